This design comes from an exercise in tuning for a short achievable clock period and few clock cycles on the open sky130 flow, not from production work. The RTL was checked by simulation tests, not by an equivalence proof against the original design. The runs stand in the order in which they began. Some may have run side by side, so a run need not build on the results above it, and the first need not be the original design. The series may have gaps, and a smaller design here may also do less where the tests do not look. Power figures rest on the tool's default switching activity, not on a simulated workload.

==> flow/design.v <==
module alu #(
    parameter int XLen = 32
) (
    input  logic [XLen-1:0] a_i,
    input  logic [XLen-1:0] b_i,
    input  logic [5:0]      op_i,
    output logic [XLen-1:0] result_o
);
  logic [XLen-1:0] sum, diff;
  logic lt;
  assign sum  = a_i + b_i;
  assign diff = a_i - b_i;
  assign lt   = (a_i[XLen-1] ^ b_i[XLen-1]) ? a_i[XLen-1] : diff[XLen-1];
  assign result_o = ({XLen{op_i[0]}} & sum)
                  | ({XLen{op_i[1]}} & diff)
                  | ({XLen{op_i[2]}} & (a_i & b_i))
                  | ({XLen{op_i[3]}} & (a_i | b_i))
                  | ({XLen{op_i[4]}} & (a_i ^ b_i))
                  | ({{(XLen-1){1'b0}}, op_i[5] & lt});
endmodule
module regfile #(
    parameter int XLen = 32,
    parameter int NReg = 32,
    localparam int NRegWidth = $clog2(NReg)
) (
    input  logic                 clk_i,
    input  logic                 rst_ni,
    input  logic [NRegWidth-1:0] a1_i,
    input  logic [NRegWidth-1:0] a2_i,
    input  logic [NRegWidth-1:0] a3_i,    
    input  logic [XLen-1:0]      wd3_i,
    output logic [XLen-1:0]      rd1_o,
    output logic [XLen-1:0]      rd2_o
);
  logic [NReg-1:1]         valid_q;
  logic [NReg*XLen-1:XLen] rf_q;
  for (genvar i = 1; i < NReg; i++) begin : g_reg
    always_ff @(posedge clk_i or negedge rst_ni) begin
      if (!rst_ni) valid_q[i] <= 1'b0;
      else if (a3_i == i) valid_q[i] <= 1'b1;
    end
    always_ff @(posedge clk_i) begin
      if (a3_i == i) rf_q[i*XLen+:XLen] <= wd3_i;
    end
  end
  logic [XLen-1:0] r1, r2;
  always_comb begin
    r1 = '0;
    r2 = '0;
    for (int i = 1; i < NReg; i++) begin
      if (a1_i == i && valid_q[i]) r1 = r1 | rf_q[i*XLen+:XLen];
      if (a2_i == i && valid_q[i]) r2 = r2 | rf_q[i*XLen+:XLen];
    end
  end
  assign rd1_o = (a3_i != '0 && a3_i == a1_i) ? wd3_i : r1;
  assign rd2_o = (a3_i != '0 && a3_i == a2_i) ? wd3_i : r2;
endmodule
module riscv_sc #(
    parameter int XLen = 32,
    parameter int ILen = 32,
    parameter int AddrWidth = 16
) (
    input logic clk_i,
    input logic rst_ni,
    output logic [AddrWidth-1:0] pmem_addr_o,
    input logic [ILen-1:0] pmem_rdata_i,
    output logic [AddrWidth-1:0] dmem_addr_o,
    input logic [XLen-1:0] dmem_rdata_i,
    output logic dmem_we_o,
    output logic [XLen-1:0] dmem_wdata_o
);
  localparam logic [6:0] OpLoad = 7'b0000011;
  localparam logic [6:0] OpStore = 7'b0100011;
  localparam logic [6:0] OpReg = 7'b0110011;
  localparam logic [6:0] OpImm = 7'b0010011;
  localparam logic [6:0] OpBranch = 7'b1100011;
  localparam logic [6:0] OpLui = 7'b0110111;
  localparam logic [6:0] OpJal = 7'b1101111;
  logic [31:0] pc_q;
  logic        d_valid_q;
  logic [31:0] d_ir_q;
  logic [31:0] d_pc_q;
  logic [31:0] e_a_q, e_b_q, e_r2_q;
  logic        e_fa_m_q, e_fa_w_q, e_fb_m_q, e_fb_w_q, e_fr_m_q, e_fr_w_q;
  logic [5:0]  e_op_q;
  logic [4:0]  e_rd_q;       
  logic        e_load_q, e_store_q, e_beq_q;
  logic [31:0] e_target_q;
  logic [31:0] m_res_q, m_wdata_q;
  logic [4:0]  m_rd_q;
  logic        m_load_q, m_store_q;
  logic [31:0] w_res_q;
  logic [4:0]  w_rd_q;
  logic [31:0] ir;
  logic [6:0]  op;
  logic [4:0]  rs1, rs2, rd;
  logic [2:0]  funct3;
  logic is_load, is_store, is_reg, is_imm, is_beq, is_lui, is_jal;
  logic beq_same, uses_rs1, uses_rs2, writes_rd;
  logic [31:0] imm_i, imm_s, imm_b, imm_j, imm_u;
  logic [31:0] rd1, rd2;
  logic [31:0] d_target, d_link;
  logic [5:0]  d_aluop;
  logic redirect_d, stall, flush_e;
  assign ir     = d_ir_q;
  assign op     = ir[6:0];
  assign rs1    = ir[19:15];
  assign rs2    = ir[24:20];
  assign rd     = ir[11:7];
  assign funct3 = ir[14:12];
  assign is_load  = op == OpLoad;
  assign is_store = op == OpStore;
  assign is_reg   = op == OpReg;
  assign is_imm   = op == OpImm;
  assign is_beq   = op == OpBranch;
  assign is_lui   = op == OpLui;
  assign is_jal   = op == OpJal;
  assign beq_same  = is_beq && rs1 == rs2;
  assign uses_rs1  = is_load | is_store | is_reg | is_imm | (is_beq & ~beq_same);
  assign uses_rs2  = is_store | is_reg | (is_beq & ~beq_same);
  assign writes_rd = (is_load | is_reg | is_imm | is_lui | is_jal) && rd != 5'd0;
  assign imm_i = {{20{ir[31]}}, ir[31:20]};
  assign imm_s = {{20{ir[31]}}, ir[31:25], ir[11:7]};
  assign imm_b = {{19{ir[31]}}, ir[31], ir[7], ir[30:25], ir[11:8], 1'b0};
  assign imm_j = {{11{ir[31]}}, ir[31], ir[19:12], ir[20], ir[30:21], 1'b0};
  assign imm_u = {ir[31:12], 12'b0};
  assign d_target = d_pc_q + (is_jal ? imm_j : imm_b);
  assign d_link   = d_pc_q + 32'd4;
  always_comb begin
    d_aluop = 6'b000001;
    if (is_reg | is_imm) begin
      unique case (funct3)
        3'b000:  d_aluop = (is_reg && ir[30]) ? 6'b000010 : 6'b000001;
        3'b111:  d_aluop = 6'b000100;
        3'b110:  d_aluop = 6'b001000;
        3'b100:  d_aluop = 6'b010000;
        3'b010:  d_aluop = 6'b100000;
        default: d_aluop = 6'b000001;
      endcase
    end
  end
  regfile #(
      .XLen(XLen),
      .NReg(32)
  ) regfile_i (
      .clk_i (clk_i),
      .rst_ni(rst_ni),
      .a1_i  (rs1),
      .a2_i  (rs2),
      .a3_i  (w_rd_q),
      .wd3_i (w_res_q),
      .rd1_o (rd1),
      .rd2_o (rd2)
  );
  assign stall = d_valid_q && e_load_q && e_rd_q != 5'd0 &&
                 ((uses_rs1 && rs1 == e_rd_q) || (uses_rs2 && rs2 == e_rd_q));
  assign redirect_d = d_valid_q && (is_jal || beq_same) && !flush_e;
  logic fa_m, fa_w, fr_m, fr_w;
  assign fa_m = rs1 != 5'd0 && rs1 == e_rd_q;
  assign fa_w = rs1 != 5'd0 && rs1 == m_rd_q && !fa_m;
  assign fr_m = rs2 != 5'd0 && rs2 == e_rd_q;
  assign fr_w = rs2 != 5'd0 && rs2 == m_rd_q && !fr_m;
  logic [31:0] a, b, r2, res;
  logic eq;
  assign a  = e_fa_m_q ? m_res_q : e_fa_w_q ? w_res_q : e_a_q;
  assign b  = e_fb_m_q ? m_res_q : e_fb_w_q ? w_res_q : e_b_q;
  assign r2 = e_fr_m_q ? m_res_q : e_fr_w_q ? w_res_q : e_r2_q;
  alu #(
      .XLen(XLen)
  ) alu_i (
      .a_i(a),
      .b_i(b),
      .op_i(e_op_q),
      .result_o(res)
  );
  assign eq = a == r2;
  assign flush_e = e_beq_q && eq;
  always_ff @(posedge clk_i or negedge rst_ni) begin
    if (!rst_ni) begin
      pc_q      <= '0;
      d_valid_q <= 1'b0;
      e_rd_q    <= '0;
      e_load_q  <= 1'b0;
      e_store_q <= 1'b0;
      e_beq_q   <= 1'b0;
      m_rd_q    <= '0;
      m_load_q  <= 1'b0;
      m_store_q <= 1'b0;
      w_rd_q    <= '0;
    end else begin
      if (flush_e) pc_q <= e_target_q;
      else if (stall) pc_q <= pc_q;
      else if (redirect_d) pc_q <= d_target;
      else pc_q <= pc_q + 32'd4;
      if (flush_e || redirect_d) d_valid_q <= 1'b0;
      else if (!stall) d_valid_q <= 1'b1;
      if (flush_e || stall || !d_valid_q) begin
        e_rd_q    <= '0;
        e_load_q  <= 1'b0;
        e_store_q <= 1'b0;
        e_beq_q   <= 1'b0;
      end else begin
        e_rd_q    <= writes_rd ? rd : 5'd0;
        e_load_q  <= is_load;
        e_store_q <= is_store;
        e_beq_q   <= is_beq && !beq_same;
      end
      m_rd_q    <= e_rd_q;
      m_load_q  <= e_load_q;
      m_store_q <= e_store_q;
      w_rd_q <= m_rd_q;
    end
  end
  always_ff @(posedge clk_i) begin
    if (!stall) begin
      d_ir_q <= pmem_rdata_i;
      d_pc_q <= pc_q;
    end
    e_a_q      <= (is_lui) ? 32'd0 : (is_jal) ? d_link : rd1;
    e_b_q      <= (is_reg) ? rd2 : (is_store) ? imm_s : (is_lui) ? imm_u : (is_jal) ? 32'd0 : imm_i;
    e_r2_q     <= rd2;
    e_fa_m_q   <= fa_m && uses_rs1;
    e_fa_w_q   <= fa_w && uses_rs1;
    e_fb_m_q   <= fr_m && is_reg;
    e_fb_w_q   <= fr_w && is_reg;
    e_fr_m_q   <= fr_m;
    e_fr_w_q   <= fr_w;
    e_op_q     <= (is_reg | is_imm) ? d_aluop : 6'b000001;
    e_target_q <= d_pc_q + imm_b;
    m_res_q   <= res;
    m_wdata_q <= r2;
    w_res_q <= m_load_q ? dmem_rdata_i : m_res_q;
  end
  assign pmem_addr_o  = pc_q[AddrWidth-1:0];
  assign dmem_addr_o  = m_res_q[AddrWidth-1:0];
  assign dmem_we_o    = m_store_q;
  assign dmem_wdata_o = m_wdata_q;
endmodule
==> flow/run.sh <==
#!/bin/bash
# synth_recipe.tcl (not shown) runs the flow's synth.tcl, then flattens the netlist and writes it again
# the make line also repeats each setting of config.mk as NAME=value (left out here)
make -C /OpenROAD-flow-scripts/flow DESIGN_CONFIG=/design/flow/config.mk WORK_HOME=/design/flow/orfs CLKGATE_MAP_FILE= SYNTH_SCRIPT=/design/flow/synth_recipe.tcl finish
==> flow/config.mk <==
export PLATFORM = sky130hd
export DESIGN_NAME = riscv_sc
export DESIGN_NICKNAME = riscv_sc
export VERILOG_FILES = /design/flow/design.v
export SDC_FILE = /design/flow/constraint.sdc
export NUM_CORES = 4
export LEC_CHECK = 0
export CAP_MARGIN = 20
export CORE_MARGIN = 2
export CORE_UTILIZATION = 30
export SETUP_SLACK_MARGIN = 0.5
export SLEW_MARGIN = 20
==> flow/constraint.sdc <==
create_clock -name core_clock -period 11.0 [get_ports {clk_i}]
set_input_delay 2.2000 -clock core_clock [delete_from_list [all_inputs] [get_ports {clk_i}]]
set_output_delay 2.2000 -clock core_clock [all_outputs]
set_load 0.01 [all_outputs]
==> out/summary.md, run 1 <==
The analysis attributes to cell leakage a power of 0.0253 uW. The clock arrives with 0.0468 ns of skew. The tools report the initial core utilization as 0.302.

The first global-routing pass estimated 408 mm of wire. The worst slew margin relative to its limit is 0.173. The most used flip-flop cell after synthesis is sky130_fd_sc_hd__edfxtp_1.

Final standard cell count with taps included and fillers excluded: 8219. For the via count of the first global-routing pass, the log shows 51.2k. The root buffer cell chosen for the clock tree is sky130_fd_sc_hd__clkbuf_16. The run gives 0.0692 mm2 as the cell area after placement. The cell taking the most area after synthesis is sky130_fd_sc_hd__edfxtp_1. The count of pins over their slew limit was 0; the total non-filler cell area in the finished layout was 0.0740 mm2. The run gives 0.596 as the sequential element share of the synthesized area. Clock-pin slew was measured on the worst setup and hold paths at 0.06 ns.

The standard cell core area came out at 0.215 mm2. Detailed placement finished with a half-perimeter wire length of 172 mm. Among the stages of the critical path, the cell type that occurs most often is sky130_fd_sc_hd__a21oi_1. The share of the synthesized area in the top cell type is 0.490. 131 I/O pins were placed.

In this run the vertical extent of the chip is 468 um. The number of design rule violations left after detail routing is 0. The first detailed-routing pass ran for 12 iterations. The number of antenna-violating nets in the routed design was 0; the share of flip-flops with an asynchronous set or reset was 0.0610. The run gives 145 as the number of CTS-inserted buffers.

The run finished with no timing, DRC or antenna violations. At the pin with the least slew margin, the transition time is 1.24 ns. The longest clock path from root to sink contains 3 buffers.

The layer flagged by global routing as most heavily used is met2. The layout cell share with drive strength beyond 1 came out at 0.109. For the finished layout, the period the worst path requires is 5.69 ns. Via count of the routed design: 54.9k. Endpoint kind of the worst setup timing path: a flop. The number of antenna violations at the first check in global routing came out at 20.

The die covers 0.219 mm2. The H-tree was split into 4 levels. For the worst-skew pair, the clock arrives at the later sink with an insertion delay of 0.83 ns.

At the worst endpoint, the required time is 11.76 ns. Counting every instance in the synthesized netlist gives 5259. After synthesis, the netlist uses 98 different library cells. The number of clock sinks came out at 1376. The signal on the critical path passes through buf_4, mux2_1, mux2i_1, inv_1, ha_1, o21bai_1, a21oi_1, o31ai_1, o211ai_1, a21oi_1, o41ai_1, o31ai_1, a21o_1, a21oi_1, fa_1, o21ai_0, nor2_1, a21bo_2. The number of buffers inserted for hold repair after clock tree synthesis is 0. The via count normalized by instance count was 6.68. The number of core rows was 170; the final weighted congestion in routability-driven placement was 0.965. The maximum achievable frequency is 0.176 GHz.

The number of buffers inserted by port buffering came out at 130. In this run, synthesis produced a sequential element count of 1376. Yosys attributes the largest share of cell area to sky130_fd_sc_hd__edfxtp_1 (49%), sky130_fd_sc_hd__dfxtp_1 (7.3%), sky130_fd_sc_hd__a22oi_1 (4.4%), sky130_fd_sc_hd__a22o_1 (3.7%), sky130_fd_sc_hd__a221oi_1 (3.7%).

Setup violations remaining at the end of the flow were counted as 0. Prior to clock tree synthesis, the placed netlist has a worst setup slack of 5.61 ns. The met2 usage in global routing came out at 0.361. The number of DRC markers after the initial detailed-route iteration is 13.6k, and the largest net degree at the start of global routing is 65. The run gives 0.337 as the met1 track demand over resource in global routing. Adding up every negative setup slack in the final design gives 0 ns.

The number of setup buffers added after CTS is 0. The total global-route track usage came out at 0.264. For the worst setup path, the data arrival time is 6.45 ns. The tool flagged a number of max-cap violations equal to 0.

Compared with the post-synthesis result, the final layout area differs by 14.3%. Once placement completed, the tool counted placed cells totaling 7941. The biggest fanout along the worst timing path is 32, and the quantity of gates resized following cts is 0. Setup repair after global routing left no endpoint under its margin. TritonCTS built the clock tree.

Number of failing hold endpoints at the final stage: 0. The standard cell with the maximum stage delay on the critical path was sky130_fd_sc_hd__o41ai_1. The run gives 2 as the number of warnings issued by yosys. Final cycle utilization of the critical path: 0.518.

The classification of the worst-slack hold path was flop to flop. The critical path in this run is classified as flop to flop. The count of flip-flops with a built-in enable after synthesis works out to 1056. For this design the ratio of total power to cell area is 174 mW/mm2. Synthesis produced a netlist with a net count of 5470. The met3 routing resource usage after global routing was 0.126. The worst path meets setup with 5.31 ns of slack.

The total congestion overflow is 0, and the highest cell delay on the worst timing path is 0.74 ns. The worst voltage drop across the vdd grid was 177 uV; the net count reported at finish was 5462. The run gives 302 mm as the final wirelength.

Dividing the detail-routed wire length by the instance count gives 36.7 um. After synthesis the cells add up to 0.0647 mm2. From left edge to right edge, the die measures 468 um.

Element type at the critical path start: a flop. The average instance in the mapped netlist occupies 12.3 um2.
-- worst paths after layout --
| kind | startpoint | endpoint | slack, ns | depth (start not counted) |
|---|---|---|---|---|
| worst max-delay path | e_fa_w_q$_DFF_P_ | m_res_q[31]$_DFF_P_ | 5.31 | 18 |
| worst min-delay path | e_load_q$_DFF_PN0_ | m_load_q$_DFF_PN0_ | 0.40 | 0 |
| worst max register to register | e_fa_w_q$_DFF_P_ | m_res_q[31]$_DFF_P_ | 5.31 | 18 |
| worst min register to register | e_load_q$_DFF_PN0_ | m_load_q$_DFF_PN0_ | 0.40 | 0 |
| max in group asynchronous | rst_ni | regfile_i.valid_q[21]$_DFFE_PN0N_ | 8.38 | 2 |
| min in group asynchronous | rst_ni | pc_q[25]$_DFFE_PN0P_ | 1.35 | 1 |
-- worst max-delay path: cells and delay by family, from the launching register on --
| family | cells | cell delay [ns] |
|---|---|---|
| AOI/OAI and AO/OA | 11 | 3.18 |
| adders and majority gates | 2 | 0.64 |
| buffers and inverters | 2 | 0.64 |
| DFF | 1 | 0.31 |
| muxes | 2 | 0.75 |
| and+or+nand+nor | 1 | 0.05 |
-- Yosys cell counts (all sizes together) (12+ instances only) --
cell and count:
edfxtp 1056, a22oi 380, clkbuf 276, a22o 271
a221oi 270, nand2 246, dfxtp 236, nor2 220
a21oi 206, buf 163, nand3 149, ha 140
o21ai 138, nand4 134, inv 114, nor3 106
mux2i 103, and3 96, dfrtp 84, xnor2 82
xor2 81, a222oi 64, mux2 64, a21o 43
o21a 43, or2 41, a211oi 37, a31oi 37
and2 37, o21bai 29, nor2b 27, o22ai 27
nand2b 23, a221o 22, o211ai 19, o221ai 18
o31ai 18, nor4 14, or3 14, a2bb2oi 12
-- kinds of logic (layout without fill, tap and decap cells) --
group	count (synthesis)	after routing	synth area share
other cells	0	9	0
compound gates	1703	1703	0.200
xor+xnor	163	163	0.0221
flops	1376	1376	0.596
fa+ha+maj	145	145	0.0286
buf+inv	556	669	0.0365
simple gates	1149	1149	0.0898
mux	167	167	0.0275
-- registers in the layout, summed over array words and instances, names as in the netlist, 6 cells and up --
register	count
regfile_i.rf_q	992
d_pc_q	32
e_op_q	6
m_res_q	32
d_ir_q	32
m_wdata_q	32
w_res_q	32
e_b_q	32
e_r2_q	32
regfile_i.valid_q	31
e_target_q	32
e_a_q	32
pc_q	32
-- routing by layer --
| layer | up-vias | share of wire |
|---|---|---|
| met5 | - | 0.00028 |
| met4 | 10 | 0.076 |
| met3 | 1405 | 0.18 |
| met2 | 5931 | 0.39 |
| met1 | 26600 | 0.35 |
| li1 | 21000 | - |
-- layout make-up --
type	instances	area, um2
fill	20700	141000
sequential	1376	38600
multi-input combinational	3327	24300
clock buffer	185	3870
tap	2838	3550
timing repair buffer	284	2450
clock inverter	83	820
inverter	117	439
antenna	9	22.5
-- power breakdown --
part           total [uW]  internal [uW]  leakage [uW]  switching [uW]
Clock                4960           2730       0.00226            2230
Combinational        1630            592        0.0103            1040
Sequential           6270           5960        0.0127             318
-- through the flow --
step	hold slack, ns	util	total power, uW
floorplan	0.331	-	7250
global placement	0.390	0.322	7920
detailed placement	0.398	0.322	7940
CTS	0.408	0.344	12800
global route	0.424	0.345	13200
finish	0.397	0.345	12900
-- cells in the final DEF (no fill, tap or decap), drive strengths merged, types with 18 or more instances in the layout --
master            n
edfxtp         1056
a22oi           380
o22ai            27
mux2             64
dfxtp           236
o221ai           18
inv             124
nand2b           23
clkbuf          185
o21ai           138
nand3           149
clkdlybuf4s50   129
ha              140
dfrtp            84
o21a             43
xor2             81
nor3            106
a21oi           206
and3             96
a222oi           64
a221o            22
nand2           246
o31ai            18
nand4           134
or2              41
mux2i           103
a21o             43
o21bai           29
clkinv           63
a31oi            37
a221oi          270
nor2b            27
nor2            220
a211oi           37
and2             37
buf             155
xnor2            82
o211ai           19
a22o            271
Testbench counts, summed over its fixed seeds: cycles 93,771.
==> run 2, diff against run 1 <==
--- a/flow/design.v
+++ b/flow/design.v
@@ -79,3 +79,9 @@
   logic [31:0] pc_q;
+  localparam int NBtb = 8;
+  logic [NBtb-1:0]   btb_valid_q;
+  logic [31:2]       btb_tag_q[NBtb];
+  logic [31:0]       btb_target_q[NBtb];
+  logic [$clog2(NBtb)-1:0] btb_ptr_q;
   logic        d_valid_q;
+  logic        d_pred_q;     
   logic [31:0] d_ir_q;
@@ -93,2 +99,14 @@
   logic [4:0]  w_rd_q;
+  logic        btb_hit;
+  logic [31:0] btb_target;
+  always_comb begin
+    btb_hit = 1'b0;
+    btb_target = '0;
+    for (int i = 0; i < NBtb; i++) begin
+      if (btb_valid_q[i] && btb_tag_q[i] == pc_q[31:2]) begin
+        btb_hit = 1'b1;
+        btb_target = btb_target_q[i];
+      end
+    end
+  end
   logic [31:0] ir;
@@ -103,3 +121,3 @@
   logic [5:0]  d_aluop;
-  logic redirect_d, stall, flush_e;
+  logic stall, flush_e;
   assign ir     = d_ir_q;
@@ -156,3 +174,6 @@
                  ((uses_rs1 && rs1 == e_rd_q) || (uses_rs2 && rs2 == e_rd_q));
-  assign redirect_d = d_valid_q && (is_jal || beq_same) && !flush_e;
+  logic taken_d, mispred_d, redirect_d;
+  assign taken_d    = is_jal || beq_same;
+  assign redirect_d = d_valid_q && !flush_e && (taken_d != d_pred_q);
+  assign mispred_d  = d_pred_q;    
   logic fa_m, fa_w, fr_m, fr_w;
@@ -180,2 +201,4 @@
       pc_q      <= '0;
+      btb_valid_q <= '0;
+      btb_ptr_q <= '0;
       d_valid_q <= 1'b0;
@@ -192,4 +215,9 @@
       else if (stall) pc_q <= pc_q;
-      else if (redirect_d) pc_q <= d_target;
+      else if (redirect_d) pc_q <= mispred_d ? d_link : d_target;
+      else if (btb_hit) pc_q <= btb_target;
       else pc_q <= pc_q + 32'd4;
+      if (redirect_d && !mispred_d) begin
+        btb_valid_q[btb_ptr_q] <= 1'b1;
+        btb_ptr_q <= btb_ptr_q + 1'b1;
+      end
       if (flush_e || redirect_d) d_valid_q <= 1'b0;
@@ -217,2 +245,7 @@
       d_pc_q <= pc_q;
+      d_pred_q <= btb_hit;
+    end
+    if (redirect_d && !mispred_d) begin
+      btb_tag_q[btb_ptr_q] <= d_pc_q[31:2];
+      btb_target_q[btb_ptr_q] <= d_target;
     end
--- a/flow/config.mk
+++ b/flow/config.mk
@@ -7,2 +7,3 @@
 export LEC_CHECK = 0
+export ABC_CLOCK_PERIOD_IN_PS = 2500
 export CAP_MARGIN = 20
@@ -10,3 +11,3 @@
 export CORE_UTILIZATION = 30
-export SETUP_SLACK_MARGIN = 0.5
+export SETUP_SLACK_MARGIN = 5
 export SLEW_MARGIN = 20
==> run 2 against run 1 <==
Worst hold slack got worse by 0.038 ns. Critical path depth decreased by 1. Die area increased by 33%. Critical path type unchanged. Still clean on timing, DRC and antenna.
==> out/summary.md, run 2 <==
The tools report the die area as 0.292 mm2 (was 0.219 mm2). The via count of the routed design came out at 69.6k (was 54.9k). Worst voltage drop across the vdd grid: 144 uV (was 177 uV). The quantity of gates resized following cts is 0 (unchanged), and the max-capacitance violation count is 0 (unchanged). The logs give 0.285 mm2 (was 0.215 mm2) for the standard cell core area and 0 (unchanged) for the number of antenna-violating nets in the routed design. The number of flip-flops in the largest register is 992 (unchanged). The synthesis-to-layout area growth is 14.6% (was 14.3%), and the net count reported at finish is 7032 (was 5462).

The logs give 0 ns (unchanged) for the final setup TNS and 0 (unchanged) for the total congestion overflow. Top cells by area, synth: sky130_fd_sc_hd__edfxtp_1 (54%), sky130_fd_sc_hd__dfxtp_1 (5.5%), sky130_fd_sc_hd__xnor2_1 (3.6%), sky130_fd_sc_hd__a22oi_1 (3.5%), sky130_fd_sc_hd__dfrtp_1 (2.8%) (was sky130_fd_sc_hd__edfxtp_1 (49%), sky130_fd_sc_hd__dfxtp_1 (7.3%), sky130_fd_sc_hd__a22oi_1 (4.4%), sky130_fd_sc_hd__a22o_1 (3.7%), sky130_fd_sc_hd__a221oi_1 (3.7%)). Setup repair after global routing left no endpoint under its margin. The routed length per placed instance works out to 36.2 um (was 36.7 um). Leading cell type in the layout, fill and taps excluded: sky130_fd_sc_hd__edfxtp_1 (unchanged). The number of buffers inserted by port buffering came out at 130 (unchanged).

The tools report the estimated wirelength of the detail-placed design as 230 mm (was 172 mm). The number of CTS-inserted buffers is 196 (was 145). The layout cell share with drive strength beyond 1 is 0.114 (was 0.109), and the flip-flop and latch count after synthesis is 1884 (was 1376). The number of instances in the placed design was 10.4k (was 7941). The clock latency reported for the late side of the worst-skew pair was 0.92 ns (was 0.83 ns); the cell count after synthesis was 6779 (was 5259).

The initial core utilization was 0.302 (about the same); the clock tree skew after final layout was 0.0997 ns (was 0.0468 ns). The maximum level of the CTS H-tree was 4 (unchanged). The number of design rule violations left after detail routing is 0 (unchanged), and the via count of the first global-routing pass is 64.6k (was 51.2k). The highest cell delay on the worst timing path works out to 0.57 ns (was 0.74 ns). The top register by number of flip-flops was regfile_i.rf_q (unchanged). The final setup violation count was 0 (unchanged); the sequential element share of the synthesized area was 0.624 (was 0.596). The post-route minimum period is 5.67 ns (was 5.69 ns), and the slack of the worst reg-to-reg path is 5.33 ns (was 5.31 ns).

The logs give 0 (unchanged) for the number of buffers inserted for hold repair after clock tree synthesis and 0.176 GHz (about the same) for the maximum achievable frequency. The number of failing hold endpoints at the final stage is 0 (unchanged). The total standard cell area after synthesis is 0.0862 mm2 (was 0.0647 mm2). The static leakage was 0.0331 uW (was 0.0253 uW); the count of pins over their slew limit was 0 (unchanged).

For the final standard cell count with taps included and fillers excluded, the log shows 10.8k (was 8219). The run finished with no timing, DRC or antenna violations. The total global-route track usage was 0.256 (was 0.264). The number of warnings issued by yosys was 2 (unchanged).

Final wirelength: 390 mm (was 302 mm). The element type at the critical path start is a flop (unchanged). The run gives 1884 (was 1376) as the number of clock sinks. Post-synth net total: 6994 (was 5470). The most repeated cell in the gate-level netlist after synthesis is sky130_fd_sc_hd__edfxtp_1 (unchanged). Most frequent cells in the layout: sky130_fd_sc_hd__edfxtp_1 (1553), sky130_fd_sc_hd__a22oi_1 (400), sky130_fd_sc_hd__nand2_1 (374) (was sky130_fd_sc_hd__edfxtp_1 (1056), sky130_fd_sc_hd__a22oi_1 (380), sky130_fd_sc_hd__a22o_1 (271)).

The count of flip-flops with a built-in enable after synthesis came out at 1553 (was 1056). The share of flip-flops with an asynchronous set or reset came out at 0.0504 (was 0.0610). In the final layout, the registers with the most flip-flops are regfile_i.rf_q: 992 flops, btb_target_q: 256 flops, btb_tag_q: 240 flops. The tools report the number of antenna violations at the first check in global routing as 32 (was 20).

The number of buffers on the longest clock path was 4 (was 3). The tools report the number of detailed-routing iterations run before antenna repair as 13 (was 12). The worst endpoint data arrival time is 6.45 ns (about the same).

The tools report the endpoint kind of the worst setup timing path as a flop (unchanged). The number of distinct library cells after synthesis is 102 (was 98), and the share of the synthesized area in the top cell type is 0.541 (was 0.490). The count of pins on the block boundary is 131 (unchanged), and the post-CTS setup-driven buffer insertion count is 0 (unchanged). Most frequent cells after synthesis: sky130_fd_sc_hd__edfxtp_1 (1553), sky130_fd_sc_hd__a22oi_1 (400), sky130_fd_sc_hd__nand2_1 (375) (was sky130_fd_sc_hd__edfxtp_1 (1056), sky130_fd_sc_hd__a22oi_1 (380), sky130_fd_sc_hd__clkbuf_1 (275)).

The run gives 0.988 (was 0.965) as the final weighted congestion in routability-driven placement. The hold path depth was 0 (unchanged); the total power per unit cell area was 193 mW/mm2 (was 174 mW/mm2). The hold path startpoint was e_store_q$_DFF_PN0_ (was e_load_q$_DFF_PN0_).

The run gives 16.1k (was 13.6k) as the number of DRC markers after the initial detailed-route iteration. Width of the die: 540 um (was 468 um). The cell chosen for the clock root is sky130_fd_sc_hd__clkbuf_16 (unchanged). The mean cell area of the mapped netlist came out at 12.7 um2 (was 12.3 um2).

The classification of the worst-slack hold path is flop to flop (unchanged). Endpoint of the worst hold-timing path: m_store_q$_DFF_PN0_ (was m_load_q$_DFF_PN0_). The tools report the worst slew margin relative to its limit as 0.0728 (was 0.173). The standard cell with the maximum stage delay on the critical path is sky130_fd_sc_hd__o21ai_1 (was sky130_fd_sc_hd__o41ai_1).

The wire length of the first global-routing pass came out at 528 mm (was 408 mm). The kind of critical path is flop to flop (unchanged). The flip-flop cell with the highest count after synthesis was sky130_fd_sc_hd__edfxtp_1 (unchanged).

The clock transition at the register clock pins on the worst setup and hold paths after CTS came out at 0.06 ns (about the same). The biggest fanout along the worst timing path came out at 32 (unchanged). Crit path cell chain: buf_4, mux2_2, mux2i_1, inv_1, ha_1, o311a_1, o211a_1, o211ai_1, nor2_1, o21ai_1, o31ai_1, a21o_1, a2111o_1, a21oi_1, fa_1, o21ai_0, a211o_1 (was buf_4, mux2_1, mux2i_1, inv_1, ha_1, o21bai_1, a21oi_1, o31ai_1, o211ai_1, a21oi_1, o41ai_1, o31ai_1, a21o_1, a21oi_1, fa_1, o21ai_0, nor2_1, a21bo_2). Beginning of the worst register-to-register path: e_fa_w_q$_DFF_P_ (unchanged). The pin slew with the least headroom to its limit is 1.38 ns (was 1.24 ns). The via count normalized by instance count is 6.46 (was 6.68). The number of core rows was 196 (was 170). The required time reported for the critical path endpoint was 11.78 ns (was 11.76 ns); the worst-case reg-to-reg path depth was 17 (was 18).

The cell taking the most area after synthesis is sky130_fd_sc_hd__edfxtp_1 (unchanged). The final cycle utilization of the critical path is 0.516 (was 0.518), and the largest net degree at the start of global routing is 65 (unchanged). TritonCTS built the clock tree. End of the worst register-to-register path: m_res_q[31]$_DFF_P_ (unchanged). Die boundary height: 540 um (was 468 um).
## run 2: report_power, final
part	internal, uW	leakage [uW]	total [uW]	switching [uW]
clock network	4050	0.00319	7000	2950
logic	960	0.0126	3280	2320
registers	8380	0.0174	8760	379
total	13400	0.0331	19000	5650
## run 2: cell families after synthesis
group	Yosys count	synth area share
XOR/XNOR	437	0.0448
AO/OA/AOI/OAI	1805	0.157
multiplexers	185	0.0228
AND/OR/NAND/NOR	1654	0.0960
adder cells (fa/ha/maj)	149	0.0221
buffers and inverters	665	0.0339
flip-flops	1884	0.624
## run 2: metal layers
metal,routed length [um],share of wire,GRT usage
met1,139000,0.36,0.329
met2,157000,0.40,0.357
met3,63500,0.16,0.102
met4,30900,0.079,0.162
met5,473,0.0012,0.00806
## run 2: worst max-delay path by stage
| stage | slack, ns | to | cells after the start | from |
|---|---|---|---|---|
| floorplan | 5.60 | btb_tag_q[2][0]$_DFFE_PP_ | 9 | d_ir_q[4]$_DFFE_PN_ |
| global placement | 5.38 | m_res_q[31]$_DFF_P_ | 17 | e_fa_w_q$_DFF_P_ |
| detailed placement | 5.42 | btb_target_q[6][6]$_DFFE_PP_ | 12 | w_res_q[8]$_DFF_P_ |
| CTS | 5.37 | btb_target_q[6][31]$_DFFE_PP_ | 12 | w_res_q[8]$_DFF_P_ |
| global route | 5.16 | m_res_q[31]$_DFF_P_ | 17 | e_fa_w_q$_DFF_P_ |
| finish | 5.33 | m_res_q[31]$_DFF_P_ | 17 | e_fa_w_q$_DFF_P_ |
## run 2: layout make-up
type	count	area [um2]
Fill cell	27500	187000
Clock inverter	111	1300
Clock buffer	239	5230
Antenna cell	35	87.6
Sequential cell	1884	53800
Inverter	143	539
Multi-Input combinational cell	4230	30100
Timing Repair Buffer	362	3040
Tap cell	3762	4710
## run 2: critical path: cells and delay by family, from the launching register on
family                     cells  cell delay (ns)
AOI/OAI and AO/OA             10             3.04
DFF                            1             0.32
muxes                          2             0.80
and+or+nand+nor                1             0.13
adders and majority gates      2             0.68
buffers and inverters          2             0.63
## run 2: through the flow
step	area (um2)	setup slack (ns)	total power, uW	hold slack [ns]	util
after global routing	98700	5.16	19400	0.375	0.346
after floorplan	86200	5.60	10400	0.331	-
final	98800	5.33	19000	0.359	0.346
after CTS	98600	5.37	18900	0.359	0.345
after global placement	92000	5.38	12000	0.340	0.322
after detailed placement	92000	5.42	12000	0.345	0.322
Testbench counts for the RTL of run 2, summed over its fixed seeds: cycles 86,380.
==> run 3, diff against run 2 <==
--- a/flow/design.v
+++ b/flow/design.v
@@ -10,5 +10,5 @@
   logic lt;
-  assign sum  = a_i + b_i;
-  assign diff = a_i - b_i;
-  assign lt   = (a_i[XLen-1] ^ b_i[XLen-1]) ? a_i[XLen-1] : diff[XLen-1];
+  pfx_add #(.W(XLen)) add_i (.a_i(a_i), .b_i(b_i),  .cin_i(1'b0), .s_o(sum));
+  pfx_add #(.W(XLen)) sub_i (.a_i(a_i), .b_i(~b_i), .cin_i(1'b1), .s_o(diff));
+  assign lt = (a_i[XLen-1] ^ b_i[XLen-1]) ? a_i[XLen-1] : diff[XLen-1];
   assign result_o = ({XLen{op_i[0]}} & sum)
@@ -19,2 +19,31 @@
                   | ({{(XLen-1){1'b0}}, op_i[5] & lt});
+endmodule
+module pfx_add #(
+    parameter int W = 32,
+    localparam int L = $clog2(W)
+) (
+    input  logic [W-1:0] a_i,
+    input  logic [W-1:0] b_i,
+    input  logic         cin_i,
+    output logic [W-1:0] s_o
+);
+  logic [(L+1)*W-1:0] g, p;
+  logic [W-1:0] p0;
+  assign p0 = a_i ^ b_i;
+  assign g[0] = (a_i[0] & b_i[0]) | (p0[0] & cin_i);
+  assign p[0] = 1'b0;
+  assign g[W-1:1] = a_i[W-1:1] & b_i[W-1:1];
+  assign p[W-1:1] = p0[W-1:1];
+  for (genvar l = 0; l < L; l++) begin : g_lvl
+    for (genvar i = 0; i < W; i++) begin : g_bit
+      if (i >= (1 << l)) begin : g_op
+        assign g[(l+1)*W+i] = g[l*W+i] | (p[l*W+i] & g[l*W+i-(1<<l)]);
+        assign p[(l+1)*W+i] = p[l*W+i] & p[l*W+i-(1<<l)];
+      end else begin : g_pass
+        assign g[(l+1)*W+i] = g[l*W+i];
+        assign p[(l+1)*W+i] = p[l*W+i];
+      end
+    end
+  end
+  assign s_o = p0 ^ {g[L*W+:W-1], cin_i};
 endmodule
@@ -81,4 +110,4 @@
   logic [NBtb-1:0]   btb_valid_q;
-  logic [31:2]       btb_tag_q[NBtb];
-  logic [31:0]       btb_target_q[NBtb];
+  logic [15:2]       btb_tag_q[NBtb];
+  logic [15:2]       btb_target_q[NBtb];
   logic [$clog2(NBtb)-1:0] btb_ptr_q;
@@ -100,3 +129,3 @@
   logic        btb_hit;
-  logic [31:0] btb_target;
+  logic [15:2] btb_target;
   always_comb begin
@@ -105,3 +134,3 @@
     for (int i = 0; i < NBtb; i++) begin
-      if (btb_valid_q[i] && btb_tag_q[i] == pc_q[31:2]) begin
+      if (btb_valid_q[i] && btb_tag_q[i] == pc_q[15:2]) begin
         btb_hit = 1'b1;
@@ -178,2 +207,7 @@
   assign mispred_d  = d_pred_q;    
+  logic        fill_q;
+  logic [31:0] fill_pc_q, fill_target_q;
+  logic        btb_fill;
+  assign btb_fill = fill_q && fill_target_q[31:16] == fill_pc_q[31:16] &&
+                    fill_target_q[1:0] == 2'b00;
   logic fa_m, fa_w, fr_m, fr_w;
@@ -203,2 +237,3 @@
       btb_ptr_q <= '0;
+      fill_q    <= 1'b0;
       d_valid_q <= 1'b0;
@@ -216,5 +251,6 @@
       else if (redirect_d) pc_q <= mispred_d ? d_link : d_target;
-      else if (btb_hit) pc_q <= btb_target;
+      else if (btb_hit) pc_q <= {pc_q[31:16], btb_target, 2'b00};
       else pc_q <= pc_q + 32'd4;
-      if (redirect_d && !mispred_d) begin
+      fill_q <= redirect_d && !mispred_d;
+      if (btb_fill) begin
         btb_valid_q[btb_ptr_q] <= 1'b1;
@@ -247,5 +283,7 @@
     end
-    if (redirect_d && !mispred_d) begin
-      btb_tag_q[btb_ptr_q] <= d_pc_q[31:2];
-      btb_target_q[btb_ptr_q] <= d_target;
+    fill_pc_q <= d_pc_q;
+    fill_target_q <= d_target;
+    if (btb_fill) begin
+      btb_tag_q[btb_ptr_q] <= fill_pc_q[15:2];
+      btb_target_q[btb_ptr_q] <= fill_target_q[15:2];
     end
==> flow/flow/run.sh (new file) <==
#!/bin/bash
set -euo pipefail
bash standard.sh SETUP_SLACK_MARGIN=7.5 finish > standard.log 2>&1
==> flow/standard.sh (new file) <==
#!/bin/bash
# synth_recipe.tcl (not shown) runs the flow's synth.tcl, then flattens the netlist and writes it again
# the make line also repeats each setting of config.mk as NAME=value (left out here)
make -C /OpenROAD-flow-scripts/flow DESIGN_CONFIG=/design/flow/config.mk WORK_HOME=/design/flow/orfs CLKGATE_MAP_FILE= SYNTH_SCRIPT=/design/flow/synth_recipe.tcl "${@:-finish}"
--- a/flow/config.mk
+++ b/flow/config.mk
@@ -7,3 +7,3 @@
 export LEC_CHECK = 0
-export ABC_CLOCK_PERIOD_IN_PS = 2500
+export ABC_CLOCK_PERIOD_IN_PS = 2000
 export CAP_MARGIN = 20
removed: flow/run.sh
==> run 3 against run 2 <==
Worst hold slack improved by 0.0070 ns. Flip-flop and latch count down 210. Synthesized area shrank 12%. Die area shrank 12%. Cell count is 9.9% lower. Sequential power decreased by 9.1%. Critical path depth fell by 2. Count of clock-buffer cells in the layout fell by 29. Power decreased by 14%. First-iteration DRC count fell by 14%. Synthesized cell count is 11% lower. Via count is 9.9% lower.
==> out/summary.md, run 3 <==
The flow ran to the end and the layout has no timing, DRC or antenna violations. Routed length per placed instance: 35.5 um (was 36.2 um). The number of buffers inserted by port buffering was 130 (unchanged); the final cycle utilization of the critical path was 0.389 (was 0.516).

The most repeated cell in the gate-level netlist after synthesis was sky130_fd_sc_hd__edfxtp_1 (unchanged). The pin slew with the least headroom to its limit is 1.19 ns (was 1.38 ns). Element type at the critical path start: a flop (unchanged).

Endpoint kind of the worst setup timing path: a flop (unchanged). Cell internal power dissipation: 11700 uW (was 13400 uW). For the final setup TNS, the log shows 0 ns (unchanged). The worst-case reg-to-reg path depth came out at 15 (was 17). The hold path depth works out to 0 (unchanged). The final weighted congestion in routability-driven placement came out at 0.955 (was 0.988). The layout cell share with drive strength beyond 1 came out at 0.197 (was 0.114). Most frequent cells after synthesis: sky130_fd_sc_hd__edfxtp_1 (1281), sky130_fd_sc_hd__a22oi_1 (377), sky130_fd_sc_hd__clkbuf_1 (357) (was sky130_fd_sc_hd__edfxtp_1 (1553), sky130_fd_sc_hd__a22oi_1 (400), sky130_fd_sc_hd__nand2_1 (375)).

The portion of total power attributed to sequential cells came out at 0.484 (was 0.460). The clock latency reported for the late side of the worst-skew pair was 0.85 ns (was 0.92 ns); the number of design rule violations left after detail routing was 0 (unchanged). The switching share of power was 0.291 (was 0.297). The kind of critical path was flop to flop (unchanged). The synthesis-to-layout area growth was 19.9% (was 14.6%). The share of flip-flops with an asynchronous set or reset came out at 0.0573 (was 0.0504).

The number of CTS-inserted buffers came out at 168 (was 196). The cell taking the most area after synthesis was sky130_fd_sc_hd__edfxtp_1 (unchanged). Standard cell core area: 0.251 mm2 (was 0.285 mm2). The number of antenna violations at the first check in global routing was 23 (was 32). The via count normalized by instance count is 6.46 (about the same). The fill cell total of the finished layout was 23.9k (was 27.5k); the worst slew margin relative to its limit was 0.200 (was 0.0728). The tools report the total global-route track usage as 0.255 (was 0.256). The biggest fanout along the worst timing path was 8 (was 32). Maximum achievable frequency: 0.234 GHz (was 0.176 GHz). TritonCTS built the clock tree. For the number of core rows, the log shows 184 (was 196). The number of flip-flops in the largest register was 992 (unchanged). The number of warnings issued by yosys is 2 (unchanged), and the number of detailed-routing iterations run before antenna repair is 12 (was 13).

The die boundary height is 507 um (was 540 um). The maximum level of the CTS H-tree is 4 (unchanged), and the count of flip-flops with a built-in enable after synthesis is 1281 (was 1553). Beginning of the worst register-to-register path: e_fa_w_q$_DFF_P_ (unchanged). The mean cell area of the mapped netlist is 12.6 um2 (was 12.7 um2), and the total power per unit cell area is 181 mW/mm2 (was 193 mW/mm2). The number of DRC markers after the initial detailed-route iteration came out at 13.8k (was 16.1k). The logs give 58.4k (was 64.6k) for the via count of the first global-routing pass and 0 (unchanged) for the number of failing hold endpoints at the final stage. Standard cell with the maximum stage delay on the critical path: sky130_fd_sc_hd__or4_4 (was sky130_fd_sc_hd__o21ai_1).

The run gives 6023 (was 6779) as the cell count after synthesis. The post-route minimum period came out at 4.28 ns (was 5.67 ns). The endpoint of the worst hold-timing path was m_store_q$_DFF_PN0_ (unchanged). The end of the worst register-to-register path was m_res_q[28]$_DFF_P_ (was m_res_q[31]$_DFF_P_). Top cells by area, synth: sky130_fd_sc_hd__edfxtp_1 (51%), sky130_fd_sc_hd__dfxtp_1 (7.8%), sky130_fd_sc_hd__a22oi_1 (3.7%), sky130_fd_sc_hd__a221oi_1 (3.2%), sky130_fd_sc_hd__dfrtp_1 (3.2%) (was sky130_fd_sc_hd__edfxtp_1 (54%), sky130_fd_sc_hd__dfxtp_1 (5.5%), sky130_fd_sc_hd__xnor2_1 (3.6%), sky130_fd_sc_hd__a22oi_1 (3.5%), sky130_fd_sc_hd__dfrtp_1 (2.8%)).

Largest registers: regfile_i.rf_q: 992 flops, btb_tag_q: 112 flops, btb_target_q: 112 flops (was regfile_i.rf_q: 992 flops, btb_target_q: 256 flops, btb_tag_q: 240 flops). The number of clock sinks came out at 1674 (was 1884). The clock network fraction of design power was 0.358 (was 0.368). The logs give 195 mm (was 230 mm) for the estimated wirelength of the detail-placed design and 0 (unchanged) for the final setup violation count.

The classification of the worst-slack hold path was flop to flop (unchanged). The number of buffers on the longest clock path is 3 (was 4), and the count of pins over their slew limit is 0 (unchanged). The total standard cell area after synthesis came out at 0.0758 mm2 (was 0.0862 mm2). Top register by number of flip-flops: regfile_i.rf_q (unchanged). The highest cell delay on the worst timing path came out at 0.58 ns (was 0.57 ns). Required time reported for the critical path endpoint: 11.73 ns (was 11.78 ns).

The worst-case setup slack after placement is 6.11 ns (was 5.42 ns). The flip-flop and latch count after synthesis was 1674 (was 1884). The logs give 131 (unchanged) for the count of pins on the block boundary and 4790 uW (was 5650 uW) for the net load switching power.

The leading cell type in the layout, fill and taps excluded was sky130_fd_sc_hd__edfxtp_1 (unchanged). The share of the synthesized area in the top cell type is 0.508 (was 0.541), and the final wirelength is 344 mm (was 390 mm). Crit path cell chain: buf_12, mux2_2, mux2i_4, ha_4, or4_4, buf_6, buf_6, nor4_4, a211oi_4, o311a_4, o41a_1, o41a_1, o21bai_1, nand3b_1, o211ai_1 (was buf_4, mux2_2, mux2i_1, inv_1, ha_1, o311a_1, o211a_1, o211ai_1, nor2_1, o21ai_1, o31ai_1, a21o_1, a2111o_1, a21oi_1, fa_1, o21ai_0, a211o_1).

The least setup slack across all paths after layout came out at 6.72 ns (was 5.33 ns). The logs give 0.302 (about the same) for the initial core utilization and 6414 (was 7032) for the net count reported at finish. The width of the die is 507 um (was 540 um), and the cell area after placement is 0.0812 mm2 (was 0.0920 mm2). The slack of the worst reg-to-reg path is 6.72 ns (was 5.33 ns). Cell chosen for the clock root: sky130_fd_sc_hd__clkbuf_16 (unchanged). Max-capacitance violation count: 0 (unchanged). The wire length of the first global-routing pass is 464 mm (was 528 mm).

For the largest net degree at the start of global routing, the log shows 65 (unchanged). The total congestion overflow is 0 (unchanged). The via count of the routed design was 62.7k (was 69.6k).

Clock tree skew after final layout: 0.0665 ns (was 0.0997 ns). For the worst endpoint data arrival time, the log shows 5.01 ns (was 6.45 ns). The tightest hold margin is 0.366 ns (was 0.359 ns). The static leakage came out at 0.0313 uW (was 0.0331 uW). The post-synth net total was 6238 (was 6994).

The logs give 0.362 (was 0.346) for the final core utilization and 0.257 mm2 (was 0.292 mm2) for the die area. The combinational cell fraction of total power came out at 0.158 (was 0.172). For the number of distinct library cells after synthesis, the log shows 85 (was 102). The run gives 0.0470 mm2 (was 0.0538 mm2) as the storage element area. Setup repair after global routing could not meet its margin everywhere. The run gives 0 (unchanged) as the number of antenna-violating nets in the routed design. The total non-filler cell area in the finished layout is 0.0909 mm2 (was 0.0988 mm2), and the worst voltage drop across the vdd grid is 165 uV (was 144 uV). The sequential element share of the synthesized area is 0.618 (was 0.624). The flip-flop cell with the highest count after synthesis is sky130_fd_sc_hd__edfxtp_1 (unchanged). The area taken by multi-input logic gates was 0.0290 mm2 (was 0.0301 mm2). The tools report the hold path startpoint as e_store_q$_DFF_PN0_ (unchanged).

The clock transition at the register clock pins on the worst setup and hold paths after CTS works out to 0.06 ns (about the same). Most frequent cells in the layout: sky130_fd_sc_hd__edfxtp_1 (1281), sky130_fd_sc_hd__a22oi_1 (375), sky130_fd_sc_hd__nand2_1 (328) (was sky130_fd_sc_hd__edfxtp_1 (1553), sky130_fd_sc_hd__a22oi_1 (400), sky130_fd_sc_hd__nand2_1 (374)).
==> run 3: per-stage QoR <==
| stage | total power [uW] | instances |
|---|---|---|
| 5_1_grt | 16800 | 9688 |
| 3_5_place_dp | 10100 | 9195 |
| 4_1_cts | 16100 | 9601 |
| 2_1_floorplan | 9120 | 6023 |
| 6_report | 16400 | 9704 |
| 3_3_place_gp | 10100 | 9193 |
==> run 3: power by group through the flow <==
stage	registers [uW]	logic (uW)	clock network, uW
3_5_place_dp	8120	1970	0
5_1_grt	7980	2730	6110
4_1_cts	7930	2320	5860
3_3_place_gp	8110	1960	0
6_report	7960	2600	5880
2_1_floorplan	7810	1310	0
==> run 3: metal layers <==
metal	global-route usage	vias to the layer above	part of all wire
li1	-	24000	-
met1	0.330	30600	0.36
met2	0.357	6439	0.40
met3	0.107	1604	0.17
met4	0.139	12	0.074
met5	0.000370	-	0.00031
==> run 3: worst max path at each step <==
stage	from	end	slack [ns]	depth (start not counted)
floorplan	e_fa_w_q$_DFF_P_	m_res_q[31]$_DFF_P_	6.95	20
global placement	e_fa_w_q$_DFF_P_	m_res_q[31]$_DFF_P_	5.99	19
detailed placement	e_fa_w_q$_DFF_P_	m_res_q[31]$_DFF_P_	6.11	18
CTS	e_fa_w_q$_DFF_P_	m_res_q[31]$_DFF_P_	6.72	19
global route	e_fa_w_q$_DFF_P_	m_res_q[31]$_DFF_P_	6.60	22
finish	e_fa_w_q$_DFF_P_	m_res_q[28]$_DFF_P_	6.72	15
==> run 3: area by class of cell <==
| cell class | count | area share |
|---|---|---|
| Clock buffer | 210 | 0.0495 |
| Antenna cell | 17 | 0.000468 |
| Clock inverter | 100 | 0.0116 |
| Sequential cell | 1674 | 0.517 |
| Multi-Input combinational cell | 3727 | 0.319 |
| Inverter | 147 | 0.00642 |
| Timing Repair Buffer | 480 | 0.0495 |
| Tap cell | 3348 | 0.0461 |
| Timing Repair inverter | 1 | 0.000179 |
==> run 3: what timing repair did <==
item                                    in CTS  in global routing
setup buffers                               91                 80
cloned                                       5                  4
gates resized for setup                    698                241
hold buffers                                 0                  0
endpoints found under the setup margin     287                165
pin swaps                                   50                129
endpoints found under the hold margin        0                  0
==> run 3: logic make-up after synthesis <==
| family | count (synthesis) | synth area share |
|---|---|---|
| xor+xnor | 332 | 0.0384 |
| compound gates | 1744 | 0.172 |
| mux | 185 | 0.0258 |
| fa+ha+maj | 149 | 0.0251 |
| buf+inv | 624 | 0.0335 |
| simple gates | 1315 | 0.0871 |
| flops | 1674 | 0.618 |
==> run 3: worst max-delay path: cells and delay by family, from the launching register on <==
kind | cells | cell delay (ns)
multiplexers | 2 | 0.57
buffers and inverters | 3 | 0.43
AND/OR/NAND/NOR | 3 | 0.93
flip-flops | 1 | 0.39
adder cells (fa/ha/maj) | 1 | 0.24
AO/OA/AOI/OAI | 6 | 1.63
Testbench counts for the RTL of run 3, summed over its fixed seeds: cycles 86,380.
==> run 4, diff against run 3 <==
--- a/flow/design.v
+++ b/flow/design.v
@@ -113,2 +113,4 @@
   logic [$clog2(NBtb)-1:0] btb_ptr_q;
+  logic        fill_q;
+  logic [31:0] fill_pc_q, fill_target_q;
   logic        d_valid_q;
@@ -118,3 +120,2 @@
   logic [31:0] e_a_q, e_b_q, e_r2_q;
-  logic        e_fa_m_q, e_fa_w_q, e_fb_m_q, e_fb_w_q, e_fr_m_q, e_fr_w_q;
   logic [5:0]  e_op_q;
@@ -140,2 +141,5 @@
   end
+  logic btb_fill;
+  assign btb_fill = fill_q && fill_target_q[31:16] == fill_pc_q[31:16] &&
+                    fill_target_q[1:0] == 2'b00;
   logic [31:0] ir;
@@ -148,3 +152,3 @@
   logic [31:0] rd1, rd2;
-  logic [31:0] d_target, d_link;
+  logic [31:0] d_target_b, d_target_j, d_target, d_link;
   logic [5:0]  d_aluop;
@@ -173,4 +177,6 @@
   assign imm_u = {ir[31:12], 12'b0};
-  assign d_target = d_pc_q + (is_jal ? imm_j : imm_b);
-  assign d_link   = d_pc_q + 32'd4;
+  assign d_target_b = d_pc_q + imm_b;
+  assign d_target_j = d_pc_q + imm_j;
+  assign d_target   = is_jal ? d_target_j : d_target_b;
+  assign d_link     = d_pc_q + 32'd4;
   always_comb begin
@@ -207,17 +213,14 @@
   assign mispred_d  = d_pred_q;    
-  logic        fill_q;
-  logic [31:0] fill_pc_q, fill_target_q;
-  logic        btb_fill;
-  assign btb_fill = fill_q && fill_target_q[31:16] == fill_pc_q[31:16] &&
-                    fill_target_q[1:0] == 2'b00;
-  logic fa_m, fa_w, fr_m, fr_w;
-  assign fa_m = rs1 != 5'd0 && rs1 == e_rd_q;
-  assign fa_w = rs1 != 5'd0 && rs1 == m_rd_q && !fa_m;
-  assign fr_m = rs2 != 5'd0 && rs2 == e_rd_q;
-  assign fr_w = rs2 != 5'd0 && rs2 == m_rd_q && !fr_m;
-  logic [31:0] a, b, r2, res;
+  logic [31:0] m_value, a_d, r2_d, b_d;
+  logic fa_e, fa_m, fr_e, fr_m;
+  assign m_value = m_load_q ? dmem_rdata_i : m_res_q;
+  assign fa_e = uses_rs1 && rs1 == e_rd_q && rs1 != 5'd0;
+  assign fa_m = uses_rs1 && rs1 == m_rd_q && rs1 != 5'd0;
+  assign fr_e = uses_rs2 && rs2 == e_rd_q && rs2 != 5'd0;
+  assign fr_m = uses_rs2 && rs2 == m_rd_q && rs2 != 5'd0;
+  assign a_d  = fa_m ? m_value : is_lui ? 32'd0 : is_jal ? d_link : rd1;
+  assign r2_d = fr_m ? m_value : rd2;
+  assign b_d  = is_reg ? r2_d : is_store ? imm_s : is_lui ? imm_u : is_jal ? 32'd0 : imm_i;
+  logic [31:0] res;
   logic eq;
-  assign a  = e_fa_m_q ? m_res_q : e_fa_w_q ? w_res_q : e_a_q;
-  assign b  = e_fb_m_q ? m_res_q : e_fb_w_q ? w_res_q : e_b_q;
-  assign r2 = e_fr_m_q ? m_res_q : e_fr_w_q ? w_res_q : e_r2_q;
   alu #(
@@ -225,4 +228,4 @@
   ) alu_i (
-      .a_i(a),
-      .b_i(b),
+      .a_i(e_a_q),
+      .b_i(e_b_q),
       .op_i(e_op_q),
@@ -230,3 +233,3 @@
   );
-  assign eq = a == r2;
+  assign eq = e_a_q == e_r2_q;
   assign flush_e = e_beq_q && eq;
@@ -234,15 +237,15 @@
     if (!rst_ni) begin
-      pc_q      <= '0;
+      pc_q        <= '0;
       btb_valid_q <= '0;
-      btb_ptr_q <= '0;
-      fill_q    <= 1'b0;
-      d_valid_q <= 1'b0;
-      e_rd_q    <= '0;
-      e_load_q  <= 1'b0;
-      e_store_q <= 1'b0;
-      e_beq_q   <= 1'b0;
-      m_rd_q    <= '0;
-      m_load_q  <= 1'b0;
-      m_store_q <= 1'b0;
-      w_rd_q    <= '0;
+      btb_ptr_q   <= '0;
+      fill_q      <= 1'b0;
+      d_valid_q   <= 1'b0;
+      e_rd_q      <= '0;
+      e_load_q    <= 1'b0;
+      e_store_q   <= 1'b0;
+      e_beq_q     <= 1'b0;
+      m_rd_q      <= '0;
+      m_load_q    <= 1'b0;
+      m_store_q   <= 1'b0;
+      w_rd_q      <= '0;
     end else begin
@@ -278,27 +281,21 @@
   always_ff @(posedge clk_i) begin
-    if (!stall) begin
-      d_ir_q <= pmem_rdata_i;
-      d_pc_q <= pc_q;
-      d_pred_q <= btb_hit;
-    end
-    fill_pc_q <= d_pc_q;
+    fill_pc_q     <= d_pc_q;
     fill_target_q <= d_target;
     if (btb_fill) begin
-      btb_tag_q[btb_ptr_q] <= fill_pc_q[15:2];
+      btb_tag_q[btb_ptr_q]    <= fill_pc_q[15:2];
       btb_target_q[btb_ptr_q] <= fill_target_q[15:2];
     end
-    e_a_q      <= (is_lui) ? 32'd0 : (is_jal) ? d_link : rd1;
-    e_b_q      <= (is_reg) ? rd2 : (is_store) ? imm_s : (is_lui) ? imm_u : (is_jal) ? 32'd0 : imm_i;
-    e_r2_q     <= rd2;
-    e_fa_m_q   <= fa_m && uses_rs1;
-    e_fa_w_q   <= fa_w && uses_rs1;
-    e_fb_m_q   <= fr_m && is_reg;
-    e_fb_w_q   <= fr_w && is_reg;
-    e_fr_m_q   <= fr_m;
-    e_fr_w_q   <= fr_w;
+    if (!stall) begin
+      d_ir_q   <= pmem_rdata_i;
+      d_pc_q   <= pc_q;
+      d_pred_q <= btb_hit;
+    end
+    e_a_q      <= fa_e ? res : a_d;
+    e_b_q      <= (fr_e && is_reg) ? res : b_d;
+    e_r2_q     <= fr_e ? res : r2_d;
     e_op_q     <= (is_reg | is_imm) ? d_aluop : 6'b000001;
-    e_target_q <= d_pc_q + imm_b;
+    e_target_q <= d_target_b;
     m_res_q   <= res;
-    m_wdata_q <= r2;
-    w_res_q <= m_load_q ? dmem_rdata_i : m_res_q;
+    m_wdata_q <= e_r2_q;
+    w_res_q <= m_value;
   end
--- a/flow/config.mk
+++ b/flow/config.mk
@@ -7,6 +7,6 @@
 export LEC_CHECK = 0
-export ABC_CLOCK_PERIOD_IN_PS = 2000
 export CAP_MARGIN = 20
 export CORE_MARGIN = 2
-export CORE_UTILIZATION = 30
+export CORE_UTILIZATION = 40
+export PLACE_DENSITY = 0.5
 export SETUP_SLACK_MARGIN = 5
==> run 4 against run 3 <==
Register-to-register slack better by 0.58 ns. Final area increased by 3.3%. Flip-flop and latch count fell by 6. Non-clock buffer count is 117 higher. Largest power group unchanged. Critical path type is now flop to output port. Synthesized cell count increased by 6.7%. Clock skew up 0.012 ns. Sequential share of layout area down 1.8 points. Worst hold slack worse by 0.0040 ns. Cell count fell by 2.7%.
==> out/summary.md, run 4 <==
The layout cell share with drive strength beyond 1 was 0.213 (was 0.197); the required time reported for the critical path endpoint was 8.80 ns (was 11.73 ns). The end of the worst register-to-register path was e_a_q[16]$_DFF_P_ (was m_res_q[28]$_DFF_P_). The logs give 4 (unchanged) for the maximum level of the CTS H-tree and 161 (was 184) for the number of core rows. The family of cells with the greatest summed delay on the critical path is flip-flops (was compound AO/OA/AOI/OAI gates). The final cycle utilization of the critical path was 0.340 (was 0.389); the portion of total power attributed to sequential cells was 0.455 (was 0.484).

The run gives 100 (was 85) as the number of distinct library cells after synthesis. Crit path cell chain: buf_12, buf_6 (was buf_12, mux2_2, mux2i_4, ha_4, or4_4, buf_6, buf_6, nor4_4, a211oi_4, o311a_4, o41a_1, o41a_1, o21bai_1, nand3b_1, o211ai_1). The number of flip-flops in the largest register was 992 (unchanged).

The sequential element share of the synthesized area was 0.605 (was 0.618). The width of the die was 443 um (was 507 um); the max-capacitance violation count was 0 (unchanged). The post-route minimum period was 3.74 ns (was 4.28 ns); the number of antenna violations at the first check in global routing was 34 (was 23). For the final setup TNS, the log shows 0 ns (unchanged). The die boundary height came out at 443 um (was 507 um). The highest cell delay on the worst timing path came out at 0.45 ns (was 0.58 ns).

Share of flip-flops with an asynchronous set or reset: 0.0576 (was 0.0573). Cell taking the most area after synthesis: sky130_fd_sc_hd__edfxtp_1 (unchanged). The tools report the beginning of the worst register-to-register path as d_ir_q[15]$_DFFE_PN_ (was e_fa_w_q$_DFF_P_). Pin slew with the least headroom to its limit: 1.27 ns (was 1.19 ns). Setup repair after global routing could not meet its margin everywhere. The run gives 3 (unchanged) as the number of buffers on the longest clock path. TritonCTS built the clock tree. The flip-flop and latch count after synthesis is 1668 (was 1674), and the number of CTS-inserted buffers is 182 (was 168). The final weighted congestion in routability-driven placement was 0.956 (was 0.955); the count of flip-flops with a built-in enable after synthesis was 1281 (unchanged). The cell count after synthesis is 6428 (was 6023).

The logs give 65.9k (was 62.7k) for the via count of the routed design and 0.197 mm2 (was 0.257 mm2) for the die area. The cell chosen for the clock root was sky130_fd_sc_hd__clkbuf_16 (unchanged). The mean cell area of the mapped netlist works out to 12.0 um2 (was 12.6 um2). The number of design rule violations left after detail routing is 0 (unchanged). For the post-synth net total, the log shows 6643 (was 6238). Largest registers: regfile_i.rf_q: 992 flops, btb_tag_q: 112 flops, btb_target_q: 112 flops (unchanged). The least setup slack across all paths after layout is 7.26 ns (was 6.72 ns), and the routed length per placed instance is 41.5 um (was 35.5 um). The biggest fanout along the worst timing path is 2 (was 8), and the switching share of power is 0.296 (was 0.291).

The number of clock sinks was 1668 (was 1674); the total power per unit cell area was 186 mW/mm2 (was 181 mW/mm2). The number of buffer and inverter stages on the critical path works out to 2 (was 3). The tools report the total congestion overflow as 0 (unchanged). The share of the synthesized area in the top cell type is 0.498 (was 0.508), and the via count normalized by instance count is 6.98 (was 6.46). The count of pins over their slew limit came out at 0 (unchanged).

The top register by number of flip-flops was regfile_i.rf_q (unchanged). Top cells by area, synth: sky130_fd_sc_hd__edfxtp_1 (50%), sky130_fd_sc_hd__a22oi_1 (8.5%), sky130_fd_sc_hd__dfxtp_1 (7.5%), sky130_fd_sc_hd__dfrtp_1 (3.1%), sky130_fd_sc_hd__xnor2_1 (2.4%) (was sky130_fd_sc_hd__edfxtp_1 (51%), sky130_fd_sc_hd__dfxtp_1 (7.8%), sky130_fd_sc_hd__a22oi_1 (3.7%), sky130_fd_sc_hd__a221oi_1 (3.2%), sky130_fd_sc_hd__dfrtp_1 (3.2%)). Most frequent cells after synthesis: sky130_fd_sc_hd__edfxtp_1 (1281), sky130_fd_sc_hd__a22oi_1 (875), sky130_fd_sc_hd__nand2_1 (480) (was sky130_fd_sc_hd__edfxtp_1 (1281), sky130_fd_sc_hd__a22oi_1 (377), sky130_fd_sc_hd__clkbuf_1 (357)).

Via count of the first global-routing pass: 60.8k (was 58.4k). The worst-case setup slack after placement was 6.34 ns (was 6.11 ns). The number of detailed-routing iterations run before antenna repair is 9 (was 12), and the net load switching power is 5180 uW (was 4790 uW).

The capture point of the critical path was pmem_addr_o[6] (was m_res_q[28]$_DFF_P_). The logs give 0.374 (was 0.255) for the total global-route track usage and 17.0k (was 23.9k) for the fill cell total of the finished layout. For the worst voltage drop across the vdd grid, the log shows 140 uV (was 165 uV).

The estimated wirelength of the detail-placed design came out at 226 mm (was 195 mm). The tools report the maximum achievable frequency as 0.267 GHz (was 0.234 GHz). The classification of the worst-slack hold path is flop to flop (unchanged). The slack of the worst reg-to-reg path is 7.30 ns (was 6.72 ns).

The number of antenna-violating nets in the routed design was 0 (unchanged). The worst-case reg-to-reg path depth works out to 10 (was 15). The tools report the source of the critical timing path as pc_q[6]$_DFFE_PN0P_ (was e_fa_w_q$_DFF_P_).

The logs give 0.362 ns (was 0.366 ns) for the tightest hold margin and 1.54 ns (was 5.01 ns) for the worst endpoint data arrival time. The count of pins on the block boundary is 131 (unchanged), and the standard cell core area is 0.192 mm2 (was 0.251 mm2). The number of DRC markers after the initial detailed-route iteration came out at 13.8k (about the same).

Standard cell with the maximum stage delay on the critical path: sky130_fd_sc_hd__dfrtp_2 (was sky130_fd_sc_hd__or4_4). For the clock tree skew after final layout, the log shows 0.0789 ns (was 0.0665 ns). The number of warnings issued by yosys came out at 2 (unchanged).

The flip-flop cell with the highest count after synthesis is sky130_fd_sc_hd__edfxtp_1 (unchanged). The run finished with no timing, DRC or antenna violations. Largest net degree at the start of global routing: 53 (was 65).

The cell area after placement is 0.0817 mm2 (was 0.0812 mm2), and the clock latency reported for the late side of the worst-skew pair is 0.87 ns (was 0.85 ns). The most repeated cell in the gate-level netlist after synthesis is sky130_fd_sc_hd__edfxtp_1 (unchanged). The endpoint kind of the worst setup timing path is an output port (was a flop). The critical path depth was 2 (was 15). Final wirelength: 392 mm (was 344 mm). The wire length of the first global-routing pass is 511 mm (was 464 mm), and the total non-filler cell area in the finished layout is 0.0938 mm2 (was 0.0909 mm2).

The tools report the static leakage as 0.0342 uW (was 0.0313 uW). Worst slew margin relative to its limit: 0.150 (was 0.200). The kind of critical path is flop to output port (was flop to flop). The run gives 0 (unchanged) as the number of failing hold endpoints at the final stage. The initial core utilization was 0.402 (was 0.302); the number of buffers inserted by port buffering was 130 (unchanged). The cell internal power dissipation is 12300 uW (was 11700 uW), and the clock network fraction of design power is 0.373 (was 0.358). Most frequent cells in the layout: sky130_fd_sc_hd__edfxtp_1 (1281), sky130_fd_sc_hd__a22oi_1 (857), sky130_fd_sc_hd__nand2_1 (475) (was sky130_fd_sc_hd__edfxtp_1 (1281), sky130_fd_sc_hd__a22oi_1 (375), sky130_fd_sc_hd__nand2_1 (328)).

The synthesis-to-layout area growth works out to 21.5% (was 19.9%). For the total standard cell area after synthesis, the log shows 0.0772 mm2 (was 0.0758 mm2). The combinational cell fraction of total power came out at 0.172 (was 0.158). The leading cell type in the layout, fill and taps excluded was sky130_fd_sc_hd__edfxtp_1 (unchanged). The element type at the critical path start was a flop (unchanged). The run gives 0 (unchanged) as the final setup violation count.

The net count reported at finish came out at 6960 (was 6414). The clock transition at the register clock pins on the worst setup and hold paths after CTS is 0.06 ns (about the same).
run 4: kinds of logic after synthesis:
logic type / Yosys count / synth area share
AOI/OAI and AO/OA: 1859 / 0.175
xor gates and xnor gates: 325 / 0.0369
adders and majority gates: 149 / 0.0246
buffers and inverters: 634 / 0.0351
DFF: 1668 / 0.605
muxes: 88 / 0.0120
and+or+nand+nor: 1705 / 0.112
run 4: worst register-to-register path, cell delays in order, from the launching register on:
cell	delay [ns]
sky130_fd_sc_hd__edfxtp_1	0.35
sky130_fd_sc_hd__buf_4	0.22
sky130_fd_sc_hd__and3b_1	0.27
sky130_fd_sc_hd__and4b_2	0.26
sky130_fd_sc_hd__clkbuf_8	0.37
sky130_fd_sc_hd__a22oi_1	0.40
sky130_fd_sc_hd__nand4_1	0.17
sky130_fd_sc_hd__nor3_2	0.25
sky130_fd_sc_hd__a31oi_4	0.25
sky130_fd_sc_hd__o211ai_1	0.79
sky130_fd_sc_hd__a21oi_1	0.23
run 4: routing by layer:
metal | share of wire | global-route usage
met1 | 0.36 | 0.478
met2 | 0.41 | 0.543
met3 | 0.15 | 0.135
met4 | 0.078 | 0.222
met5 | 0.00096 | 0.00220
run 4: worst min-delay path by stage:
stage / slack, ns / startpoint / end / cells after the start
floorplan: 0.33 / e_store_q$_DFF_PN0_ / m_store_q$_DFF_PN0_ / 0
global placement: 0.36 / e_r2_q[22]$_DFF_P_ / m_wdata_q[22]$_DFF_P_ / 0
detailed placement: 0.36 / e_r2_q[8]$_DFF_P_ / m_wdata_q[8]$_DFF_P_ / 0
CTS: 0.36 / e_r2_q[22]$_DFF_P_ / m_wdata_q[22]$_DFF_P_ / 0
global route: 0.37 / e_r2_q[22]$_DFF_P_ / m_wdata_q[22]$_DFF_P_ / 0
finish: 0.36 / e_r2_q[22]$_DFF_P_ / m_wdata_q[22]$_DFF_P_ / 0
run 4: area by class of cell:
| cell class | instances | area [um2] | share of cell area |
|---|---|---|---|
| Antenna cell | 15 | 37.5 | 0.000400 |
| Clock buffer | 241 | 4950 | 0.0527 |
| Multi-Input combinational cell | 4129 | 30600 | 0.326 |
| Sequential cell | 1668 | 46900 | 0.500 |
| Timing Repair inverter | 1 | 5.00 | 0.0000533 |
| Inverter | 166 | 647 | 0.00689 |
| Timing Repair Buffer | 597 | 6180 | 0.0658 |
| Clock inverter | 102 | 1370 | 0.0146 |
| Tap cell | 2526 | 3160 | 0.0337 |
run 4: metrics by stage:
stage | util | cells | power [uW]
6_report | 0.488 | 9445 | 17500
5_1_grt | 0.488 | 9433 | 17900
4_1_cts | 0.472 | 9288 | 17300
3_5_place_dp | 0.425 | 8824 | 10600
3_3_place_gp | 0.425 | 8822 | 10600
2_1_floorplan | - | 6428 | 9410
run 4: repair_timing:
item / 4_1_cts / 5_1_grt
buffers inserted: 117 / 123
pin swaps: 44 / 68
hold buffers: 0 / 0
resized for setup: 785 / 341
gates cloned: 4 / 19
endpoints found under the setup margin: 502 / 178
run 4: power by group through the flow:
stage               clock, uW  sequential, uW  combinational (uW)
global placement            0            8170                2390
detailed placement          0            8170                2390
global route             6770            7990                3160
floorplan                   0            7800                1610
finish                   6520            7960                3000
CTS                      6540            7940                2800
Testbench counts for the RTL of run 4, summed over its fixed seeds: cycles 86,380.
==> run 5, diff against run 4 <==
--- a/flow/design.v
+++ b/flow/design.v
@@ -8,15 +8,18 @@
 );
-  logic [XLen-1:0] sum, diff;
+  logic [XLen-1:0] p, cs, cd;
   logic lt;
-  pfx_add #(.W(XLen)) add_i (.a_i(a_i), .b_i(b_i),  .cin_i(1'b0), .s_o(sum));
-  pfx_add #(.W(XLen)) sub_i (.a_i(a_i), .b_i(~b_i), .cin_i(1'b1), .s_o(diff));
-  assign lt = (a_i[XLen-1] ^ b_i[XLen-1]) ? a_i[XLen-1] : diff[XLen-1];
-  assign result_o = ({XLen{op_i[0]}} & sum)
-                  | ({XLen{op_i[1]}} & diff)
+  assign p = a_i ^ b_i;
+  pfx_carry #(.W(XLen)) add_i (.a_i(a_i), .b_i(b_i),  .cin_i(1'b0), .c_o(cs));
+  pfx_carry #(.W(XLen)) sub_i (.a_i(a_i), .b_i(~b_i), .cin_i(1'b1), .c_o(cd));
+  assign lt = p[XLen-1] ? a_i[XLen-1] : ~cd[XLen-1];
+  assign result_o = ({XLen{op_i[0]}} & p & ~cs)
+                  | ({XLen{op_i[0]}} & ~p & cs)
+                  | ({XLen{op_i[1]}} & ~p & ~cd)
+                  | ({XLen{op_i[1]}} & p & cd)
                   | ({XLen{op_i[2]}} & (a_i & b_i))
                   | ({XLen{op_i[3]}} & (a_i | b_i))
-                  | ({XLen{op_i[4]}} & (a_i ^ b_i))
+                  | ({XLen{op_i[4]}} & p)
                   | ({{(XLen-1){1'b0}}, op_i[5] & lt});
 endmodule
-module pfx_add #(
+module pfx_carry #(
     parameter int W = 32,
@@ -27,3 +30,3 @@
     input  logic         cin_i,
-    output logic [W-1:0] s_o
+    output logic [W-1:0] c_o
 );
@@ -47,3 +50,3 @@
   end
-  assign s_o = p0 ^ {g[L*W+:W-1], cin_i};
+  assign c_o = {g[L*W+:W-1], cin_i};
 endmodule
@@ -108,2 +111,3 @@
   logic [31:0] pc_q;
+  logic [AddrWidth-1:0] pc_out_q;      
   localparam int NBtb = 8;
@@ -119,2 +123,5 @@
   logic [31:0] d_pc_q;
+  logic        d_pred_h_q;
+  logic [31:0] d_ir_h_q;
+  logic [31:0] d_pc_h_q;
   logic [31:0] e_a_q, e_b_q, e_r2_q;
@@ -209,4 +216,7 @@
                  ((uses_rs1 && rs1 == e_rd_q) || (uses_rs2 && rs2 == e_rd_q));
+  logic beq_z, e_zero;
+  assign beq_z = is_beq && !beq_same && e_rd_q != 5'd0 && !e_load_q && !e_op_q[5] &&
+                 ((rs2 == 5'd0 && rs1 == e_rd_q) || (rs1 == 5'd0 && rs2 == e_rd_q));
   logic taken_d, mispred_d, redirect_d;
-  assign taken_d    = is_jal || beq_same;
+  assign taken_d    = is_jal || beq_same || (beq_z && e_zero);
   assign redirect_d = d_valid_q && !flush_e && (taken_d != d_pred_q);
@@ -234,3 +244,17 @@
   assign eq = e_a_q == e_r2_q;
+  logic [31:0] e_ab_x;
+  assign e_ab_x = e_a_q ^ e_b_q;
+  assign e_zero = (e_op_q[0] && e_ab_x == {e_a_q[30:0] | e_b_q[30:0], 1'b0})
+               || ((e_op_q[1] || e_op_q[4]) && e_ab_x == 32'd0)
+               || (e_op_q[2] && (e_a_q & e_b_q) == 32'd0)
+               || (e_op_q[3] && (e_a_q | e_b_q) == 32'd0);
   assign flush_e = e_beq_q && eq;
+  logic [31:0] pc_d;
+  always_comb begin
+    if (flush_e) pc_d = e_target_q;
+    else if (stall) pc_d = pc_q;
+    else if (redirect_d) pc_d = mispred_d ? d_link : d_target;
+    else if (btb_hit) pc_d = {pc_q[31:16], btb_target, 2'b00};
+    else pc_d = pc_q + 32'd4;
+  end
   always_ff @(posedge clk_i or negedge rst_ni) begin
@@ -248,11 +272,6 @@
       m_load_q    <= 1'b0;
-      m_store_q   <= 1'b0;
       w_rd_q      <= '0;
     end else begin
-      if (flush_e) pc_q <= e_target_q;
-      else if (stall) pc_q <= pc_q;
-      else if (redirect_d) pc_q <= mispred_d ? d_link : d_target;
-      else if (btb_hit) pc_q <= {pc_q[31:16], btb_target, 2'b00};
-      else pc_q <= pc_q + 32'd4;
-      fill_q <= redirect_d && !mispred_d;
+      pc_q <= pc_d;
+      fill_q <= redirect_d && !mispred_d && (is_jal || beq_same);
       if (btb_fill) begin
@@ -272,3 +291,3 @@
         e_store_q <= is_store;
-        e_beq_q   <= is_beq && !beq_same;
+        e_beq_q   <= is_beq && !beq_same && !beq_z;
       end
@@ -276,3 +295,2 @@
       m_load_q  <= e_load_q;
-      m_store_q <= e_store_q;
       w_rd_q <= m_rd_q;
@@ -281,2 +299,22 @@
   always_ff @(posedge clk_i) begin
+    if (!rst_ni) begin
+      d_ir_h_q   <= '0;
+      d_pc_h_q   <= '0;
+      d_pred_h_q <= 1'b0;
+    end else if (!stall) begin
+      d_ir_h_q   <= pmem_rdata_i;
+      d_pc_h_q   <= pc_q;
+      d_pred_h_q <= btb_hit;
+    end
+  end
+  always_ff @(posedge clk_i) begin
+    if (!rst_ni) begin
+      pc_out_q  <= '0;
+      m_store_q <= 1'b0;
+    end else begin
+      pc_out_q  <= pc_d[AddrWidth-1:0];
+      m_store_q <= e_store_q;
+    end
+  end
+  always_ff @(posedge clk_i) begin
     fill_pc_q     <= d_pc_q;
@@ -287,7 +325,5 @@
     end
-    if (!stall) begin
-      d_ir_q   <= pmem_rdata_i;
-      d_pc_q   <= pc_q;
-      d_pred_q <= btb_hit;
-    end
+    d_ir_q   <= stall ? d_ir_h_q : pmem_rdata_i;
+    d_pc_q   <= stall ? d_pc_h_q : pc_q;
+    d_pred_q <= stall ? d_pred_h_q : btb_hit;
     e_a_q      <= fa_e ? res : a_d;
@@ -301,3 +337,3 @@
   end
-  assign pmem_addr_o  = pc_q[AddrWidth-1:0];
+  assign pmem_addr_o  = pc_out_q;
   assign dmem_addr_o  = m_res_q[AddrWidth-1:0];
==> flow/flow/run.sh (replaced) <==
#!/bin/bash
set -euo pipefail
bash standard.sh SETUP_SLACK_MARGIN=8 finish > standard.log 2>&1
--- a/flow/config.mk
+++ b/flow/config.mk
@@ -9,4 +9,6 @@
 export CORE_MARGIN = 2
-export CORE_UTILIZATION = 40
-export PLACE_DENSITY = 0.5
+export CORE_UTILIZATION = 50
+export CTS_CLUSTER_DIAMETER = 80
+export CTS_CLUSTER_SIZE = 25
+export PLACE_DENSITY = 0.6
 export SETUP_SLACK_MARGIN = 5
==> run 5 against run 4 <==
Worst setup slack better by 0.17 ns. Wire length is 0.40% higher. Maximum frequency rose by 4.8%. Combinational power rose by 7.7%. Register-to-register slack gained 0.13 ns. Worst hold slack gained 0.0016 ns. Sequential power up 5.5%. Critical path type is now flop to flop.
==> out/summary.md, run 5 <==
The total power per unit cell area came out at 160 mW/mm2 (was 186 mW/mm2). Highest routed metal layer: met5 (unchanged). The final core utilization was 0.638 (was 0.488).

TritonCTS built the clock tree. The number of buffers on the longest clock path is 3 (unchanged), and the final weighted congestion in routability-driven placement is 1.01 (was 0.956). The tools report the clock latency reported for the late side of the worst-skew pair as 0.82 ns (was 0.87 ns). Clock tree skew after final layout: 0.0734 ns (was 0.0789 ns). The worst slew margin relative to its limit is 0.197 (was 0.150).

The count of flip-flops with a built-in enable after synthesis works out to 1216 (was 1281). The total global-route track usage is 0.478 (was 0.374), and the standard cell core area is 0.156 mm2 (was 0.192 mm2). Most frequent cells after synthesis: sky130_fd_sc_hd__edfxtp_1 (1216), sky130_fd_sc_hd__dfxtp_1 (438), sky130_fd_sc_hd__nand2_1 (433) (was sky130_fd_sc_hd__edfxtp_1 (1281), sky130_fd_sc_hd__a22oi_1 (875), sky130_fd_sc_hd__nand2_1 (480)).

The worst-case reg-to-reg path depth works out to 11 (was 10). The tools report the number of DRC markers after the initial detailed-route iteration as 15.9k (was 13.8k). The layout cell share with drive strength beyond 1 came out at 0.301 (was 0.213). The tools report the number of distinct library cells after synthesis as 96 (was 100). The number of detailed-routing iterations run before antenna repair is 22 (was 9). The total standard cell area after synthesis came out at 0.0783 mm2 (was 0.0772 mm2). The run gives 64.0k (was 60.8k) as the via count of the first global-routing pass. The share of flip-flops with an asynchronous set or reset is 0.0543 (was 0.0576), and the initial core utilization is 0.502 (was 0.402). The via count of the routed design was 70.5k (was 65.9k); the final cycle utilization of the critical path was 0.325 (was 0.340).

The classification of the worst-slack hold path is flop to flop (unchanged). Worst-case setup slack after placement: 5.92 ns (was 6.34 ns). The biggest fanout along the worst timing path came out at 24 (was 2). Endpoint kind of the worst setup timing path: a flop (was an output port).

For the worst voltage drop across the vdd grid, the log shows 159 uV (was 140 uV). Pin slew with the least headroom to its limit: 1.20 ns (was 1.27 ns). The mean cell area of the mapped netlist was 12.3 um2 (was 12.0 um2). The max-capacitance violation count came out at 0 (unchanged). The top register by number of flip-flops was regfile_i.rf_q (unchanged). The synthesis-to-layout area growth is 27.1% (was 21.5%), and the post-route minimum period is 3.57 ns (was 3.74 ns). The count of pins over their slew limit is 0 (unchanged). The kind of critical path was flop to flop (was flop to output port).

The tools report the number of clock sinks as 1749 (was 1668). The static leakage came out at 0.0357 uW (was 0.0342 uW). The sequential element share of the synthesized area is 0.609 (was 0.605), and the tightest hold margin is 0.364 ns (was 0.362 ns). The count of pins on the block boundary was 131 (unchanged); the share of the synthesized area in the top cell type was 0.467 (was 0.498). The logs give 2 (unchanged) for the number of warnings issued by yosys and 0 (unchanged) for the total congestion overflow. For the number of antenna-violating nets in the routed design, the log shows 0 (unchanged).

Endpoint of the worst hold-timing path: m_wdata_q[22]$_DFF_P_ (unchanged). The cell chosen for the clock root is sky130_fd_sc_hd__clkbuf_16 (unchanged). The clock transition at the register clock pins on the worst setup and hold paths after CTS was 0.12 ns (was 0.06 ns); the number of design rule violations left after detail routing was 0 (unchanged). Leading cell type in the layout, fill and taps excluded: sky130_fd_sc_hd__edfxtp_1 (unchanged). The cell taking the most area after synthesis was sky130_fd_sc_hd__edfxtp_1 (unchanged). The tools report the element type at the critical path start as a flop (unchanged).

The routed length per placed instance is 43.4 um (was 41.5 um). Least setup slack across all paths after layout: 7.43 ns (was 7.26 ns). The run gives 0.160 mm2 (was 0.197 mm2) as the die area. Largest registers: regfile_i.rf_q: 992 flops, btb_tag_q: 112 flops, btb_target_q: 112 flops (unchanged).

The tools report the cell count after synthesis as 6364 (was 6428). The logs give 3 (was 4) for the maximum level of the CTS H-tree and 4.20 ns (was 1.54 ns) for the worst endpoint data arrival time. Required time reported for the critical path endpoint: 11.63 ns (was 8.80 ns).

Top cells by area, synth: sky130_fd_sc_hd__edfxtp_1 (47%), sky130_fd_sc_hd__dfxtp_1 (11%), sky130_fd_sc_hd__a221oi_1 (4.2%), sky130_fd_sc_hd__a22o_1 (3.6%), sky130_fd_sc_hd__dfrtp_1 (3.0%) (was sky130_fd_sc_hd__edfxtp_1 (50%), sky130_fd_sc_hd__a22oi_1 (8.5%), sky130_fd_sc_hd__dfxtp_1 (7.5%), sky130_fd_sc_hd__dfrtp_1 (3.1%), sky130_fd_sc_hd__xnor2_1 (2.4%)). The tools report the beginning of the worst register-to-register path as d_ir_q[15]$_DFF_P_ (was d_ir_q[15]$_DFFE_PN_). The maximum achievable frequency was 0.280 GHz (was 0.267 GHz); the number of flip-flops in the largest register was 992 (unchanged). The number of antenna violations at the first check in global routing was 38 (was 34).

The die boundary height was 400 um (was 443 um). Most frequent cells in the layout: sky130_fd_sc_hd__edfxtp_1 (1216), sky130_fd_sc_hd__buf_4 (505), sky130_fd_sc_hd__nand2_1 (423) (was sky130_fd_sc_hd__edfxtp_1 (1281), sky130_fd_sc_hd__a22oi_1 (857), sky130_fd_sc_hd__nand2_1 (475)). The number of buffers inserted by port buffering works out to 130 (unchanged). For the total length of routed met3 wires, the log shows 69.2 mm (was 57.0 mm). The hold path startpoint was e_r2_q[22]$_DFF_P_ (unchanged).

For the estimated wirelength of the detail-placed design, the log shows 211 mm (was 226 mm). The post-synth net total came out at 6577 (was 6643). The net count reported at finish is 7115 (was 6960), and the number of CTS-inserted buffers is 96 (was 182). The final setup TNS is 0 ns (unchanged), and the number of failing hold endpoints at the final stage is 0 (unchanged). Final wirelength: 394 mm (was 392 mm).

The slack of the worst reg-to-reg path is 7.43 ns (was 7.30 ns). Flip-flop and latch count after synthesis: 1749 (was 1668). The largest net degree at the start of global routing came out at 49 (was 53). The end of the worst register-to-register path is e_a_q[27]$_DFF_P_ (was e_a_q[16]$_DFF_P_).

The flow ran to the end and the layout has no timing, DRC or antenna violations. The routed length on met2 is 153 mm (was 163 mm), and the final setup violation count is 0 (unchanged). The length of routed wiring on met1 is 131 mm (was 141 mm), and the wire length of the first global-routing pass is 526 mm (was 511 mm).

The via count normalized by instance count was 7.77 (was 6.98); the width of the die was 400 um (was 443 um). Setup repair after global routing could not meet its margin everywhere. Flip-flop cell with the highest count after synthesis: sky130_fd_sc_hd__edfxtp_1 (unchanged). The hold path depth works out to 0 (unchanged). The run gives 145 (was 161) as the number of core rows. The fill cell total of the finished layout was 11.5k (was 17.0k).

Most repeated cell in the gate-level netlist after synthesis: sky130_fd_sc_hd__edfxtp_1 (unchanged).
-- run 5: cell types whose count changed in the layout (fill, tap and decap cells not counted), sizes merged, moves of 68 or more --
cell	change
a22oi	-597
a22o	+303
nor2	-68
clkbuf	-136
nand4	+101
dfxtp	+147
a221oi	+351
buf	+335
-- run 5: layout make-up --
class | count | area (um2) | share of cell area
Tap cell | 2058 | 2570 | 0.0259
Antenna cell | 29 | 72.6 | 0.000729
Multi-Input combinational cell | 3976 | 34200 | 0.344
Inverter | 144 | 562 | 0.00565
Timing Repair Buffer | 935 | 10800 | 0.108
Clock buffer | 127 | 2570 | 0.0258
Sequential cell | 1749 | 48000 | 0.483
Clock inverter | 54 | 697 | 0.00700
-- run 5: how the worst max path moves through the flow --
stage                            from              endpoint  slack (ns)  cells after the start
5_1_grt             e_a_q[26]$_DFF_P_  pc_q[29]$_DFFE_PN0P_        7.42                     16
2_1_floorplan        dmem_rdata_i[22]     e_b_q[22]$_DFF_P_        7.92                      5
6_report           d_ir_q[15]$_DFF_P_     e_a_q[27]$_DFF_P_        7.43                     11
4_1_cts        pc_out_q[1]$_SDFF_PN0_        pmem_addr_o[1]        7.48                      1
3_5_place_dp      w_rd_q[1]$_DFF_PN0_     e_a_q[27]$_DFF_P_        5.92                     12
3_3_place_gp      w_rd_q[1]$_DFF_PN0_     e_a_q[27]$_DFF_P_        5.50                     12
-- run 5: power breakdown --
part	internal, uW	switching (uW)
Combinational	1340	1890
Clock	1870	2440
Sequential	7690	712
Total	10900	5040
-- run 5: cells by family (layout without fill, tap and decap cells) --
logic type,Yosys count,in the layout,share of synthesized area
xor gates and xnor gates,368,368,0.0412
buffers and inverters,643,1260,0.0333
muxes,80,80,0.0109
adders and majority gates,147,147,0.0237
other,0,29,0
AOI/OAI and AO/OA,1888,1889,0.186
DFF,1749,1749,0.609
and+or+nand+nor,1489,1492,0.0962
-- run 5: timing repair --
action / in CTS / in global routing
resized for setup: 1587 / 339
setup endpoints to repair: 420 / 303
gates cloned: 52 / 2
hold buffers: 0 / 0
setup buffers: 445 / 122
pin swaps: 376 / 276
-- run 5: per-layer routing --
metal | GRT usage | up-vias
li1 | - | 26200
met4 | 0.333 | 63
met5 | 0.0496 | -
met1 | 0.579 | 34200
met3 | 0.258 | 2438
met2 | 0.642 | 7578
-- run 5: worst max-delay path: stages, from the launching register on --
cell                       delay, ns
sky130_fd_sc_hd__dfxtp_4        0.38
sky130_fd_sc_hd__buf_8          0.14
sky130_fd_sc_hd__and3b_2        0.26
sky130_fd_sc_hd__and3_4         0.18
sky130_fd_sc_hd__buf_12         0.21
sky130_fd_sc_hd__a22o_1         0.22
sky130_fd_sc_hd__a221oi_1       0.28
sky130_fd_sc_hd__nand4_1        0.23
sky130_fd_sc_hd__o32ai_4        0.69
sky130_fd_sc_hd__mux2i_4        0.22
sky130_fd_sc_hd__a221oi_4       0.42
sky130_fd_sc_hd__a21oi_2        0.10
-- run 5: per-stage QoR --
step                instance area, um2  power, uW  cells
finish                           99500      15900   9072
global route                     99400      16300   9052
CTS                              96700      15600   8918
detailed placement               82300      10900   8240
global placement                 82200      10900   8240
floorplan                        78600       9750   6364
Testbench counts for the RTL of run 5, summed over its fixed seeds: cycles 84,578.

## separate check: timing with driven ports
No port has a modelled driver above. Below, the same layouts with a new extraction and two added sets of constraints.
Step 1: set_driving_cell puts a clkbuf_16 on clk_i and a buf_2 on each other input, an assumption about the parent block.
Step 2 moves the port delays by t, midway between the first and last clock arrival at a register: inputs arrive t later, outputs are due t later. That takes back most of the time a late clock gives input paths.
Slacks: ideal / step 1 / step 2; pairs: ideal / step 1.
run	t (ns)	slack for setup (ns)	slew at the worst register clock pin (ns)	worst slew at a driven data input, ns	pins driven straight from the clock port
run 1	0.895	5.307 / 5.307 / 5.307	0.07 / 0.07	0.08	1
run 2	0.980	5.327 / 5.327 / 5.327	0.07 / 0.07	0.18	1
run 3	0.903	6.723 / 6.723 / 6.723	0.07 / 0.07	0.19	1
run 4	0.919	7.256 / 7.169 / 6.928	0.07 / 0.07	0.08	1
run 5	0.877	7.426 / 7.372 / 6.821	0.12 / 0.12	0.07	1
After both steps every run listed still meets setup and hold. The setup slack of run 5, which loses most, moves by -0.054 ns with the drivers and by -0.605 ns with both steps.
